Background: an optimization exercise with open tools, aiming at small area. Do not read the settings as production practice. Only simulation tests tie the RTL to the original design; equivalence was not proved. The runs stand in the order in which they began. Some may have run side by side, so a run need not build on the results above it, and the first need not be the original design. The series may have gaps, and a smaller design here may also do less where the tests do not look. Power figures rest on the tool's default switching activity, not on a simulated workload.

**flow/design.v**
```verilog
`timescale 1ns / 1ps
module top_module(
    input wire clk,
    input wire rst,
    input wire I2C_SDA_in,
    output wire I2C_SDA_out,
    output wire I2C_SDA_oe,
    input wire dht_in,
    output wire dht_out,
    output wire dht_oe,
    input wire [4:0] BTN,
    output wire I2C_SCL,
    output wire [17:0] LEDR,
    output wire [8:0] LEDG,
    output wire data_out
);
    localparam G2A = 3'd0, G2B = 3'd1, G1 = 3'd2, G1B = 3'd3,
               G3 = 3'd4, G3B = 3'd5, G4 = 3'd6, G4B = 3'd7;
    localparam O_IDLE = 4'd0, O_SLOW = 4'd1, O_WHIGH = 4'd2, O_RLOW = 4'd3,
               O_RHIGH = 4'd4, O_READ = 4'd5, O_WCS = 4'd6, O_CS = 4'd7,
               O_DONE = 4'd8;
    reg [2:0]  g,    g_n;
    reg        Bp,   Bp_n;
    reg [3:0]  ost,  ost_n;
    reg [6:0]  cnt,  cnt_n;
    reg        led3, led3_n;
    reg        M,    M_n;
    reg [15:0] sr,   sr_n;
    reg        so,   so_n;
    reg        soe,  soe_n;
    reg        scl,  scl_n;
    reg        red,  red_n;
    reg [13:0] W,    W_n;
    reg [18:0] I,    I_n;
    wire [7:0] T = sr[15:8];
    wire [7:0] U = sr[7:0];
    wire first = W[10];           
    wire [4:0] st  = I[4:0];
    wire [2:0] bn  = I[7:5];
    wire       x3  = I[8];
    wire [1:0] c   = I[10:9];
    wire [4:0] idx = I[15:11];
    wire [1:0] blk = I[17:16];
    wire       S   = I[18];
    wire [7:0] acc = I[7:0];
    wire [5:0] bc  = I[13:8];
    wire [1:0] rs  = I[15:14];
    wire [2:0] cy  = I[2:0];
    wire       cf  = I[3];
    wire        wm   = W[13];
    wire [4:0]  wk   = W[4:0];
    wire [4:0]  wbit = W[9:5];
    wire [2:0]  wled = W[12:10];
    wire [4:0] Qd = W[4:0];
    wire [3:0] Rd = W[8:5];
    wire [3:0] sd = {W[13:11], W[9]};
    wire cnt_nz = |cnt;
    wire rd_done = ost[3] | (ost[2:1] == 2'b11);         
    assign dht_oe  = ((ost == O_IDLE) & cnt_nz) | ((ost[2:0] == 3'd1) & cnt[6]);
    assign dht_out = ~dht_oe;
    wire din  = dht_oe ? 1'b0 : dht_in;
    wire vbit = (cnt > 7'd50);
    wire [2:0] apos = ~bc[2:0];
    wire [8:0] acar;
    wire [7:0] asum;
    assign acar[0] = 1'b0;
    genvar ai;
    generate for (ai = 0; ai < 8; ai = ai + 1) begin : g_acc
        wire t = acar[ai] | (vbit & (apos == ai));
        assign asum[ai] = acc[ai] ^ t;
        assign acar[ai+1] = acc[ai] & t;
    end endgenerate
    localparam [127:0] LINE1 = "N: 10 T: 06 N:25";
    localparam [127:0] LINE2 = "Temp: 00.00 oC  ";
    localparam [31:0]  BLK1  = 32'h0228010E;
    localparam [7:0]   ADDR  = 8'h4E;
    wire is_q = (idx[4:1] == 4'd9) | (idx[4:1] == 4'd6);
    wire is_r = (idx[4:1] == 4'd8) | (idx[4:1] == 4'd5);
    wire [3:0] dnib = idx[0] ? (is_q ? (Qd[4] ? 4'h4 : 4'h3) : 4'h3)
                             : (is_q ? Qd[3:0] : Rd);
    wire [3:0] nib2 = (is_q | is_r) ? dnib : LINE2[{idx, 2'b00} +: 4];
    reg [3:0] nib;
    always @(*) begin
        case (blk)
            2'd0: nib = BLK1[{idx[2:0], 2'b00} +: 4];
            2'd1: nib = LINE1[{idx, 2'b00} +: 4];
            2'd2: nib = idx[0] ? 4'hC : 4'h0;
            default: nib = nib2;
        endcase
    end
    wire [7:0] byte_v = {nib, 1'b1, ~S, 1'b0, blk[0]};
    assign I2C_SDA_out = so;
    assign I2C_SDA_oe  = soe;
    assign I2C_SCL     = scl;
    wire sda = soe ? so : I2C_SDA_in;
    wire fw = first & (blk == 2'd0) & (idx == 5'd7) & !S;    
    wire [3:0] X = {x3, bn};
    wire [7:0] dx  = idx[4] ? T : U;
    wire       dxk = dx[~sd[2:0]] & rd_done;
    wire [4:0] R2  = {(sd[2:0] == 3'd0) ? 4'd0 : Rd, dxk};
    wire       qb  = (R2 >= 5'd10);
    wire [4:0] R2s = qb ? (R2 - 5'd10) : R2;
    wire [3:0]  ci  = wk[3:0];
    wire [15:0] A1  = {6'd0, T, 2'd0};
    wire [15:0] A2  = {3'd0, T, 5'd0};
    wire [15:0] A3  = {2'd0, T, 6'd0};
    wire [15:0] A4  = {8'd0, U};
    wire [15:0] KA  = 16'd80;
    wire [15:0] KC  = 16'd3000;
    wire [2:0]  ccin = (ci == 4'd0) ? 3'd0 : cy;
    wire        cfin = (ci == 4'd0) ? 1'b1 : cf;
    wire [3:0]  csum = A1[ci] + A2[ci] + A3[ci] + A4[ci] + KA[ci] + ccin;
    wire        cv   = csum[0];
    wire        cf_o = (cv & !KC[ci]) | (!(cv ^ KC[ci]) & cfin);
    wire cur = red ? (wbit[4:3] == 2'b01) : wbit[4];
    assign data_out = g[2] & g[1] & wm & (wk >= 5'd3) & (wk <= (cur ? 5'd11 : 5'd7));
    always @(*) begin
        g_n = g; Bp_n = Bp; ost_n = ost; cnt_n = cnt; led3_n = led3; M_n = M; sr_n = sr;
        so_n = so; soe_n = soe; scl_n = scl; red_n = red; W_n = W; I_n = I;
        case (g)
            G2A: begin
                g_n = G2B;
                I_n = {1'b0, 2'd0, 5'd7, (first ? 2'd0 : 2'd2), 1'b0, 3'd7, 5'd1};
            end
            G2B: g_n = G3;
            G3: begin
                if ((st == 5'd22) && (blk == 2'd3) && ((idx == 5'd20) || (idx == 5'd14))) begin
                    if (!sd[3]) begin
                        {W_n[13:11], W_n[9]} = sd + 4'd1;
                        W_n[8:5]   = R2s[3:0];
                        W_n[4:0]   = {Qd[3:0], qb};
                    end
                end else {W_n[13:11], W_n[9]} = 4'd0;
                I_n[10:9] = c + 2'd1;
                if (c == 2'd1) begin
                    case (st)
                        5'd1: begin soe_n = 1'b1; so_n = 1'b1; scl_n = 1'b1; I_n[4:0] = 5'd2; end
                        5'd2: begin so_n = 1'b0; I_n[4:0] = 5'd3; end
                        5'd3: begin scl_n = 1'b0; I_n[4:0] = 5'd4; end
                        5'd4: begin
                            so_n = ADDR[bn];
                            if (bn == 3'd0) I_n[4:0] = 5'd7;
                            else begin I_n[4:0] = 5'd5; I_n[7:5] = bn - 3'd1; end
                        end
                        5'd5: begin scl_n = 1'b1; I_n[4:0] = 5'd6; end
                        5'd6: begin scl_n = 1'b0; I_n[4:0] = 5'd4; end
                        5'd7: begin scl_n = 1'b1; I_n[4:0] = 5'd8; end
                        5'd8: begin scl_n = 1'b0; soe_n = 1'b0; if (!sda) I_n[4:0] = 5'd10; end
                        5'd10: begin scl_n = 1'b1; if (!sda) I_n[4:0] = 5'd11; end
                        5'd11: begin scl_n = 1'b0; if (sda) I_n[4:0] = 5'd12; end
                        5'd12: begin I_n[7:5] = 3'd7; soe_n = 1'b1; I_n[4:0] = 5'd13; end
                        5'd13: begin
                            so_n = byte_v[bn];
                            if (bn == 3'd0) I_n[4:0] = 5'd16;
                            else begin I_n[4:0] = 5'd14; I_n[7:5] = bn - 3'd1; end
                        end
                        5'd14: begin scl_n = 1'b1; I_n[4:0] = 5'd15; end
                        5'd15: begin scl_n = 1'b0; I_n[4:0] = 5'd13; end
                        5'd16: begin scl_n = 1'b1; I_n[4:0] = 5'd17; end
                        5'd17: begin scl_n = 1'b0; soe_n = 1'b0; if (!sda) I_n[4:0] = 5'd19; end
                        5'd19: begin scl_n = 1'b1; if (!sda) I_n[4:0] = 5'd20; end
                        5'd20: begin scl_n = 1'b0; if (sda) I_n[4:0] = 5'd22; end
                        5'd22: begin
                            if (X == (fw ? 4'd7 : 4'd9)) begin
                                I_n[8:5] = 4'd0;
                                if (!S) begin I_n[18] = 1'b1; I_n[4:0] = 5'd12; end
                                else if (idx == 5'd0) I_n[4:0] = 5'd23;
                                else begin I_n[15:11] = idx - 5'd1; I_n[18] = 1'b0; I_n[4:0] = 5'd12; end
                            end else I_n[8:5] = X + 4'd1;
                        end
                        5'd23: begin
                            if (blk == 2'd3) I_n[4:0] = 5'd24;
                            else begin
                                I_n[17:16] = blk + 2'd1;
                                I_n[15:11] = (blk == 2'd1) ? 5'd1 : 5'd31;
                                I_n[18] = 1'b0;
                                I_n[4:0] = 5'd12;
                            end
                        end
                        5'd24: begin
                            soe_n = 1'b1; so_n = 1'b1; scl_n = 1'b1;
                            I_n = {1'b0, 2'd0, 5'd7, c + 2'd1, 1'b0, 3'd7, 5'd1};
                            g_n = G3B;
                        end
                        default: soe_n = 1'b0;
                    endcase
                end
            end
            G3B: begin
                g_n = G4;
                W_n = {1'b0, 2'b00, first, first, 4'b0000, 2'b00, first, 1'b0, 1'b1};
            end
            G4: begin
                if (wk == ((wm & !cur) ? 5'd16 : 5'd19)) begin
                    W_n[4:0] = 5'd0;
                    if (wbit == 5'd23) begin
                        W_n[9:5] = 5'd0;
                        W_n[12:10] = wled + 3'd1;
                        if (wled == 3'd7) W_n[13] = 1'b0;     
                    end else W_n[9:5] = wbit + 5'd1;
                end else W_n[4:0] = wk + 5'd1;
                if (!wm) begin
                    if (W[12:0] == 13'd0) g_n = G4B;
                    if ((wled == 3'd0) && (wbit == 5'd1) && (wk[4:2] != 3'b011) && !wk[4]) begin
                        I_n[2:0] = csum[3:1];
                        I_n[3]   = cf_o;
                    end
                    if ((wled == 3'd1) && (wbit == 5'd16) && (wk == 5'd4)) red_n = cf;
                    if ((wled == 3'd1) && (wbit == 5'd16) && (wk == 5'd5)) begin W_n[13] = 1'b1; W_n[12:0] = 13'd0; end
                end
            end
            G4B: g_n = G1;
            G1: begin
                if (BTN == 5'b00001) Bp_n = 1'b1;
                if (Bp) begin
                    case (ost[2:0])
                        3'd0: begin
                            if (ost[3]) begin        
                                Bp_n = 1'b0;
                                g_n = G1B;
                                cnt_n = cnt + 7'd1;
                                if (cnt > 7'd100) begin cnt_n = 7'd0; ost_n = 4'd9; end
                            end else begin           
                                cnt_n = cnt + 7'd1;
                                if (cnt > 7'd100) ost_n = O_SLOW;
                            end
                        end
                        3'd1: begin
                            if (cnt > 7'd40) ost_n[2:0] = 3'd2;
                            else cnt_n = cnt + 7'd1;
                        end
                        3'd2: if (!din) ost_n[2:0] = 3'd3;
                        3'd3: begin
                            if (cnt > 7'd85) begin cnt_n = 7'd0; ost_n[2:0] = 3'd4; end
                            else cnt_n = cnt + 7'd1;
                        end
                        3'd4: begin
                            I_n[15:14] = 2'd0;
                            if (!ost[3]) begin I_n[13:0] = 14'd0; M_n = 1'b0; end
                            if (din) begin
                                if (cnt > 7'd85) begin cnt_n = 7'd0; ost_n[2:0] = 3'd5; end
                                else cnt_n = cnt + 7'd1;
                            end else cnt_n = 7'd0;
                        end
                        3'd5: begin
                            case (rs)
                                2'd0: if (!din) begin cnt_n = 7'd0; I_n[15:14] = 2'd1; end
                                2'd1: if (din) begin cnt_n = 7'd0; I_n[15:14] = 2'd2; end
                                2'd2: begin
                                    if (din) begin
                                        if (cnt != 7'd127) cnt_n = cnt + 7'd1;
                                        led3_n = 1'b1;
                                    end else begin
                                        if (!ost[3]) begin
                                            I_n[13:8] = bc + 6'd1;
                                            if (!bc[5]) I_n[7:0] = asum;
                                            else M_n = M | (vbit ^ acc[~bc[2:0]]);
                                            if (bc[5:4] == 2'b01) sr_n = {sr[14:0], vbit};
                                            if (bc == 6'd39) ost_n = O_WCS;
                                        end
                                        cnt_n = 7'd0;
                                        I_n[15:14] = 2'd0;
                                    end
                                end
                                default: ;
                            endcase
                        end
                        3'd6: if (!ost[3]) ost_n = O_CS;
                        default: if (!ost[3]) ost_n = O_DONE;
                    endcase
                end
            end
            default: g_n = G2A;    
        endcase
    end
    always @(posedge clk or negedge rst) begin
        if (!rst) begin
            g <= G2A; Bp <= 1'b0; ost <= O_IDLE; cnt <= 7'd0; led3 <= 1'b0;
            so <= 1'b1; soe <= 1'b1; scl <= 1'b1; red <= 1'b0;
            W[10] <= 1'b1;
        end else begin
            g <= g_n; Bp <= Bp_n; ost <= ost_n; cnt <= cnt_n; led3 <= led3_n;
            so <= so_n; soe <= soe_n; scl <= scl_n; red <= red_n;
            W[10] <= W_n[10];
        end
    end
    always @(posedge clk) begin
        M <= M_n; sr <= sr_n;
        W[13:11] <= W_n[13:11]; W[9:0] <= W_n[9:0];
        I <= I_n;
    end
    wire in_read = (ost == O_READ);
    wire ledg_v  = ost[3] & ((ost[2:0] != 3'd0) | cnt_nz);
    assign LEDG[8]   = 1'b0;
    assign LEDG[7]   = ledg_v & (M | T[7]);
    assign LEDG[6:0] = (ledg_v & !M) ? T[6:0] : 7'd0;
    assign LEDR[2:0]   = 3'b000;
    assign LEDR[6:3]   = {4{red}};
    assign LEDR[7]     = 1'b0;
    assign LEDR[8]     = (ost != O_IDLE) | cnt_nz;
    assign LEDR[9]     = rd_done | (in_read & ((rs != 2'd0) | (bc != 6'd0)));
    assign LEDR[10]    = rd_done | (in_read & (rs[1] | (bc != 6'd0)));
    assign LEDR[11]    = led3;
    assign LEDR[12]    = rd_done;
    assign LEDR[13]    = ost[3];
    assign LEDR[14]    = 1'b0;
    assign LEDR[15]    = g[2];
    assign LEDR[16]    = !g[2] & !first;
    assign LEDR[17]    = 1'b0;
endmodule
```
**flow/constraint.sdc**
```tcl
create_clock -name core_clock -period 10.0 [get_ports {clk}]
set_input_delay 2.0000 -clock core_clock [delete_from_list [all_inputs] [get_ports {clk}]]
set_output_delay 2.0000 -clock core_clock [all_outputs]
set_load 0.01 [all_outputs]
```
**flow/config.mk**
```make
export PLATFORM = sky130hd
export DESIGN_NAME = top_module
export DESIGN_NICKNAME = top_module
export VERILOG_FILES = /design/flow/design.v
export SDC_FILE = /design/flow/constraint.sdc
export NUM_CORES = 4
export LEC_CHECK = 0
export CAP_MARGIN = 20
export CORE_MARGIN = 2
export CORE_UTILIZATION = 40
export SLEW_MARGIN = 20
```
**flow/run.sh**
```bash
#!/bin/bash
# synth_recipe.tcl (not shown) runs the flow's synth.tcl, then flattens the netlist and writes it again
# the make line also repeats each setting of config.mk as NAME=value (left out here)
make -C /OpenROAD-flow-scripts/flow DESIGN_CONFIG=/design/flow/config.mk WORK_HOME=/design/flow/orfs CLKGATE_MAP_FILE= SYNTH_SCRIPT=/design/flow/synth_recipe.tcl finish
```
==> results of run 1 <==
state kept, by name, indices dropped and copies added (netlist names), named ones only:
name and count:
W 14, g 1, sr 16, M 1
Bp 1, ost 4, cnt 7, red 1
soe 1, led3 1, scl 1, I 19
so 1
cell usage after synthesis, types with 17 or more instances:
| master | count | area share, % |
|---|---|---|
| inv_1 | 51 | 2.6 |
| and2_1 | 17 | 1.4 |
| ha_1 | 61 | 10 |
| dfrtp_1 | 17 | 5.7 |
| a21oi_1 | 59 | 3.9 |
| nand2_1 | 89 | 4.5 |
| xnor2_1 | 18 | 2.1 |
| nand2b_1 | 22 | 1.8 |
| o21ai_0 | 54 | 3.6 |
| clkbuf_1 | 49 | 2.5 |
| edfxtp_1 | 49 | 20 |
| nand3_1 | 20 | 1.3 |
| nor2_1 | 61 | 3.1 |
routing by layer:
metal	share of wire [%]	routed length (um)	global-route usage [%]
met5	0	0	0
met4	2.8	614	8.579
met3	6.1	1353	2.480
met2	46	10120	34.99
met1	46	10090	31.67
worst max path at each step:
stage                     slack, ns           start       end  depth (start not counted)
after floorplan                5.67  W[9]$_DFFE_PP_  data_out                          9
after global placement         5.33  W[9]$_DFFE_PP_  data_out                          9
after detailed placement       5.27  W[9]$_DFFE_PP_  data_out                          9
after CTS                      4.89  W[9]$_DFFE_PP_  data_out                          9
after global routing           4.62  W[9]$_DFFE_PP_  data_out                          9
final                          4.83  W[9]$_DFFE_PP_  data_out                          9
worst register-to-register path: cells and delay by family (launching register included):
kind	cells	cell delay, ns
fa+ha+maj	4	1.67
flops	1	0.92
compound gates	4	0.78
mux	1	0.62
simple gates	2	0.25
buf+inv	2	0.09
layout by cell type (no fill, tap or decap), types with 16 or more instances in the layout:
cell type,instances
a21oi_1,59
and2_1,17
clkdlybuf4s50_1,34
dfrtp_1,17
edfxtp_1,49
ha_1,61
inv_1,51
nand2_1,89
nand2b_1,22
nand3_1,20
nor2_1,61
nor2b_1,16
nor3_1,16
o21ai_0,54
xnor2_1,18
stage by stage:
stage,worst slack [ns],instances,instance area [um^2]
2_1_floorplan,5.669,901,7528
3_3_place_gp,5.334,1104,7888
3_5_place_dp,5.270,1104,7888
4_1_cts,4.889,1120,8168
5_1_grt,4.624,1120,8168
6_report,4.831,1120,8168
cell families after synthesis:
group	after synthesis	synth area share (%)
muxes	26	5.368
xor gates and xnor gates	20	2.334
AOI/OAI and AO/OA	272	25.19
other	1	0.04996
buffers and inverters	128	7.435
DFF	70	26.67
and+or+nand+nor	313	21.85
adders and majority gates	65	11.10
layout make-up:
type	count	area [um^2]
fill	1831	10410
multi-input combinational	703	4975
sequential	70	2002
timing repair buffer	45	422.9
tap	234	292.8
clock buffer	9	225.2
inverter	52	195.2
clock inverter	7	55.05
==> results.ini, run 1 <==
[synth]
synthFlopType = edfxtp_1
syn_avg_cell_area_um2 = 8.387
ys_seq_area_share_pct = 26.67
synth_seq_cells = 70
synth_area_mm2 = 0.007506
syn_inst = 895
synth_cell_types = 91
async_flop_share_pct = 30.00
synth_warnings = 1
synth_edf_count = 49

[route]
num_vias = 6915
drt-vias-per-instance = 6.174
drt_iter0_drc = 729
drc = 0
wire_per_inst_um = 19.81
dr.pass1.iters = 6
ant_nets = 0
wirelength_mm = 22.18

[critical_path]
cp_top_family = compound AO/OA/AOI/OAI gates
crit_slowest_cell = clkdlybuf4s50_1
worstPathMaxFanout = 11
required_ns = 8.00
rr_startpoint = W[0]$_DFFE_PP_
worst-r2r-cell-count = 13
r2r_end = I[0]$_DFFE_PP_
worst-path-buf-inv = 3
crit_top_cell = inv_1
crit_path_end_kind = primary output
r2r_setup_slack_ns = 5.40
cp.arrival_ns = 3.17
path_class = reg -> out
crit_chain = inv_1 > o21a_1 > inv_1 > ha_1 > a31o_2 > a21oi_1 > a31oi_1 > a2111oi_0 > clkdlybuf4s50_1
crit_path_max_incr_delay_ns = 0.63
start_kind = flop

[clock_network]
cts_htree_levels = 3
clockBufferDepth = 2
clk_latency_ns = 0.36
cts_tree = done
path_clk_slew_ns = 0.07
cts_root_buf = clkbuf_16
clock_sinks = 70
hold_buffers = 0
cts_setup_buffers = 0
post_cts_resized = 0
cts_made_buffers = 9

[global_routing]
grt_pass1_wl_mm = 35.21
grt-ovfl-total = 0
grt_max_degree = 39
antenna_found_initial = 0
grt_use_total_pct = 22.31
grt_pass1_vias = 6401

[placement]
gp_congestion = 0.9017
dpl.hpwl_mm = 15.77
port_buffers = 34

[floorplanning]
start_util_pct = 40.40
coreArea_mm2 = 0.01858
fp.dieH_um = 141.0
dieArea_mm2 = 0.01988
fp.dieW_um = 141.0
fp-row-count = 50
ios = 42

[outcome]
status = finished clean

[sta]
holdWs_ns = 0.4761
fin_skew_ns = 0.01293
tns_ns = 0
finalMaxSlewViolations = 0
rsz0062_at_grt = no
worst_slew_pin_slew_ns = 1.050
worst_slew_margin_rel_pct = 30.01
final.min_clock_period_ns = 5.169
finalHoldViolations = 0
clock.fmax_mhz = 193.5
setup_violations = 0
fin_crit_sh_pct = 51.69

[final_layout]
diodes = 0
num-nets-final = 954
final_core_utilization_pct = 43.96
area_growth_syn_to_layout_pct = 8.818
final_layout_size_suffix_gt1_share_pct = 7.901

[min_path]
whs_path_depth = 0
min_delay_worst_endpoint = sr[2]$_DFFE_PP_
worstHoldStart = sr[1]$_DFFE_PP_
hp-class = reg -> reg

[job]
drv_cap = 0

Power of run 1 is not shown: the default activity estimate is doubtful for this run.
==> run 2, diff against run 1 <==
--- a/flow/design.v
+++ b/flow/design.v
@@ -16,6 +16,9 @@
 );
     localparam G2A = 3'd0, G2B = 3'd1, G1 = 3'd2, G1B = 3'd3,
                G3 = 3'd4, G3B = 3'd5, G4 = 3'd6, G4B = 3'd7;
+    localparam S_A = 4'd0, S_B = 4'd1, S_C = 4'd2, S_BL = 4'd3, S_CL = 4'd4, S_D = 4'd5,
+               S_E = 4'd6, S_LOAD = 4'd7, S_WAIT = 4'd8, S_NEXT = 4'd9, S_END = 4'd10,
+               S_ST1 = 4'd11, S_ST2 = 4'd12, S_ST3 = 4'd13;
     localparam O_IDLE = 4'd0, O_SLOW = 4'd1, O_WHIGH = 4'd2, O_RLOW = 4'd3,
                O_RHIGH = 4'd4, O_READ = 4'd5, O_WCS = 4'd6, O_CS = 4'd7,
                O_DONE = 4'd8;
@@ -31,17 +34,17 @@
     reg        scl,  scl_n;
     reg        red,  red_n;
     reg [13:0] W,    W_n;
-    reg [18:0] I,    I_n;
+    reg [17:0] I,    I_n;
     wire [7:0] T = sr[15:8];
     wire [7:0] U = sr[7:0];
     wire first = W[10];           
-    wire [4:0] st  = I[4:0];
-    wire [2:0] bn  = I[7:5];
-    wire       x3  = I[8];
-    wire [1:0] c   = I[10:9];
-    wire [4:0] idx = I[15:11];
-    wire [1:0] blk = I[17:16];
-    wire       S   = I[18];
+    wire [3:0] st  = I[3:0];
+    wire [2:0] bn  = I[6:4];
+    wire       x3  = I[7];
+    wire [1:0] c   = I[9:8];
+    wire [4:0] idx = I[14:10];
+    wire [1:0] blk = I[16:15];
+    wire       S   = I[17];
     wire [7:0] acc = I[7:0];
     wire [5:0] bc  = I[13:8];
     wire [1:0] rs  = I[15:14];
@@ -72,8 +75,8 @@
     end endgenerate
     localparam [127:0] LINE1 = "N: 10 T: 06 N:25";
     localparam [127:0] LINE2 = "Temp: 00.00 oC  ";
-    localparam [31:0]  BLK1  = 32'h0228010E;
-    localparam [7:0]   ADDR  = 8'h4E;
+    localparam [35:0]  BLK1  = 36'h40228010E;      
+    wire addr = (blk == 2'd0) & idx[3];
     wire is_q = (idx[4:1] == 4'd9) | (idx[4:1] == 4'd6);
     wire is_r = (idx[4:1] == 4'd8) | (idx[4:1] == 4'd5);
     wire [3:0] dnib = idx[0] ? (is_q ? (Qd[4] ? 4'h4 : 4'h3) : 4'h3)
@@ -82,13 +85,13 @@
     reg [3:0] nib;
     always @(*) begin
         case (blk)
-            2'd0: nib = BLK1[{idx[2:0], 2'b00} +: 4];
+            2'd0: nib = BLK1[{idx[3:0], 2'b00} +: 4];
             2'd1: nib = LINE1[{idx, 2'b00} +: 4];
             2'd2: nib = idx[0] ? 4'hC : 4'h0;
             default: nib = nib2;
         endcase
     end
-    wire [7:0] byte_v = {nib, 1'b1, ~S, 1'b0, blk[0]};
+    wire [7:0] byte_v = {nib, 1'b1, ~S, addr, blk[0]};
     assign I2C_SDA_out = so;
     assign I2C_SDA_oe  = soe;
     assign I2C_SCL     = scl;
@@ -120,69 +123,63 @@
         case (g)
             G2A: begin
                 g_n = G2B;
-                I_n = {1'b0, 2'd0, 5'd7, (first ? 2'd0 : 2'd2), 1'b0, 3'd7, 5'd1};
+                I_n = {1'b0, 2'd0, 5'd8, (first ? 2'd0 : 2'd2), 1'b0, 3'd7, S_ST1};
             end
             G2B: g_n = G3;
             G3: begin
-                if ((st == 5'd22) && (blk == 2'd3) && ((idx == 5'd20) || (idx == 5'd14))) begin
+                if ((st == S_WAIT) && (blk == 2'd3) && ((idx == 5'd20) || (idx == 5'd14))) begin
                     if (!sd[3]) begin
                         {W_n[13:11], W_n[9]} = sd + 4'd1;
                         W_n[8:5]   = R2s[3:0];
                         W_n[4:0]   = {Qd[3:0], qb};
                     end
                 end else {W_n[13:11], W_n[9]} = 4'd0;
-                I_n[10:9] = c + 2'd1;
+                I_n[9:8] = c + 2'd1;
                 if (c == 2'd1) begin
                     case (st)
-                        5'd1: begin soe_n = 1'b1; so_n = 1'b1; scl_n = 1'b1; I_n[4:0] = 5'd2; end
-                        5'd2: begin so_n = 1'b0; I_n[4:0] = 5'd3; end
-                        5'd3: begin scl_n = 1'b0; I_n[4:0] = 5'd4; end
-                        5'd4: begin
-                            so_n = ADDR[bn];
-                            if (bn == 3'd0) I_n[4:0] = 5'd7;
-                            else begin I_n[4:0] = 5'd5; I_n[7:5] = bn - 3'd1; end
-                        end
-                        5'd5: begin scl_n = 1'b1; I_n[4:0] = 5'd6; end
-                        5'd6: begin scl_n = 1'b0; I_n[4:0] = 5'd4; end
-                        5'd7: begin scl_n = 1'b1; I_n[4:0] = 5'd8; end
-                        5'd8: begin scl_n = 1'b0; soe_n = 1'b0; if (!sda) I_n[4:0] = 5'd10; end
-                        5'd10: begin scl_n = 1'b1; if (!sda) I_n[4:0] = 5'd11; end
-                        5'd11: begin scl_n = 1'b0; if (sda) I_n[4:0] = 5'd12; end
-                        5'd12: begin I_n[7:5] = 3'd7; soe_n = 1'b1; I_n[4:0] = 5'd13; end
-                        5'd13: begin
+                        S_ST1: begin soe_n = 1'b1; so_n = 1'b1; scl_n = 1'b1; I_n[3:0] = S_ST2; end
+                        S_ST2: begin so_n = 1'b0; I_n[3:0] = S_ST3; end
+                        S_ST3: begin scl_n = 1'b0; I_n[3:0] = S_A; end
+                        S_A: begin
                             so_n = byte_v[bn];
-                            if (bn == 3'd0) I_n[4:0] = 5'd16;
-                            else begin I_n[4:0] = 5'd14; I_n[7:5] = bn - 3'd1; end
+                            if (bn == 3'd0) I_n[3:0] = S_BL;
+                            else begin I_n[3:0] = S_B; I_n[6:4] = bn - 3'd1; end
+                        end
+                        S_B:  begin scl_n = 1'b1; I_n[3:0] = S_C; end
+                        S_C:  begin scl_n = 1'b0; I_n[3:0] = S_A; end
+                        S_BL: begin scl_n = 1'b1; I_n[3:0] = S_CL; end
+                        S_CL: begin scl_n = 1'b0; soe_n = 1'b0; if (!sda) I_n[3:0] = S_D; end
+                        S_D:  begin scl_n = 1'b1; if (!sda) I_n[3:0] = S_E; end
+                        S_E:  begin
+                            scl_n = 1'b0;
+                            if (sda) begin
+                                if (addr) begin I_n[14:10] = 5'd7; I_n[3:0] = S_LOAD; end
+                                else I_n[3:0] = S_WAIT;
+                            end
                         end
-                        5'd14: begin scl_n = 1'b1; I_n[4:0] = 5'd15; end
-                        5'd15: begin scl_n = 1'b0; I_n[4:0] = 5'd13; end
-                        5'd16: begin scl_n = 1'b1; I_n[4:0] = 5'd17; end
-                        5'd17: begin scl_n = 1'b0; soe_n = 1'b0; if (!sda) I_n[4:0] = 5'd19; end
-                        5'd19: begin scl_n = 1'b1; if (!sda) I_n[4:0] = 5'd20; end
-                        5'd20: begin scl_n = 1'b0; if (sda) I_n[4:0] = 5'd22; end
-                        5'd22: begin
+                        S_LOAD: begin I_n[6:4] = 3'd7; soe_n = 1'b1; I_n[3:0] = S_A; end
+                        S_WAIT: begin
                             if (X == (fw ? 4'd7 : 4'd9)) begin
-                                I_n[8:5] = 4'd0;
-                                if (!S) begin I_n[18] = 1'b1; I_n[4:0] = 5'd12; end
-                                else if (idx == 5'd0) I_n[4:0] = 5'd23;
-                                else begin I_n[15:11] = idx - 5'd1; I_n[18] = 1'b0; I_n[4:0] = 5'd12; end
-                            end else I_n[8:5] = X + 4'd1;
+                                I_n[7:4] = 4'd0;
+                                if (!S) begin I_n[17] = 1'b1; I_n[3:0] = S_LOAD; end
+                                else if (idx == 5'd0) I_n[3:0] = S_NEXT;
+                                else begin I_n[14:10] = idx - 5'd1; I_n[17] = 1'b0; I_n[3:0] = S_LOAD; end
+                            end else I_n[7:4] = X + 4'd1;
                         end
-                        5'd23: begin
-                            if (blk == 2'd3) I_n[4:0] = 5'd24;
+                        S_NEXT: begin
+                            if (blk == 2'd3) I_n[3:0] = S_END;
                             else begin
-                                I_n[17:16] = blk + 2'd1;
-                                I_n[15:11] = (blk == 2'd1) ? 5'd1 : 5'd31;
-                                I_n[18] = 1'b0;
-                                I_n[4:0] = 5'd12;
+                                I_n[16:15] = blk + 2'd1;
+                                I_n[14:10] = (blk == 2'd1) ? 5'd1 : 5'd31;
+                                I_n[17] = 1'b0;
+                                I_n[3:0] = S_LOAD;
                             end
                         end
-                        5'd24: begin
+                        S_END: begin
                             soe_n = 1'b1; so_n = 1'b1; scl_n = 1'b1;
-                            I_n = {1'b0, 2'd0, 5'd7, c + 2'd1, 1'b0, 3'd7, 5'd1};
                             g_n = G3B;
                         end
-                        default: soe_n = 1'b0;
+                        default: ;
                     endcase
                 end
             end
@@ -209,7 +206,7 @@
                     if ((wled == 3'd1) && (wbit == 5'd16) && (wk == 5'd5)) begin W_n[13] = 1'b1; W_n[12:0] = 13'd0; end
                 end
             end
-            G4B: g_n = G1;
+            G4B: begin g_n = G1; I_n = 18'd0; end    
             G1: begin
                 if (BTN == 5'b00001) Bp_n = 1'b1;
                 if (Bp) begin
@@ -235,8 +232,6 @@
                             else cnt_n = cnt + 7'd1;
                         end
                         3'd4: begin
-                            I_n[15:14] = 2'd0;
-                            if (!ost[3]) begin I_n[13:0] = 14'd0; M_n = 1'b0; end
                             if (din) begin
                                 if (cnt > 7'd85) begin cnt_n = 7'd0; ost_n[2:0] = 3'd5; end
                                 else cnt_n = cnt + 7'd1;
@@ -275,17 +270,17 @@
     end
     always @(posedge clk or negedge rst) begin
         if (!rst) begin
-            g <= G2A; Bp <= 1'b0; ost <= O_IDLE; cnt <= 7'd0; led3 <= 1'b0;
+            g <= G2A; Bp <= 1'b0; ost <= O_IDLE; cnt <= 7'd0; led3 <= 1'b0; M <= 1'b0;
             so <= 1'b1; soe <= 1'b1; scl <= 1'b1; red <= 1'b0;
             W[10] <= 1'b1;
         end else begin
-            g <= g_n; Bp <= Bp_n; ost <= ost_n; cnt <= cnt_n; led3 <= led3_n;
+            g <= g_n; Bp <= Bp_n; ost <= ost_n; cnt <= cnt_n; led3 <= led3_n; M <= M_n;
             so <= so_n; soe <= soe_n; scl <= scl_n; red <= red_n;
             W[10] <= W_n[10];
         end
     end
     always @(posedge clk) begin
-        M <= M_n; sr <= sr_n;
+        sr <= sr_n;
         W[13:11] <= W_n[13:11]; W[9:0] <= W_n[9:0];
         I <= I_n;
     end
==> results.ini, run 2 <==
[placement]
gp_congestion = 0.9401  ; was 0.9017
port_buffers = 34  ; unchanged
dpl.hpwl_mm = 16.62  ; was 15.77 mm

[job]
drv_cap = 0  ; unchanged

[global_routing]
grt-ovfl-total = 0  ; unchanged
grt_use_total_pct = 23.64  ; was 22.31%
grt_use_met1_pct = 32.16  ; was 31.67%
grt_max_degree = 47  ; was 39
met3_usage_pct = 4.662  ; was 2.480%
busiest_layer = met2  ; unchanged
grt_pass1_wl_mm = 36.43  ; was 35.21 mm
antenna_found_initial = 0  ; unchanged
grt_pass1_vias = 6409  ; was 6,401
met2_usage_pct = 36.48  ; was 34.99%

[route]
ant_nets = 0  ; unchanged
drt_iter0_drc = 820  ; was 729
drt-vias-per-instance = 6.373  ; was 6.174
dr.pass1.iters = 5  ; was 6
num_vias = 6889  ; was 6,915
wirelength_mm = 23.11  ; was 22.18 mm
drc = 0  ; unchanged
wire_per_inst_um = 21.38  ; was 19.81 um

[critical_path]
worstPathMaxFanout = 11  ; unchanged
path_class = reg -> out  ; unchanged
required_ns = 8.00  ; about the same
cp.arrival_ns = 3.14  ; was 3.17 ns
crit_path_end_kind = primary output  ; unchanged
start_kind = flop  ; unchanged

[floorplanning]
ios = 42  ; unchanged
fp-row-count = 49  ; was 50
start_util_pct = 40.68  ; was 40.40%
fp.dieW_um = 139.2  ; was 141.0 um
fp.dieH_um = 139.2  ; was 141.0 um
coreArea_mm2 = 0.01796  ; was 0.01858 mm^2
dieArea_mm2 = 0.01936  ; was 0.01988 mm^2

[synth]
synth_warnings = 1  ; unchanged
synthFlopType = edfxtp_1  ; unchanged
synthTopCellsByArea = edfxtp_1, ha_1, dfrtp_1, nand2_1, a21oi_1  ; unchanged
syn_avg_cell_area_um2 = 8.497  ; was 8.387 um^2
synth_cell_types = 97  ; was 91
netlist_top_cells_count = nand2_1, a21oi_1, o21ai_0  ; was nand2_1, ha_1, nor2_1
syn_inst = 860  ; was 895
synth.most_common_cell = nand2_1  ; unchanged
async_flop_share_pct = 31.88  ; was 30.00%
synth_top_cell_by_area = edfxtp_1  ; unchanged
ys_seq_area_share_pct = 26.92  ; was 26.67%
synth_area_mm2 = 0.007307  ; was 0.007506 mm^2
synth_edf_count = 47  ; was 49
synth_top_area_share_pct = 19.32  ; was 19.60%
synth_seq_cells = 69  ; was 70

[final_layout]
area_growth_syn_to_layout_pct = 8.682  ; was 8.818%
n_fill_cell = 1800  ; was 1,831
num-nets-final = 916  ; was 954
diodes = 0  ; unchanged
reg.largest.list = I x18, sr x16, W x14  ; was I x19, sr x16, W x14
largest_register_ffs = 18  ; was 19
largest_register = I  ; unchanged
final_layout_size_suffix_gt1_share_pct = 8.920  ; was 7.901%
final_common_cell = nand2_1  ; unchanged
layout_common_cells = nand2_1, a21oi_1, o21ai_0, ha_1, edfxtp_1  ; was nand2_1, nor2_1, ha_1

[clock_network]
cts_made_buffers = 9  ; unchanged
path_clk_slew_ns = 0.06  ; was 0.07 ns
hold_buffers = 0  ; unchanged
cts_setup_buffers = 0  ; unchanged
cts_tree = done  ; unchanged
cts_htree_levels = 3  ; unchanged
clk_latency_ns = 0.36  ; about the same
post_cts_resized = 0  ; unchanged
cts_root_buf = clkbuf_16  ; unchanged
clock_sinks = 69  ; was 70
clockBufferDepth = 2  ; unchanged

[sta]
fin_skew_ns = 0.009813  ; was 0.01293 ns
finalHoldViolations = 0  ; unchanged
setup_violations = 0  ; unchanged
final.min_clock_period_ns = 5.142  ; was 5.169 ns
finalMaxSlewViolations = 0  ; unchanged
rsz0062_at_grt = no  ; unchanged
clock.fmax_mhz = 194.5  ; was 193.5 MHz
tns_ns = 0  ; unchanged
worst_slew_pin_slew_ns = 1.048  ; was 1.050 ns
fin_crit_sh_pct = 51.42  ; was 51.69%
worst_slew_margin_rel_pct = 29.66  ; was 30.01%

[outcome]
status = finished clean  ; unchanged

[min_path]
hp-class = reg -> reg  ; unchanged

run 2: area by class of cell:
| class | instances | area (um^2) | area share (%) |
|---|---|---|---|
| well taps | 229 | 286.5 | 3.608 |
| clock buffers | 9 | 225.2 | 2.836 |
| clock inverters | 7 | 51.30 | 0.6460 |
| multi-input cells | 678 | 4827 | 60.78 |
| flip-flops and latches | 69 | 1967 | 24.77 |
| repair buffers | 44 | 415.4 | 5.231 |
| inverters | 45 | 168.9 | 2.127 |
run 2: worst paths after layout:
path / startpoint / to / slack [ns] / cells after the start
min reg2reg: sr[3]$_DFFE_PP_ / sr[4]$_DFFE_PP_ / 0.48 / 0
min in group asynchronous: rst / ost[2]$_DFFE_PN0P_ / 2.02 / 2
max reg2reg: cnt[0]$_DFFE_PN0P_ / I[7]$_DFFE_PP_ / 5.12 / 22
max in group asynchronous: rst / W[10]$_DFFE_PN1P_ / 7.66 / 2
max: W[9]$_DFFE_PP_ / data_out / 4.86 / 9
min: sr[3]$_DFFE_PP_ / sr[4]$_DFFE_PP_ / 0.48 / 0
run 2: cell families after synthesis:
family                   share of synthesized area, %
AO/OA/AOI/OAI                                   24.59
XOR/XNOR                                        1.798
adder cells (fa/ha/maj)                         10.72
buffers and inverters                           7.329
flip-flops                                      26.92
multiplexers                                    6.216
other                                         0.05132
AND/OR/NAND/NOR                                 22.38
run 2: per-stage QoR:
step / instances / setup slack (ns) / instance area (um^2) / hold WS [ns] / util, %
after global routing: 1081 / 4.660 / 7941 / 0.5003 / 44.21
after detailed placement: 1065 / 5.151 / 7665 / 0.4597 / 42.67
after CTS: 1081 / 4.890 / 7941 / 0.4811 / 44.21
after global placement: 1065 / 5.287 / 7665 / 0.4583 / 42.67
final: 1081 / 4.858 / 7941 / 0.4799 / 44.21
after floorplan: 866 / 5.625 / 7330 / 0.4377 / -
run 2: routing by layer:
metal | up-vias | wire length (um) | share of wire [%]
met5 | - | 0 | 0
met4 | 0 | 970 | 4.2
met3 | 63 | 1455 | 6.3
met2 | 294 | 10540 | 46
met1 | 3357 | 10140 | 44
li1 | 3175 | - | -
run 2: worst max-delay path, cell delays in order, from the launching register on:
cell	delay [ns]
edfxtp_1	0.56
and2_1	0.24
or2_2	0.31
inv_1	0.06
ha_1	0.23
a31o_2	0.20
a21oi_1	0.14
a31oi_1	0.06
a2111oi_0	0.38
clkdlybuf4s50_1	0.61
Power of run 2 is not shown: the default activity estimate is doubtful for this run.
==> run 3, diff against run 2 <==
==> flow/flow/run.sh (new file) <==
#!/bin/bash
# Standard ORFS layout, with the combinational part of the standard synthesis
# re-mapped for area (registers untouched). Each tool logs to its own file here.
set -uo pipefail
W=$PWD
R=$W/orfs/results/$FLOW_PLATFORM/top_module/base
LIB=$FLOW_HOME/platforms/$FLOW_PLATFORM/lib/sky130_fd_sc_hd__tt_025C_1v80.lib

bash standard.sh synth > $W/standard_synth.log 2>&1 || exit 1

cp $R/1_2_yosys.v $W/netlist_standard.v
sed -e "s|@LIB@|$LIB|g" -e "s|@IN@|$W/netlist_standard.v|" -e "s|@TOP@|$FLOW_TOP|" \
    -e "s|@ABC@|$W/flow/abc.script|" -e "s|@OUT@|$W/netlist_remapped.v|g" flow/remap.ys > $W/remap_run.ys
if yosys -s $W/remap_run.ys > $W/yosys_remap.log 2>&1; then
  ffl() { grep -oE "sky130_fd_sc_hd__(df|edf|sdf|sedf|dl)[a-z]*_[0-9]+ +[^ ]+" "$1" | sort; }
  if [[ "$(ffl $W/netlist_standard.v)" == "$(ffl $W/netlist_remapped.v)" ]]; then
    cp $W/netlist_remapped.v $R/1_2_yosys.v
    touch $R/1_2_yosys.v
    echo "remapped netlist in use" > $W/remap_status.log
  else
    echo "register mismatch: standard netlist kept" > $W/remap_status.log
  fi
else
  echo "remap failed: standard netlist kept" > $W/remap_status.log
fi

bash standard.sh finish > $W/standard_finish.log 2>&1
==> flow/flow/abc.script (new file) <==
strash
&get -n
&deepsyn -T 60
&put
dch
amap
topo
==> flow/flow/remap.ys (new file) <==
# Re-map the combinational logic of the standard synthesis netlist for area.
# Every flip-flop instance (name, cell type, connections) is kept as it is:
# sequential cells are read as black boxes, only combinational cells are
# flattened into gates and re-mapped by ABC.
read_liberty -ignore_miss_func @LIB@
blackbox sky130_fd_sc_hd__df* sky130_fd_sc_hd__edf* sky130_fd_sc_hd__sdf* sky130_fd_sc_hd__sedf* sky130_fd_sc_hd__dlr* sky130_fd_sc_hd__dlx* sky130_fd_sc_hd__lpflow_inputisolatch* sky130_fd_sc_hd__conb*
read_verilog @IN@
hierarchy -top @TOP@
flatten
techmap
opt -full
abc -liberty @LIB@ -dont_use *lpflow* -dont_use *probe* -script @ABC@
opt_clean -purge
hilomap -singleton -hicell sky130_fd_sc_hd__conb_1 HI -locell sky130_fd_sc_hd__conb_1 LO
insbuf -buf sky130_fd_sc_hd__buf_4 A X
splitnets
opt_clean -purge
tee -o @OUT@.stat stat -liberty @LIB@
write_verilog -noattr -nohex -nodec @OUT@
==> flow/standard.sh (new file) <==
#!/bin/bash
# synth_recipe.tcl (not shown) runs the flow's synth.tcl, then flattens the netlist and writes it again
# the make line also repeats each setting of config.mk as NAME=value (left out here)
make -C /OpenROAD-flow-scripts/flow DESIGN_CONFIG=/design/flow/config.mk WORK_HOME=/design/flow/orfs CLKGATE_MAP_FILE= SYNTH_SCRIPT=/design/flow/synth_recipe.tcl "${@:-finish}"
removed: flow/run.sh
==> results.ini, run 3 <==
[critical_path]
path_class = reg -> out  ; unchanged
worstPathMaxFanout = 10  ; was 11
worst-r2r-cell-count = 12  ; was 22
crit_path_end_kind = primary output  ; unchanged
start_kind = flop  ; unchanged
cp.arrival_ns = 2.89  ; was 3.14 ns
required_ns = 8.00  ; about the same

[floorplanning]
start_util_pct = 40.99  ; was 40.68%
dieArea_mm2 = 0.01391  ; was 0.01936 mm^2
fp-row-count = 41  ; was 49
coreArea_mm2 = 0.01267  ; was 0.01796 mm^2
ios = 42  ; unchanged
fp.dieW_um = 118.0  ; was 139.2 um
fp.dieH_um = 118.0  ; was 139.2 um

[clock_network]
cts_htree_levels = 3  ; unchanged
cts_root_buf = clkbuf_16  ; unchanged
post_cts_resized = 0  ; unchanged
hold_buffers = 0  ; unchanged
clock_sinks = 69  ; unchanged
cts_setup_buffers = 0  ; unchanged
cts_tree = done  ; unchanged
cts_made_buffers = 9  ; unchanged
clockBufferDepth = 2  ; unchanged
clk_latency_ns = 0.35  ; was 0.36 ns
path_clk_slew_ns = 0.06  ; about the same

[final_layout]
area_growth_syn_to_layout_pct = 15.97  ; was 8.682%
layoutNonFillerInstCount = 943  ; was 1,081
diodes = 0  ; unchanged
largest_register_ffs = 18  ; unchanged
final_common_cell = nor2_1  ; was nand2_1
largest_register = I  ; unchanged
reg.largest.list = I x18, sr x16, W x14  ; unchanged
n_fill_cell = 1295  ; was 1,800
final_layout_size_suffix_gt1_share_pct = 3.113  ; was 8.920%
layout_common_cells = nor2_1, clkinv_1, nand2_1  ; was nand2_1, a21oi_1, o21ai_0, ha_1, edfxtp_1
num-nets-final = 775  ; was 916

[sta]
clock.fmax_mhz = 204.6  ; was 194.5 MHz
worst_slew_pin_slew_ns = 0.9715  ; was 1.048 ns
setup_violations = 0  ; unchanged
fin_skew_ns = 0.006842  ; was 0.009813 ns
finalHoldViolations = 0  ; unchanged
rsz0062_at_grt = no  ; unchanged
worst_slew_margin_rel_pct = 34.39  ; was 29.66%
final.min_clock_period_ns = 4.888  ; was 5.142 ns
tns_ns = 0  ; unchanged
finalMaxSlewViolations = 0  ; unchanged
fin_crit_sh_pct = 48.88  ; was 51.42%

[route]
dr.pass1.iters = 5  ; unchanged
wirelength_mm = 17.63  ; was 23.11 mm
wire_per_inst_um = 18.69  ; was 21.38 um
drt_iter0_drc = 653  ; was 820
drc = 0  ; unchanged
ant_nets = 0  ; unchanged
num_vias = 5644  ; was 6,889
drt-vias-per-instance = 5.985  ; was 6.373

[global_routing]
grt_max_degree = 17  ; was 47
grt-ovfl-total = 0  ; unchanged
antenna_found_initial = 0  ; unchanged
grt_use_total_pct = 25.71  ; was 23.64%
grt_pass1_vias = 5212  ; was 6,409
grt_pass1_wl_mm = 28.23  ; was 36.43 mm

[placement]
gp_congestion = 0.9841  ; was 0.9401
dpl.hpwl_mm = 13.81  ; was 16.62 mm
dpl.cell_count = 927  ; was 1,065
port_buffers = 34  ; unchanged

[synth]
synth_warnings = 1  ; unchanged
syn_inst = 725  ; was 860
synth_area_mm2 = 0.005194  ; was 0.007307 mm^2
syn_avg_cell_area_um2 = 7.164  ; was 8.497 um^2

[job]
drv_cap = 0  ; unchanged

[min_path]
whs_path_depth = 0  ; unchanged
hp-class = reg -> reg  ; unchanged

[outcome]
status = finished clean  ; unchanged

## run 3: metal layers
layer  global-route usage [%]  up-vias  part of all wire, %
met5                        0        -                    0
met4                    12.27        0                  4.4
met3                    3.973       51                  6.5
met2                    39.21      268                   44
met1                    35.63     2647                   45
li1                         -     2678                    -
## run 3: stage by stage
step | instance area [um^2] | setup slack, ns | hold slack, ns | utilization [%]
final | 6023 | 5.112 | 0.4645 | 47.54
after global routing | 6023 | 4.898 | 0.4714 | 47.54
after CTS | 6023 | 5.107 | 0.4677 | 47.54
after detailed placement | 5700 | 5.193 | 0.4516 | 44.99
after global placement | 5697 | 5.300 | 0.4443 | 44.96
after floorplan | 5216 | 6.173 | 0.4174 | -
## run 3: worst paths after layout
path,end,slack (ns),startpoint
max in group asynchronous,soe$_DFFE_PN1P_,7.40,rst
setup reg to reg,I[3]$_DFFE_PP_,5.87,g[1]$_DFFE_PN0P_
hold / removal,sr[15]$_DFFE_PP_,0.46,sr[14]$_DFFE_PP_
hold reg to reg,sr[15]$_DFFE_PP_,0.46,sr[14]$_DFFE_PP_
setup / recovery,LEDR[9],5.11,I[12]$_DFFE_PP_
min in group asynchronous,async pin,1.96,rst
## run 3: cell type report
| cell class | instances | area, um^2 | area share [%] |
|---|---|---|---|
| Clock inverter | 6 | 93.84 | 1.558 |
| Timing Repair Buffer | 38 | 370.4 | 6.149 |
| Tap cell | 172 | 215.2 | 3.573 |
| Clock buffer | 10 | 229.0 | 3.801 |
| Sequential cell | 69 | 1967 | 32.65 |
| Multi-Input combinational cell | 540 | 2743 | 45.53 |
| Inverter | 108 | 405.4 | 6.730 |
## run 3: critical path: stages (launching register included)
cell	delay, ns
edfxtp_1	0.53
nor2_1	0.20
clkinv_1	0.14
nor2_1	0.15
clkinv_1	0.15
nor2_1	0.19
clkinv_1	0.11
nor3_1	0.26
o21ai_0	0.15
o21bai_1	0.17
clkdlybuf4s50_1	0.48
Power of run 3 is not shown: the default activity estimate is doubtful for this run.
==> run 4, diff against run 3 <==
--- a/flow/config.mk
+++ b/flow/config.mk
@@ -8,4 +8,5 @@
 export CAP_MARGIN = 20
 export CORE_MARGIN = 2
 export CORE_UTILIZATION = 40
+export CTS_BUF_LIST = sky130_fd_sc_hd__clkbuf_8
 export SLEW_MARGIN = 20
==> results.ini, run 4 <==
[clock_network]
path_clk_slew_ns = 0.08  ; was 0.06 ns
cts_made_buffers = 9  ; unchanged
cts_tree = done  ; unchanged
cts_root_buf = clkbuf_8  ; was clkbuf_16
cts_setup_buffers = 0  ; unchanged
cts_htree_levels = 3  ; unchanged
post_cts_resized = 0  ; unchanged
hold_buffers = 0  ; unchanged
clockBufferDepth = 2  ; unchanged
clk_latency_ns = 0.38  ; was 0.35 ns
clock_sinks = 69  ; unchanged

[sta]
worst_slew_margin_rel_pct = 35.15  ; was 34.39%
finalMaxSlewViolations = 0  ; unchanged
fin_skew_ns = 0.01045  ; was 0.006842 ns
finalHoldViolations = 0  ; unchanged
setup_violations = 0  ; unchanged
clock.fmax_mhz = 203.4  ; was 204.6 MHz
final.min_clock_period_ns = 4.918  ; was 4.888 ns
tns_ns = 0  ; unchanged
fin_crit_sh_pct = 49.18  ; was 48.88%
worst_slew_pin_slew_ns = 0.9602  ; was 0.9715 ns
rsz0062_at_grt = no  ; unchanged

[synth]
synth_area_mm2 = 0.005194  ; unchanged
syn_avg_cell_area_um2 = 7.164  ; unchanged
synth_warnings = 1  ; unchanged
syn_inst = 725  ; unchanged

[route]
wire_per_inst_um = 18.74  ; was 18.69 um
drc = 0  ; unchanged
dr.pass1.iters = 6  ; was 5
drt-vias-per-instance = 5.945  ; was 5.985
drt_iter0_drc = 701  ; was 653
ant_nets = 0  ; unchanged
wirelength_mm = 17.67  ; was 17.63 mm
num_vias = 5606  ; was 5,644

[min_path]
whs_path_depth = 0  ; unchanged
hp-class = reg -> reg  ; unchanged

[final_layout]
area_growth_syn_to_layout_pct = 14.02  ; was 15.97%
diodes = 0  ; unchanged
layoutNonFillerInstCount = 943  ; unchanged
final_layout_size_suffix_gt1_share_pct = 3.113  ; unchanged
largest_register = I  ; unchanged
finalInstanceArea_mm2 = 0.005922  ; was 0.006023 mm^2
final_core_utilization_pct = 46.74  ; was 47.54%
final_common_cell = nor2_1  ; unchanged
reg.largest.list = I x18, sr x16, W x14  ; unchanged
layout_common_cells = nor2_1, clkinv_1, nand2_1  ; unchanged
largest_register_ffs = 18  ; unchanged
n_fill_cell = 1310  ; was 1,295
num-nets-final = 775  ; unchanged

[floorplanning]
fp.dieH_um = 118.0  ; unchanged
start_util_pct = 40.99  ; unchanged
fp-row-count = 41  ; unchanged
dieArea_mm2 = 0.01391  ; unchanged
coreArea_mm2 = 0.01267  ; unchanged
fp.dieW_um = 118.0  ; unchanged
ios = 42  ; unchanged

[critical_path]
worst-r2r-cell-count = 12  ; unchanged
crit_path_end_kind = primary output  ; unchanged
rr_startpoint = g[1]$_DFFE_PN0P_  ; unchanged
crit_slowest_cell = edfxtp_1  ; unchanged
r2r_end = I[3]$_DFFE_PP_  ; unchanged
crit_start = I[12]$_DFFE_PP_  ; unchanged
cp-endpoint = LEDR[9]  ; unchanged
worstPathMaxFanout = 10  ; unchanged
start_kind = flop  ; unchanged
crit_chain = nor2_1 > clkinv_1 > nor2_1 > clkinv_1 > nor2_1 > clkinv_1 > nor3_1 > o21ai_0 > o21bai_1 > clkdlybuf4s50_1  ; unchanged
crit_path_max_incr_delay_ns = 0.53  ; about the same
path_class = reg -> out  ; unchanged
r2r_setup_slack_ns = 5.86  ; was 5.87 ns
required_ns = 8.00  ; about the same
cp.arrival_ns = 2.92  ; was 2.89 ns

[placement]
postPlaceCellArea_mm2 = 0.005700  ; unchanged
port_buffers = 34  ; unchanged
gp_congestion = 0.9841  ; unchanged
dpl.hpwl_mm = 13.81  ; unchanged
dpl.cell_count = 927  ; unchanged

[global_routing]
grt-ovfl-total = 0  ; unchanged
antenna_found_initial = 0  ; unchanged
grt_pass1_wl_mm = 28.26  ; was 28.23 mm
grt_use_total_pct = 25.67  ; was 25.71%
grt_pass1_vias = 5239  ; was 5,212
grt_max_degree = 17  ; unchanged

[outcome]
status = finished clean  ; unchanged

[job]
drv_cap = 0  ; unchanged

-- run 4: area by class of cell --
cell class / count / area [um^2] / share of cell area (%)
Multi-Input combinational cell: 540 / 2743 / 46.31
Sequential cell: 69 / 1967 / 33.21
Inverter: 108 / 405.4 / 6.846
Timing Repair Buffer: 38 / 370.4 / 6.254
Tap cell: 172 / 215.2 / 3.634
Clock buffer: 9 / 123.9 / 2.092
Clock inverter: 7 / 97.59 / 1.648
-- run 4: worst max-delay path, delay by kind of cell, from the launching register on --
kind / cells / cell delay, ns
flip-flops: 1 / 0.53
buffers and inverters: 4 / 0.89
AO/OA/AOI/OAI: 2 / 0.32
AND/OR/NAND/NOR: 4 / 0.80
-- run 4: stage by stage --
step	hold slack, ns	setup WS [ns]
after floorplan	0.4174	6.173
after global placement	0.4443	5.300
after detailed placement	0.4516	5.193
after CTS	0.4735	5.064
after global routing	0.4781	4.858
final	0.4696	5.082
-- run 4: worst min path at each step --
stage | endpoint | startpoint
floorplan | sr[1]$_DFFE_PP_ | sr[0]$_DFFE_PP_
global placement | sr[15]$_DFFE_PP_ | sr[14]$_DFFE_PP_
detailed placement | sr[9]$_DFFE_PP_ | sr[8]$_DFFE_PP_
CTS | sr[15]$_DFFE_PP_ | sr[14]$_DFFE_PP_
global route | sr[15]$_DFFE_PP_ | sr[14]$_DFFE_PP_
finish | sr[15]$_DFFE_PP_ | sr[14]$_DFFE_PP_
-- run 4: per-layer routing --
| metal | vias up | part of all wire, % | global-route usage, % |
|---|---|---|---|
| met4 | 0 | 4.3 | 12.42 |
| met5 | - | 0 | 0 |
| met3 | 47 | 6.3 | 3.876 |
| li1 | 2668 | - | - |
| met1 | 2623 | 45 | 35.32 |
| met2 | 268 | 45 | 39.43 |
Power of run 4 is not shown: the default activity estimate is doubtful for this run.
==> run 5, diff against run 4 <==
--- a/flow/design.v
+++ b/flow/design.v
@@ -30,8 +30,6 @@
     reg        M,    M_n;
     reg [15:0] sr,   sr_n;
     reg        so,   so_n;
-    reg        soe,  soe_n;
-    reg        scl,  scl_n;
     reg        red,  red_n;
     reg [13:0] W,    W_n;
     reg [17:0] I,    I_n;
@@ -93,6 +91,11 @@
     end
     wire [7:0] byte_v = {nib, 1'b1, ~S, addr, blk[0]};
     assign I2C_SDA_out = so;
+    wire ackw = (st == S_CL) | (st == S_D) | (st == S_E);
+    wire in3  = (g == G3);
+    wire st_start = (st == S_ST1) | (st == S_ST2) | (st == S_ST3);
+    wire scl = !in3 | st_start | (st == S_C) | ((st == S_CL) & !x3) | ((st == S_D) & x3) | ((st == S_E) & !x3);
+    wire soe = !in3 | st_start | (st == S_A) | (st == S_B) | (st == S_C) | (st == S_BL) | ((st == S_CL) & !x3);
     assign I2C_SDA_oe  = soe;
     assign I2C_SCL     = scl;
     wire sda = soe ? so : I2C_SDA_in;
@@ -119,7 +122,7 @@
     assign data_out = g[2] & g[1] & wm & (wk >= 5'd3) & (wk <= (cur ? 5'd11 : 5'd7));
     always @(*) begin
         g_n = g; Bp_n = Bp; ost_n = ost; cnt_n = cnt; led3_n = led3; M_n = M; sr_n = sr;
-        so_n = so; soe_n = soe; scl_n = scl; red_n = red; W_n = W; I_n = I;
+        so_n = so; red_n = red; W_n = W; I_n = I;
         case (g)
             G2A: begin
                 g_n = G2B;
@@ -137,27 +140,27 @@
                 I_n[9:8] = c + 2'd1;
                 if (c == 2'd1) begin
                     case (st)
-                        S_ST1: begin soe_n = 1'b1; so_n = 1'b1; scl_n = 1'b1; I_n[3:0] = S_ST2; end
+                        S_ST1: begin so_n = 1'b1; I_n[3:0] = S_ST2; end
                         S_ST2: begin so_n = 1'b0; I_n[3:0] = S_ST3; end
-                        S_ST3: begin scl_n = 1'b0; I_n[3:0] = S_A; end
+                        S_ST3: I_n[3:0] = S_A;
                         S_A: begin
                             so_n = byte_v[bn];
                             if (bn == 3'd0) I_n[3:0] = S_BL;
                             else begin I_n[3:0] = S_B; I_n[6:4] = bn - 3'd1; end
                         end
-                        S_B:  begin scl_n = 1'b1; I_n[3:0] = S_C; end
-                        S_C:  begin scl_n = 1'b0; I_n[3:0] = S_A; end
-                        S_BL: begin scl_n = 1'b1; I_n[3:0] = S_CL; end
-                        S_CL: begin scl_n = 1'b0; soe_n = 1'b0; if (!sda) I_n[3:0] = S_D; end
-                        S_D:  begin scl_n = 1'b1; if (!sda) I_n[3:0] = S_E; end
+                        S_B:  I_n[3:0] = S_C;
+                        S_C:  I_n[3:0] = S_A;
+                        S_BL: I_n[3:0] = S_CL;
+                        S_CL: begin I_n[7] = sda; if (!sda) I_n[3:0] = S_D; end
+                        S_D:  begin I_n[7] = sda; if (!sda) I_n[3:0] = S_E; end
                         S_E:  begin
-                            scl_n = 1'b0;
+                            I_n[7] = !sda;
                             if (sda) begin
                                 if (addr) begin I_n[14:10] = 5'd7; I_n[3:0] = S_LOAD; end
                                 else I_n[3:0] = S_WAIT;
                             end
                         end
-                        S_LOAD: begin I_n[6:4] = 3'd7; soe_n = 1'b1; I_n[3:0] = S_A; end
+                        S_LOAD: begin I_n[6:4] = 3'd7; I_n[3:0] = S_A; end
                         S_WAIT: begin
                             if (X == (fw ? 4'd7 : 4'd9)) begin
                                 I_n[7:4] = 4'd0;
@@ -176,7 +179,7 @@
                             end
                         end
                         S_END: begin
-                            soe_n = 1'b1; so_n = 1'b1; scl_n = 1'b1;
+                            so_n = 1'b1;
                             g_n = G3B;
                         end
                         default: ;
@@ -271,11 +274,11 @@
     always @(posedge clk or negedge rst) begin
         if (!rst) begin
             g <= G2A; Bp <= 1'b0; ost <= O_IDLE; cnt <= 7'd0; led3 <= 1'b0; M <= 1'b0;
-            so <= 1'b1; soe <= 1'b1; scl <= 1'b1; red <= 1'b0;
+            so <= 1'b1; red <= 1'b0;
             W[10] <= 1'b1;
         end else begin
             g <= g_n; Bp <= Bp_n; ost <= ost_n; cnt <= cnt_n; led3 <= led3_n; M <= M_n;
-            so <= so_n; soe <= soe_n; scl <= scl_n; red <= red_n;
+            so <= so_n; red <= red_n;
             W[10] <= W_n[10];
         end
     end
==> flow/flow/abc.script (replaced) <==
strash
&get -n
&deepsyn -T 180
&put
dch
amap
strash
dch
amap
topo
==> results.ini, run 5 <==
[floorplanning]
fp.dieW_um = 117.2  ; was 118.0 um
ios = 42  ; unchanged
start_util_pct = 40.81  ; was 40.99%
fp.dieH_um = 117.2  ; was 118.0 um
fp-row-count = 41  ; unchanged
dieArea_mm2 = 0.01374  ; was 0.01391 mm^2
coreArea_mm2 = 0.01257  ; was 0.01267 mm^2

[sta]
tns_ns = 0  ; unchanged
worst_slew_pin_slew_ns = 0.8702  ; was 0.9602 ns
fin_skew_ns = 0.008763  ; was 0.01045 ns
finalMaxSlewViolations = 0  ; unchanged
fin_crit_sh_pct = 55.23  ; was 49.18%
holdWs_ns = 0.4870  ; was 0.4696 ns
fin_ws_ns = 4.477  ; was 5.082 ns
rsz0062_at_grt = no  ; unchanged
finalHoldViolations = 0  ; unchanged
worst_slew_margin_rel_pct = 41.45  ; was 35.15%
final.min_clock_period_ns = 5.523  ; was 4.918 ns
setup_violations = 0  ; unchanged
clock.fmax_mhz = 181.1  ; was 203.4 MHz

[clock_network]
cts_root_buf = clkbuf_8  ; unchanged
hold_buffers = 0  ; unchanged
path_clk_slew_ns = 0.09  ; was 0.08 ns
clockBufferDepth = 2  ; unchanged
cts_tree = done  ; unchanged
clock_sinks = 67  ; was 69
cts_htree_levels = 3  ; unchanged
cts_setup_buffers = 0  ; unchanged
clk_latency_ns = 0.37  ; was 0.38 ns
cts_made_buffers = 9  ; unchanged
post_cts_resized = 0  ; unchanged

[final_layout]
largest_register_ffs = 18  ; unchanged
final_core_utilization_pct = 46.31  ; was 46.74%
num-nets-final = 758  ; was 775
final_layout_size_suffix_gt1_share_pct = 2.918  ; was 3.113%
layout_common_cells = nor2_1, clkinv_1, nand2_1  ; unchanged
area_growth_syn_to_layout_pct = 13.49  ; was 14.02%
largest_register = I  ; unchanged
reg.largest.list = I x18, sr x16, W x14  ; unchanged
final_common_cell = nor2_1  ; unchanged
diodes = 0  ; unchanged

[critical_path]
start_kind = flop  ; unchanged
crit_top_cell = clkinv_1
worst-path-buf-inv = 4  ; unchanged
crit_slowest_cell = nor2_1  ; was edfxtp_1
cp.arrival_ns = 3.52  ; was 2.92 ns
cp_top_family = buffers and inverters  ; unchanged
worstPathMaxFanout = 8  ; was 10
path_class = reg -> out  ; unchanged
crit_chain = clkinv_1 > nor2_1 > clkinv_1 > nor2_1 > clkinv_1 > a21oi_1 > o221ai_1 > a31o_1 > clkdlybuf4s50_1  ; was nor2_1 > clkinv_1 > nor2_1 > clkinv_1 > nor2_1 > clkinv_1 > nor3_1 > o21ai_0 > o21bai_1 > clkdlybuf4s50_1
crit_path_max_incr_delay_ns = 0.47  ; was 0.53 ns
crit_path_end_kind = primary output  ; unchanged
required_ns = 8.00  ; about the same
worst-r2r-cell-count = 10  ; was 12
cp.depth = 9  ; was 10

[synth]
syn_avg_cell_area_um2 = 7.234  ; was 7.164 um^2
synth_warnings = 1  ; unchanged
synth_area_mm2 = 0.005129  ; was 0.005194 mm^2
syn_inst = 709  ; was 725

[global_routing]
met3_usage_pct = 3.605  ; was 3.876%
met2_usage_pct = 42.38  ; was 39.43%
grt_max_degree = 21  ; was 17
grt-ovfl-total = 0  ; unchanged
busiest_layer = met2  ; unchanged
grt_use_total_pct = 27.52  ; was 25.67%
grt_pass1_wl_mm = 28.64  ; was 28.26 mm
grt_pass1_vias = 5190  ; was 5,239
antenna_found_initial = 0  ; unchanged
grt_use_met1_pct = 38.16  ; was 35.32%

[job]
drv_cap = 0  ; unchanged

[placement]
gp_congestion = 1.009  ; was 0.9841
dpl_worst_slack_ns = 4.799  ; was 5.193 ns
port_buffers = 34  ; unchanged
dpl.hpwl_mm = 13.90  ; was 13.81 mm

[route]
drt_iter0_drc = 862  ; was 701
wire_per_inst_um = 19.49  ; was 18.74 um
ant_nets = 0  ; unchanged
dr.pass1.iters = 8  ; was 6
wirelength_mm = 18.04  ; was 17.67 mm
num_vias = 5667  ; was 5,606
drt-vias-per-instance = 6.120  ; was 5.945
drc = 0  ; unchanged

[min_path]
whs_path_depth = 0  ; unchanged
hp-class = reg -> reg  ; unchanged
worstHoldStart = sr[0]$_DFFE_PP_  ; was sr[14]$_DFFE_PP_

[outcome]
status = finished clean  ; unchanged

## run 5: path summary, 6_finish.rpt
check | endpoint | slack [ns]
max | I2C_SCL | 4.48
min | sr[1]$_DFFE_PP_ | 0.49
max reg2reg | I[0]$_DFFE_PP_ | 5.95
min reg2reg | sr[1]$_DFFE_PP_ | 0.49
max in group asynchronous | so$_DFFE_PN1P_ | 8.00
min in group asynchronous | cnt[6]$_DFFE_PN0P_ | 1.61
## run 5: per-layer routing
metal | up-vias | routed length, um
met5 | - | 0
met4 | 0 | 885
met3 | 69 | 1476
met2 | 368 | 7949
met1 | 2599 | 7732
li1 | 2631 | -
## run 5: area by class of cell
class	count	area (um^2)
sequential	67	1914
clock buffer	9	123.9
timing repair buffer	37	357.8
fill	1300	6748
clock inverter	7	77.57
tap	172	215.2
multi-input combinational	537	2768
inverter	97	364.1
## run 5: metrics by stage
step	cells	area (um^2)
6_report	926	5821
2_1_floorplan	715	5151
3_5_place_dp	910	5619
5_1_grt	926	5821
3_3_place_gp	910	5624
4_1_cts	926	5821
## run 5: worst reg2reg max path, stage by stage (launching register included)
cell	delay [ns]
dfrtp_1	0.45
clkinv_1	0.25
nor2_1	0.31
clkinv_1	0.25
nor2_1	0.47
clkinv_1	0.34
a21oi_1	0.26
o211ai_1	0.20
a31oi_1	0.29
nor3_1	0.11
nor4_1	0.74
Power of run 5 is not shown: the default activity estimate is doubtful for this run.
==> run 6, diff against run 5 <==
--- a/flow/config.mk
+++ b/flow/config.mk
@@ -8,5 +8,5 @@
 export CAP_MARGIN = 20
 export CORE_MARGIN = 2
 export CORE_UTILIZATION = 40
-export CTS_BUF_LIST = sky130_fd_sc_hd__clkbuf_8
+export CTS_BUF_LIST = sky130_fd_sc_hd__clkbuf_4 sky130_fd_sc_hd__clkbuf_8
 export SLEW_MARGIN = 20
==> results.ini, run 6 <==
[outcome]
status = finished clean  ; unchanged

[clock_network]
post_cts_resized = 0  ; unchanged
cts_made_buffers = 9  ; unchanged
cts_htree_levels = 3  ; unchanged
clock_sinks = 67  ; unchanged
cts_setup_buffers = 0  ; unchanged
hold_buffers = 0  ; unchanged
cts_tree = done  ; unchanged
clockBufferDepth = 2  ; unchanged
path_clk_slew_ns = 0.08  ; was 0.09 ns
clk_latency_ns = 0.38  ; was 0.37 ns
cts_root_buf = clkbuf_8  ; unchanged

[placement]
dpl_worst_slack_ns = 4.991  ; was 4.799 ns
gp_congestion = 1.075  ; was 1.009
port_buffers = 34  ; unchanged
dpl.hpwl_mm = 14.35  ; was 13.90 mm

[critical_path]
worstPathMaxFanout = 8  ; unchanged
path_class = reg -> out  ; unchanged
cp.arrival_ns = 3.38  ; was 3.52 ns
crit_path_end_kind = primary output  ; unchanged
worst-path-buf-inv = 4  ; unchanged
cp_top_family = buffers and inverters  ; unchanged
required_ns = 8.00  ; about the same
start_kind = flop  ; unchanged
crit_slowest_cell = clkdlybuf4s50_1  ; was nor2_1
crit_chain = clkinv_1 > nor2_1 > clkinv_1 > nor2_1 > clkinv_1 > a221o_1 > or2_0 > clkdlybuf4s50_1  ; was clkinv_1 > nor2_1 > clkinv_1 > nor2_1 > clkinv_1 > a21oi_1 > o221ai_1 > a31o_1 > clkdlybuf4s50_1
crit_top_cell = clkinv_1  ; unchanged
crit_path_max_incr_delay_ns = 0.51  ; was 0.47 ns

[route]
dr.pass1.iters = 6  ; was 8
ant_nets = 0  ; unchanged
num_vias = 5648  ; was 5,667
wirelength_mm = 18.46  ; was 18.04 mm
wire_per_inst_um = 19.87  ; was 19.49 um
drc = 0  ; unchanged
drt-vias-per-instance = 6.080  ; was 6.120
drt_iter0_drc = 630  ; was 862

[final_layout]
num-nets-final = 762  ; was 758
layout_common_cells = nor2_1, clkinv_1, nand2_1  ; unchanged
area_growth_syn_to_layout_pct = 13.48  ; was 13.49%
seq_area_mm2 = 0.001914  ; unchanged
reg.largest.list = I x18, sr x16, W x14  ; unchanged
final_layout_size_suffix_gt1_share_pct = 2.774  ; was 2.918%
largest_register = I  ; unchanged
final_common_cell = nor2_1  ; unchanged
largest_register_ffs = 18  ; unchanged
multi_input_area_mm2 = 0.002734  ; was 0.002768 mm^2
diodes = 0  ; unchanged
n_fill_cell = 1303  ; was 1,300

[sta]
finalMaxSlewViolations = 0  ; unchanged
clock.fmax_mhz = 185.9  ; was 181.1 MHz
setup_violations = 0  ; unchanged
rsz0062_at_grt = no  ; unchanged
holdWs_ns = 0.4649  ; was 0.4870 ns
fin_ws_ns = 4.621  ; was 4.477 ns
finalHoldViolations = 0  ; unchanged
worst_slew_margin_rel_pct = 34.00  ; was 41.45%
final.min_clock_period_ns = 5.379  ; was 5.523 ns
fin_skew_ns = 0.01757  ; was 0.008763 ns
worst_slew_pin_slew_ns = 0.9875  ; was 0.8702 ns
fin_crit_sh_pct = 53.79  ; was 55.23%
tns_ns = 0  ; unchanged

[synth]
syn_inst = 713  ; was 709
synth_area_mm2 = 0.005105  ; was 0.005129 mm^2
synth_warnings = 1  ; unchanged
syn_avg_cell_area_um2 = 7.160  ; was 7.234 um^2

[floorplanning]
fp.dieH_um = 117.0  ; was 117.2 um
coreArea_mm2 = 0.01252  ; was 0.01257 mm^2
ios = 42  ; unchanged
fp.dieW_um = 117.0  ; was 117.2 um
fp-row-count = 41  ; unchanged
start_util_pct = 40.78  ; was 40.81%
dieArea_mm2 = 0.01368  ; was 0.01374 mm^2

[job]
drv_cap = 0  ; unchanged

[global_routing]
antenna_found_initial = 0  ; unchanged
grt-ovfl-total = 0  ; unchanged
grt_max_degree = 21  ; unchanged
grt_use_total_pct = 28.09  ; was 27.52%
grt_pass1_vias = 5228  ; was 5,190
grt_pass1_wl_mm = 28.73  ; was 28.64 mm

[min_path]
hp-class = reg -> reg  ; unchanged

[run 6: final timing paths]
| path | from | endpoint | slack [ns] | cells past startpoint |
|---|---|---|---|---|
| setup / recovery | flop | I2C_SDA_oe | 4.62 | 8 |
| setup reg to reg | I[10]$_DFFE_PP_ | I[7]$_DFFE_PP_ | 5.67 | 19 |
| min in group asynchronous | rst | cnt[4]$_DFFE_PN0P_ | 1.60 | 1 |
| hold reg to reg | sr[12]$_DFFE_PP_ | sr[13]$_DFFE_PP_ | 0.46 | 0 |
| max in group asynchronous | rst | W[10]$_DFFE_PN1P_ | 8.02 | 1 |
| hold / removal | sr[12]$_DFFE_PP_ | sr[13]$_DFFE_PP_ | 0.46 | 0 |
[run 6: area by class of cell]
type | instances | area share [%]
tap | 172 | 3.715
timing repair buffer | 37 | 6.177
sequential | 67 | 33.05
inverter | 100 | 6.479
clock buffer | 11 | 2.505
multi-input combinational | 538 | 47.19
clock inverter | 4 | 0.8855
[run 6: worst reg2reg max path, stage by stage (launching register included)]
cell and delay (ns):
edfxtp_1 0.72, clkinv_1 0.46, nor2_1 0.44, clkinv_1 0.24
nor2_1 0.20, clkinv_1 0.13, o2111ai_1 0.13, nor2_1 0.10
a21oi_1 0.21, nand2_1 0.13, o21ai_0 0.18, nand2_1 0.12
o21ai_0 0.15, nand2_1 0.12, o21ai_0 0.11, nand2_1 0.10
o21ai_0 0.11, nand2_1 0.08, o211ai_1 0.10, o311ai_0 0.21
[run 6: through the flow]
step	instances	cell area [um^2]	utilization, %
2_1_floorplan	719	5127	-
3_3_place_gp	913	5593	44.68
3_5_place_dp	914	5600	44.74
4_1_cts	929	5797	46.31
5_1_grt	929	5793	46.28
6_report	929	5793	46.28
[run 6: layer usage]
| metal | track usage [%] | vias up | share of wire, % |
|---|---|---|---|
| met5 | 0 | - | 0 |
| met2 | 43.51 | 304 | 45 |
| met1 | 36.90 | 2641 | 42 |
| met4 | 16.63 | 0 | 5.5 |
| met3 | 4.943 | 64 | 7.9 |
| li1 | - | 2639 | - |
Power of run 6 is not shown: the default activity estimate is doubtful for this run.
==> run 7, diff against run 6 <==
--- a/flow/flow/run.sh
+++ b/flow/flow/run.sh
@@ -24,4 +24,4 @@
   echo "remap failed: standard netlist kept" > $W/remap_status.log
 fi
 
-bash standard.sh finish > $W/standard_finish.log 2>&1
+bash standard.sh finish "BUFFER_PORTS_ARGS=-buffer_cell sky130_fd_sc_hd__buf_1" > $W/standard_finish.log 2>&1
--- a/flow/config.mk
+++ b/flow/config.mk
@@ -8,5 +8,5 @@
 export CAP_MARGIN = 20
 export CORE_MARGIN = 2
 export CORE_UTILIZATION = 40
-export CTS_BUF_LIST = sky130_fd_sc_hd__clkbuf_4 sky130_fd_sc_hd__clkbuf_8
+export CTS_BUF_LIST = sky130_fd_sc_hd__clkbuf_8
 export SLEW_MARGIN = 20
==> results.ini, run 7 <==
[final_layout]
final_common_cell = nor2_1  ; unchanged
diodes = 0  ; unchanged
layout_common_cells = nor2_1, clkinv_1, nand2_1  ; unchanged
n_fill_cell = 1302  ; was 1,303
final_core_utilization_pct = 44.67  ; was 46.28%
num-nets-final = 758  ; was 762
largest_register_ffs = 18  ; unchanged
area_growth_syn_to_layout_pct = 9.466  ; was 13.48%
final_layout_size_suffix_gt1_share_pct = 2.785  ; was 2.774%
reg.largest.list = I x18, sr x16, W x14  ; unchanged
largest_register = I  ; unchanged

[clock_network]
cts_htree_levels = 3  ; unchanged
clk_latency_ns = 0.39  ; was 0.38 ns
cts_root_buf = clkbuf_8  ; unchanged
cts_setup_buffers = 0  ; unchanged
hold_buffers = 0  ; unchanged
cts_tree = done  ; unchanged
clockBufferDepth = 2  ; unchanged
cts_made_buffers = 9  ; unchanged
post_cts_resized = 0  ; unchanged
clock_sinks = 67  ; unchanged
path_clk_slew_ns = 0.08  ; about the same

[floorplanning]
start_util_pct = 40.81  ; was 40.78%
dieArea_mm2 = 0.01374  ; was 0.01368 mm^2
fp-row-count = 41  ; unchanged
fp.dieW_um = 117.2  ; was 117.0 um
ios = 42  ; unchanged
fp.dieH_um = 117.2  ; was 117.0 um
coreArea_mm2 = 0.01257  ; was 0.01252 mm^2

[critical_path]
cp-endpoint = I2C_SCL  ; was I2C_SDA_oe
crit_slowest_cell = nor2_1  ; was clkdlybuf4s50_1
crit_path_end_kind = primary output  ; unchanged
crit_top_cell = clkinv_1  ; unchanged
r2r_setup_slack_ns = 5.87  ; was 5.67 ns
required_ns = 8.00  ; about the same
start_kind = flop  ; unchanged
cp.arrival_ns = 3.26  ; was 3.38 ns
crit_chain = clkinv_1 > nor2_1 > clkinv_1 > nor2_1 > clkinv_1 > a21oi_1 > o221ai_1 > a31o_1 > buf_1  ; was clkinv_1 > nor2_1 > clkinv_1 > nor2_1 > clkinv_1 > a221o_1 > or2_0 > clkdlybuf4s50_1
worstPathMaxFanout = 8  ; unchanged
r2r_end = I[1]$_DFFE_PP_  ; was I[7]$_DFFE_PP_
path_class = reg -> out  ; unchanged
worst-r2r-cell-count = 10  ; was 19
crit_path_max_incr_delay_ns = 0.52  ; was 0.51 ns

[job]
drv_cap = 0  ; unchanged

[pwr]
leakage_nw = 1.823
powerDensity_mw_per_mm2 = 98.56
ir_drop_uv = 61.85
p_total_uw = 553.4

[placement]
gp_congestion = 1.044  ; was 1.075
port_buffers = 34  ; unchanged
dpl.hpwl_mm = 13.53  ; was 14.35 mm

[sta]
rsz0062_at_grt = no  ; unchanged
worst_slew_pin_slew_ns = 0.9181  ; was 0.9875 ns
clock.fmax_mhz = 190.1  ; was 185.9 MHz
fin_skew_ns = 0.02265  ; was 0.01757 ns
finalHoldViolations = 0  ; unchanged
fin_crit_sh_pct = 52.60  ; was 53.79%
finalMaxSlewViolations = 0  ; unchanged
setup_violations = 0  ; unchanged
tns_ns = 0  ; unchanged
final.min_clock_period_ns = 5.260  ; was 5.379 ns
worst_slew_margin_rel_pct = 38.23  ; was 34.00%

[route]
ant_nets = 0  ; unchanged
wire_per_inst_um = 19.03  ; was 19.87 um
drt-vias-per-instance = 6.059  ; was 6.080
dr.pass1.iters = 9  ; was 6
drc = 0  ; unchanged
drt_iter0_drc = 808  ; was 630
wirelength_mm = 17.62  ; was 18.46 mm
num_vias = 5611  ; was 5,648

[synth]
synth_warnings = 1  ; unchanged
syn_inst = 709  ; was 713
synth_area_mm2 = 0.005129  ; was 0.005105 mm^2
syn_avg_cell_area_um2 = 7.234  ; was 7.160 um^2

[global_routing]
grt_use_total_pct = 26.87  ; was 28.09%
antenna_found_initial = 0  ; unchanged
grt_pass1_wl_mm = 28.03  ; was 28.73 mm
grt_max_degree = 21  ; unchanged
grt_pass1_vias = 5185  ; was 5,228
grt-ovfl-total = 0  ; unchanged

[outcome]
status = finished clean  ; unchanged

[min_path]
hp-class = reg -> reg  ; unchanged

-- run 7: worst max-delay path: cells and delay by family, from the launching register on --
family | cells | cell delay, ns
DFF | 1 | 0.45
AOI/OAI and AO/OA | 3 | 0.64
buffers and inverters | 4 | 0.98
and+or+nand+nor | 2 | 0.82
-- run 7: worst min-delay path by stage --
stage                               start              end  slack (ns)  cells past startpoint
after detailed placement  sr[0]$_DFFE_PP_  sr[1]$_DFFE_PP_        0.46                      0
final                     sr[0]$_DFFE_PP_  sr[1]$_DFFE_PP_        0.47                      0
after CTS                 sr[0]$_DFFE_PP_  sr[1]$_DFFE_PP_        0.48                      0
after global placement    sr[0]$_DFFE_PP_  sr[1]$_DFFE_PP_        0.45                      0
after floorplan           sr[0]$_DFFE_PP_  sr[1]$_DFFE_PP_        0.43                      0
after global routing      sr[0]$_DFFE_PP_  sr[1]$_DFFE_PP_        0.49                      0
-- run 7: stage by stage --
| step | worst slack (ns) | hold slack [ns] | area, um^2 | cells |
|---|---|---|---|---|
| after floorplan | 6.010 | 0.4268 | 5151 | 715 |
| after global placement | 5.315 | 0.4459 | 5411 | 910 |
| after detailed placement | 5.156 | 0.4596 | 5411 | 910 |
| after CTS | 4.896 | 0.4772 | 5612 | 926 |
| after global routing | 4.551 | 0.4882 | 5614 | 926 |
| final | 4.740 | 0.4725 | 5614 | 926 |
-- run 7: power by group --
| part | internal, mW | switching [mW] | total, mW |
|---|---|---|---|
| combinational | 0.00472 | 0.0108 | 0.0155 |
| clock | 0.116 | 0.125 | 0.241 |
| sequential | 0.295 | 0.00161 | 0.297 |
| total | 0.416 | 0.137 | 0.553 |
-- run 7: final cells by class --
class / instances / area (um^2) / share of cell area, %
Multi-Input combinational cell: 537 / 2770 / 49.34
Sequential cell: 67 / 1914 / 34.10
Inverter: 97 / 364.1 / 6.485
Tap cell: 172 / 215.2 / 3.833
Timing Repair Buffer: 37 / 150.1 / 2.674
Clock buffer: 9 / 123.9 / 2.206
Clock inverter: 7 / 76.32 / 1.359
-- run 7: routing by layer --
layer | GRT usage (%) | vias up | wire length (um)
met5 | 0 | - | 0
met4 | 14.43 | 0 | 758
met3 | 3.811 | 49 | 1244
met2 | 41.57 | 311 | 8029
met1 | 36.40 | 2617 | 7585
li1 | - | 2634 | -
==> run 8, diff against run 7 <==
--- a/flow/flow/run.sh
+++ b/flow/flow/run.sh
@@ -1,5 +1,5 @@
 #!/bin/bash
-# Standard ORFS layout, with the combinational part of the standard synthesis
+# Standard ORFS layout (ports buffered with buf_1), with the combinational part of the standard synthesis
 # re-mapped for area (registers untouched). Each tool logs to its own file here.
 set -uo pipefail
 W=$PWD
==> results.ini, run 8 <==
[min_path]
whs_path_depth = 0  ; unchanged
hp-class = reg -> reg  ; unchanged

[global_routing]
grt-ovfl-total = 0  ; unchanged
grt_max_degree = 21  ; unchanged
grt_pass1_vias = 5185  ; unchanged
grt_use_total_pct = 26.87  ; unchanged
grt_pass1_wl_mm = 28.03  ; unchanged
antenna_found_initial = 0  ; unchanged

[clock_network]
cts_made_buffers = 9  ; unchanged
cts_setup_buffers = 0  ; unchanged
clock_sinks = 67  ; unchanged
clk_latency_ns = 0.39  ; about the same
cts_htree_levels = 3  ; unchanged
cts_tree = done  ; unchanged
post_cts_resized = 0  ; unchanged
path_clk_slew_ns = 0.08  ; about the same
clockBufferDepth = 2  ; unchanged
cts_root_buf = clkbuf_8  ; unchanged
hold_buffers = 0  ; unchanged

[pwr]
p_total_uw = 553.4  ; unchanged
powerDensity_mw_per_mm2 = 98.56  ; unchanged
leakage_nw = 1.823  ; unchanged
ir_drop_uv = 61.85  ; unchanged

[sta]
fin_ws_ns = 4.740  ; unchanged
setup_violations = 0  ; unchanged
tns_ns = 0  ; unchanged
finalHoldViolations = 0  ; unchanged
worst_slew_margin_rel_pct = 38.23  ; unchanged
fin_crit_sh_pct = 52.60  ; unchanged
holdWs_ns = 0.4725  ; unchanged
rsz0062_at_grt = no  ; unchanged
clock.fmax_mhz = 190.1  ; unchanged
finalMaxSlewViolations = 0  ; unchanged
final.min_clock_period_ns = 5.260  ; unchanged
fin_skew_ns = 0.02265  ; unchanged
worst_slew_pin_slew_ns = 0.9181  ; unchanged

[critical_path]
worstPathMaxFanout = 8  ; unchanged
crit_path_end_kind = primary output  ; unchanged
cp.arrival_ns = 3.26  ; about the same
r2r_setup_slack_ns = 5.87  ; about the same
path_class = reg -> out  ; unchanged
start_kind = flop  ; unchanged
required_ns = 8.00  ; about the same
worst-r2r-cell-count = 10  ; unchanged

[synth]
synth_warnings = 1  ; unchanged
syn_inst = 709  ; unchanged
syn_avg_cell_area_um2 = 7.234  ; unchanged
synth_area_mm2 = 0.005129  ; unchanged

[final_layout]
layoutNonFillerInstCount = 926  ; unchanged
final_core_utilization_pct = 44.67  ; unchanged
layout_common_cells = nor2_1, clkinv_1, nand2_1  ; unchanged
multi_input_area_mm2 = 0.002770  ; unchanged
reg.largest.list = I x18, sr x16, W x14  ; unchanged
largest_register = I  ; unchanged
num-nets-final = 758  ; unchanged
final_common_cell = nor2_1  ; unchanged
largest_register_ffs = 18  ; unchanged
finalInstanceArea_mm2 = 0.005614  ; unchanged
area_growth_syn_to_layout_pct = 9.466  ; unchanged
final_layout_size_suffix_gt1_share_pct = 2.785  ; unchanged
seq_area_mm2 = 0.001914  ; unchanged
n_fill_cell = 1302  ; unchanged
diodes = 0  ; unchanged

[job]
drv_cap = 0  ; unchanged

[placement]
dpl.cell_count = 910  ; unchanged
gp_congestion = 1.044  ; unchanged
postPlaceCellArea_mm2 = 0.005411  ; unchanged
dpl_worst_slack_ns = 5.156  ; unchanged
dpl.hpwl_mm = 13.53  ; unchanged
port_buffers = 34  ; unchanged

[floorplanning]
ios = 42  ; unchanged
fp.dieW_um = 117.2  ; unchanged
coreArea_mm2 = 0.01257  ; unchanged
dieArea_mm2 = 0.01374  ; unchanged
start_util_pct = 40.81  ; unchanged
fp.dieH_um = 117.2  ; unchanged
fp-row-count = 41  ; unchanged

[route]
num_vias = 5611  ; unchanged
drt-vias-per-instance = 6.059  ; unchanged
ant_nets = 0  ; unchanged
wirelength_mm = 17.62  ; unchanged
dr.pass1.iters = 9  ; unchanged
drc = 0  ; unchanged
drt_iter0_drc = 808  ; unchanged
wire_per_inst_um = 19.03  ; unchanged

[outcome]
status = finished clean  ; unchanged

==> run 8: critical path, cell delays in order, from the launching register on <==
cell,delay (ns)
dfrtp_1,0.45
clkinv_1,0.25
nor2_1,0.30
clkinv_1,0.25
nor2_1,0.52
clkinv_1,0.36
a21oi_1,0.28
o221ai_1,0.16
a31o_1,0.20
buf_1,0.12
==> run 8: layout make-up <==
class                           count  area share, %
Multi-Input combinational cell    537          49.34
Sequential cell                    67          34.10
Inverter                           97          6.485
Tap cell                          172          3.833
Timing Repair Buffer               37          2.674
Clock buffer                        9          2.206
Clock inverter                      7          1.359
==> run 8: final timing paths <==
kind,from,end
min in group asynchronous,rst,Bp$_DFFE_PN0P_
min reg2reg,sr[0]$_DFFE_PP_,sr[1]$_DFFE_PP_
max reg2reg,flop,I[1]$_DFFE_PP_
max,flop,I2C_SCL
max in group asynchronous,rst,W[10]$_DFFE_PN1P_
min,sr[0]$_DFFE_PP_,sr[1]$_DFFE_PP_
==> run 8: layer usage <==
metal | part of all wire, % | vias to the layer above | track usage, %
met1 | 43 | 2617 | 36.40
met3 | 7.1 | 49 | 3.811
li1 | - | 2634 | -
met5 | 0 | - | 0
met2 | 46 | 311 | 41.57
met4 | 4.3 | 0 | 14.43
==> run 8: power by group <==
part           switching [mW]  internal (mW)  total, mW
Sequential            0.00161          0.295      0.297
Combinational          0.0108        0.00472     0.0155
Clock                   0.125          0.116      0.241
Total                   0.137          0.416      0.553
==> run 9, diff against run 8 <==
--- a/flow/flow/remap.ys
+++ b/flow/flow/remap.ys
@@ -12,7 +12,7 @@
 abc -liberty @LIB@ -dont_use *lpflow* -dont_use *probe* -script @ABC@
 opt_clean -purge
 hilomap -singleton -hicell sky130_fd_sc_hd__conb_1 HI -locell sky130_fd_sc_hd__conb_1 LO
-insbuf -buf sky130_fd_sc_hd__buf_4 A X
+insbuf -buf sky130_fd_sc_hd__buf_1 A X
 splitnets
 opt_clean -purge
 tee -o @OUT@.stat stat -liberty @LIB@
--- a/flow/config.mk
+++ b/flow/config.mk
@@ -9,4 +9,6 @@
 export CORE_MARGIN = 2
 export CORE_UTILIZATION = 40
 export CTS_BUF_LIST = sky130_fd_sc_hd__clkbuf_8
+export CTS_CLUSTER_DIAMETER = 200
+export CTS_CLUSTER_SIZE = 30
 export SLEW_MARGIN = 20
==> results.ini, run 9 <==
[sta]
finalHoldViolations = 0  ; unchanged
fin_skew_ns = 0.01619  ; was 0.02265 ns
finalMaxSlewViolations = 0  ; unchanged
worst_slew_pin_slew_ns = 0.8864  ; was 0.9181 ns
holdWs_ns = 0.4678  ; was 0.4725 ns
tns_ns = 0  ; unchanged
worst_slew_margin_rel_pct = 40.36  ; was 38.23%
rsz0062_at_grt = no  ; unchanged
final.min_clock_period_ns = 5.266  ; was 5.260 ns
clock.fmax_mhz = 189.9  ; was 190.1 MHz
fin_crit_sh_pct = 52.66  ; was 52.60%
setup_violations = 0  ; unchanged

[clock_network]
cts_tree = done  ; unchanged
path_clk_slew_ns = 0.08  ; about the same
cts_root_buf = clkbuf_8  ; unchanged
cts_made_buffers = 9  ; unchanged
clk_latency_ns = 0.38  ; was 0.39 ns
cts_htree_levels = 3  ; unchanged
hold_buffers = 0  ; unchanged
cts_setup_buffers = 0  ; unchanged
post_cts_resized = 0  ; unchanged
clock_sinks = 67  ; unchanged
clockBufferDepth = 2  ; unchanged

[global_routing]
antenna_found_initial = 0  ; unchanged
grt_max_degree = 21  ; unchanged
grt_use_total_pct = 26.63  ; was 26.87%
grt_pass1_vias = 5135  ; was 5,185
grt-ovfl-total = 0  ; unchanged
grt_pass1_wl_mm = 27.64  ; was 28.03 mm

[placement]
gp_congestion = 0.9713  ; was 1.044
dpl.hpwl_mm = 13.53  ; about the same
port_buffers = 34  ; unchanged

[floorplanning]
coreArea_mm2 = 0.01252  ; was 0.01257 mm^2
dieArea_mm2 = 0.01361  ; was 0.01374 mm^2
ios = 42  ; unchanged
fp.dieH_um = 116.7  ; was 117.2 um
start_util_pct = 40.55  ; was 40.81%
fp.dieW_um = 116.7  ; was 117.2 um
fp-row-count = 41  ; unchanged

[route]
drc = 0  ; unchanged
dr.pass1.iters = 5  ; was 9
drt-vias-per-instance = 6.080  ; was 6.059
num_vias = 5630  ; was 5,611
drt_iter0_drc = 722  ; was 808
wirelength_mm = 17.31  ; was 17.62 mm
wire_per_inst_um = 18.69  ; was 19.03 um
ant_nets = 0  ; unchanged

[final_layout]
largest_register_ffs = 18  ; unchanged
largest_register = I  ; unchanged
layout_common_cells = nor2_1, clkinv_1, nand2_1  ; unchanged
final_layout_size_suffix_gt1_share_pct = 2.785  ; unchanged
area_growth_syn_to_layout_pct = 10.60  ; was 9.466%
final_common_cell = nor2_1  ; unchanged
diodes = 0  ; unchanged
num-nets-final = 758  ; unchanged
reg.largest.list = I x18, sr x16, W x14  ; unchanged

[critical_path]
cp_top_family = buffers and inverters  ; unchanged
path_class = reg -> out  ; unchanged
required_ns = 8.00  ; about the same
crit_path_max_incr_delay_ns = 0.53  ; was 0.52 ns
crit_top_cell = clkinv_1  ; unchanged
start_kind = flop  ; unchanged
worstPathMaxFanout = 8  ; unchanged
cp.arrival_ns = 3.27  ; was 3.26 ns
crit_slowest_cell = nor2_1  ; unchanged
crit_chain = clkinv_1 > nor2_1 > clkinv_1 > nor2_1 > clkinv_1 > a21oi_1 > o221ai_1 > a31o_1 > buf_1  ; unchanged
crit_path_end_kind = primary output  ; unchanged
worst-path-buf-inv = 4  ; unchanged

[job]
drv_cap = 0  ; unchanged

[synth]
syn_inst = 709  ; unchanged
synth_warnings = 1  ; unchanged
syn_avg_cell_area_um2 = 7.160  ; was 7.234 um^2
synth_area_mm2 = 0.005076  ; was 0.005129 mm^2

[min_path]
hp-class = reg -> reg  ; unchanged

[outcome]
status = finished clean  ; unchanged

run 9: cell types whose count changed in the layout (fill, tap and decap cells not counted):
cell	change
inv_6	+1
clkinv_4	-1
run 9: path summary, 6_finish.rpt:
kind,startpoint,end,slack [ns],cells after the start
max reg2reg,flop,I[1]$_DFFE_PP_,5.84,10
min in group asynchronous,rst,cnt[2]$_DFFE_PN0P_,1.58,2
max,flop,I2C_SCL,4.73,9
min,sr[0]$_DFFE_PP_,sr[1]$_DFFE_PP_,0.47,0
max in group asynchronous,rst,so$_DFFE_PN1P_,8.13,2
min reg2reg,sr[0]$_DFFE_PP_,sr[1]$_DFFE_PP_,0.47,0
run 9: stage by stage:
step | util [%] | cell area, um^2 | worst slack [ns] | cells
finish | 44.85 | 5614 | 4.734 | 926
global route | 44.85 | 5614 | 4.452 | 926
CTS | 44.85 | 5614 | 4.825 | 926
detailed placement | 43.25 | 5414 | 5.203 | 910
global placement | 43.23 | 5411 | 5.406 | 910
floorplan | - | 5099 | 6.010 | 715
run 9: final cells by class:
| type | instances | area (um^2) |
|---|---|---|
| well taps | 172 | 215.2 |
| inverters | 97 | 364.1 |
| multi-input cells | 537 | 2770 |
| flip-flops and latches | 67 | 1914 |
| clock buffers | 9 | 123.9 |
| clock inverters | 7 | 76.32 |
| fillers | 1282 | 6903 |
| repair buffers | 37 | 150.1 |
run 9: per-layer routing:
layer  global-route usage (%)  wire [um]
met1                    36.49       7663
met2                    39.50       7501
met3                    5.034       1423
met4                    14.98        723
met5                        0          0
Power of run 9 is not shown: the default activity estimate is doubtful for this run.
==> run 10, diff against run 9 <==
--- a/flow/design.v
+++ b/flow/design.v
@@ -31,7 +31,7 @@
     reg [15:0] sr,   sr_n;
     reg        so,   so_n;
     reg        red,  red_n;
-    reg [13:0] W,    W_n;
+    reg [12:0] W,    W_n;
     reg [17:0] I,    I_n;
     wire [7:0] T = sr[15:8];
     wire [7:0] U = sr[7:0];
@@ -48,13 +48,13 @@
     wire [1:0] rs  = I[15:14];
     wire [2:0] cy  = I[2:0];
     wire       cf  = I[3];
-    wire        wm   = W[13];
+    wire        wm   = !(W[9] & W[8]);    
     wire [4:0]  wk   = W[4:0];
     wire [4:0]  wbit = W[9:5];
     wire [2:0]  wled = W[12:10];
     wire [4:0] Qd = W[4:0];
     wire [3:0] Rd = W[8:5];
-    wire [3:0] sd = {W[13:11], W[9]};
+    wire [2:0] sd = {W[12:11], W[9]};
     wire cnt_nz = |cnt;
     wire rd_done = ost[3] | (ost[2:1] == 2'b11);         
     assign dht_oe  = ((ost == O_IDLE) & cnt_nz) | ((ost[2:0] == 3'd1) & cnt[6]);
@@ -102,8 +102,9 @@
     wire fw = first & (blk == 2'd0) & (idx == 5'd7) & !S;    
     wire [3:0] X = {x3, bn};
     wire [7:0] dx  = idx[4] ? T : U;
-    wire       dxk = dx[~sd[2:0]] & rd_done;
-    wire [4:0] R2  = {(sd[2:0] == 3'd0) ? 4'd0 : Rd, dxk};
+    wire [2:0] dk  = 3'd4 - sd;
+    wire       dxk = dx[dk] & rd_done;
+    wire [4:0] R2  = {(sd == 3'd0) ? {1'b0, dx[7:5] & {3{rd_done}}} : Rd, dxk};
     wire       qb  = (R2 >= 5'd10);
     wire [4:0] R2s = qb ? (R2 - 5'd10) : R2;
     wire [3:0]  ci  = wk[3:0];
@@ -131,12 +132,12 @@
             G2B: g_n = G3;
             G3: begin
                 if ((st == S_WAIT) && (blk == 2'd3) && ((idx == 5'd20) || (idx == 5'd14))) begin
-                    if (!sd[3]) begin
-                        {W_n[13:11], W_n[9]} = sd + 4'd1;
+                    if (sd != 3'd5) begin
+                        {W_n[12:11], W_n[9]} = sd + 3'd1;
                         W_n[8:5]   = R2s[3:0];
                         W_n[4:0]   = {Qd[3:0], qb};
                     end
-                end else {W_n[13:11], W_n[9]} = 4'd0;
+                end else {W_n[12:11], W_n[9]} = 3'd0;
                 I_n[9:8] = c + 2'd1;
                 if (c == 2'd1) begin
                     case (st)
@@ -188,25 +189,27 @@
             end
             G3B: begin
                 g_n = G4;
-                W_n = {1'b0, 2'b00, first, first, 4'b0000, 2'b00, first, 1'b0, 1'b1};
+                W_n = {first, 1'b0, first, 5'b11000, 2'b00, first, 1'b0, 1'b1};
             end
             G4: begin
                 if (wk == ((wm & !cur) ? 5'd16 : 5'd19)) begin
                     W_n[4:0] = 5'd0;
                     if (wbit == 5'd23) begin
-                        W_n[9:5] = 5'd0;
+                        W_n[9:5] = (wled == 3'd7) ? 5'd24 : 5'd0;    
+                        W_n[12:10] = wled + 3'd1;
+                    end else if (wbit == 5'd31) begin
+                        W_n[9:5] = 5'd24;
                         W_n[12:10] = wled + 3'd1;
-                        if (wled == 3'd7) W_n[13] = 1'b0;     
                     end else W_n[9:5] = wbit + 5'd1;
                 end else W_n[4:0] = wk + 5'd1;
                 if (!wm) begin
-                    if (W[12:0] == 13'd0) g_n = G4B;
-                    if ((wled == 3'd0) && (wbit == 5'd1) && (wk[4:2] != 3'b011) && !wk[4]) begin
+                    if ((wled == 3'd0) && (wbit == 5'd24) && (wk == 5'd0)) g_n = G4B;
+                    if ((wled == 3'd0) && (wbit == 5'd25) && (wk[4:2] != 3'b011) && !wk[4]) begin
                         I_n[2:0] = csum[3:1];
                         I_n[3]   = cf_o;
                     end
-                    if ((wled == 3'd1) && (wbit == 5'd16) && (wk == 5'd4)) red_n = cf;
-                    if ((wled == 3'd1) && (wbit == 5'd16) && (wk == 5'd5)) begin W_n[13] = 1'b1; W_n[12:0] = 13'd0; end
+                    if ((wled == 3'd5) && (wbit == 5'd24) && (wk == 5'd4)) red_n = cf;
+                    if ((wled == 3'd5) && (wbit == 5'd24) && (wk == 5'd5)) W_n = 13'd0;
                 end
             end
             G4B: begin g_n = G1; I_n = 18'd0; end    
@@ -284,7 +287,7 @@
     end
     always @(posedge clk) begin
         sr <= sr_n;
-        W[13:11] <= W_n[13:11]; W[9:0] <= W_n[9:0];
+        W[12:11] <= W_n[12:11]; W[9:0] <= W_n[9:0];
         I <= I_n;
     end
     wire in_read = (ost == O_READ);
--- a/flow/flow/remap.ys
+++ b/flow/flow/remap.ys
@@ -12,7 +12,7 @@
 abc -liberty @LIB@ -dont_use *lpflow* -dont_use *probe* -script @ABC@
 opt_clean -purge
 hilomap -singleton -hicell sky130_fd_sc_hd__conb_1 HI -locell sky130_fd_sc_hd__conb_1 LO
-insbuf -buf sky130_fd_sc_hd__buf_1 A X
+insbuf -buf sky130_fd_sc_hd__buf_4 A X
 splitnets
 opt_clean -purge
 tee -o @OUT@.stat stat -liberty @LIB@
--- a/flow/config.mk
+++ b/flow/config.mk
@@ -9,6 +9,4 @@
 export CORE_MARGIN = 2
 export CORE_UTILIZATION = 40
 export CTS_BUF_LIST = sky130_fd_sc_hd__clkbuf_8
-export CTS_CLUSTER_DIAMETER = 200
-export CTS_CLUSTER_SIZE = 30
 export SLEW_MARGIN = 20
==> results.ini, run 10 <==
[outcome]
status = finished clean  ; unchanged

[clock_network]
cts_root_buf = clkbuf_8  ; unchanged
hold_buffers = 0  ; unchanged
cts_htree_levels = 3  ; unchanged
cts_made_buffers = 9  ; unchanged
path_clk_slew_ns = 0.08  ; about the same
clock_sinks = 66  ; was 67
post_cts_resized = 0  ; unchanged
clk_latency_ns = 0.36  ; was 0.38 ns
cts_tree = done  ; unchanged
clockBufferDepth = 2  ; unchanged
cts_setup_buffers = 0  ; unchanged

[global_routing]
met3_usage_pct = 6.231  ; was 5.034%
antenna_found_initial = 0  ; unchanged
met2_usage_pct = 39.73  ; was 39.50%
grt-ovfl-total = 0  ; unchanged
grt_max_degree = 21  ; unchanged
grt_pass1_vias = 5026  ; was 5,135
busiest_layer = met2  ; unchanged
grt_pass1_wl_mm = 26.92  ; was 27.64 mm
grt_use_met1_pct = 36.17  ; was 36.49%
grt_use_total_pct = 25.90  ; was 26.63%

[sta]
fin_crit_sh_pct = 52.41  ; was 52.66%
setup_violations = 0  ; unchanged
clock.fmax_mhz = 190.8  ; was 189.9 MHz
fin_skew_ns = 0.009339  ; was 0.01619 ns
finalMaxSlewViolations = 0  ; unchanged
final.min_clock_period_ns = 5.241  ; was 5.266 ns
rsz0062_at_grt = no  ; unchanged
tns_ns = 0  ; unchanged
finalHoldViolations = 0  ; unchanged
worst_slew_pin_slew_ns = 1.107  ; was 0.8864 ns
worst_slew_margin_rel_pct = 25.51  ; was 40.36%

[critical_path]
crit_path_max_incr_delay_ns = 0.49  ; was 0.53 ns
worstPathMaxFanout = 10  ; was 8
required_ns = 8.00  ; about the same
crit_chain = clkinv_1 > nor2_1 > clkinv_1 > nor2_1 > clkinv_1 > nor2_1 > clkinv_1 > nand2_1 > nor2_1 > nand2_1 > a21oi_1 > nand2_1 > buf_1  ; was clkinv_1 > nor2_1 > clkinv_1 > nor2_1 > clkinv_1 > a21oi_1 > o221ai_1 > a31o_1 > buf_1
start_kind = flop  ; unchanged
crit_path_end_kind = primary output  ; unchanged
worst-r2r-cell-count = 10  ; unchanged
cp.arrival_ns = 3.24  ; was 3.27 ns
path_class = reg -> out  ; unchanged
crit_slowest_cell = edfxtp_1  ; was nor2_1

[final_layout]
num-nets-final = 762  ; was 758
largest_register = I  ; unchanged
layout_common_cells = nor2_1, clkinv_1, nand2_1  ; unchanged
reg.largest.list = I x18, sr x16, W x13  ; was I x18, sr x16, W x14
final_layout_size_suffix_gt1_share_pct = 2.507  ; was 2.785%
largest_register_ffs = 18  ; unchanged
area_growth_syn_to_layout_pct = 9.493  ; was 10.60%
diodes = 0  ; unchanged
final_common_cell = nor2_1  ; unchanged

[floorplanning]
dieArea_mm2 = 0.01364  ; was 0.01361 mm^2
fp.dieH_um = 116.8  ; was 116.7 um
ios = 42  ; unchanged
start_util_pct = 40.64  ; was 40.55%
coreArea_mm2 = 0.01252  ; unchanged
fp-row-count = 41  ; unchanged
fp.dieW_um = 116.8  ; was 116.7 um

[route]
ant_nets = 0  ; unchanged
drt-vias-per-instance = 6.090  ; was 6.080
drc = 0  ; unchanged
wire_per_inst_um = 18.48  ; was 18.69 um
num_vias = 5664  ; was 5,630
dr.pass1.iters = 6  ; was 5
drt_iter0_drc = 730  ; was 722
wirelength_mm = 17.19  ; was 17.31 mm

[placement]
gp_congestion = 1.067  ; was 0.9713
port_buffers = 34  ; unchanged
dpl.hpwl_mm = 13.30  ; was 13.53 mm

[synth]
synth_area_mm2 = 0.005087  ; was 0.005076 mm^2
syn_avg_cell_area_um2 = 7.155  ; was 7.160 um^2
syn_inst = 711  ; was 709
synth_warnings = 1  ; unchanged

[min_path]
whs_path_depth = 2  ; was 0
hp-class = reg -> reg  ; unchanged

[job]
drv_cap = 0  ; unchanged

[run 10: area by class of cell]
| class | count | area [um^2] |
|---|---|---|
| fill | 1304 | 6947 |
| multi-input combinational | 543 | 2768 |
| sequential | 66 | 1884 |
| inverter | 94 | 352.8 |
| tap | 172 | 215.2 |
| timing repair buffer | 39 | 165.2 |
| clock buffer | 9 | 123.9 |
| clock inverter | 7 | 61.31 |
[run 10: routing by layer]
layer / up-vias / share of wire (%)
met4: 0 / 2.8
met5: - / 0
met2: 379 / 45
met3: 51 / 10
li1: 2632 / -
met1: 2602 / 42
[run 10: path summary, 6_finish.rpt]
kind	slack [ns]	to	from
setup / recovery	4.76	I2C_SCL	I[3]$_DFFE_PP_
hold / removal	0.48	so$_DFFE_PN1P_	so$_DFFE_PN1P_
setup reg to reg	5.77	W[6]$_DFFE_PP_	I[14]$_DFFE_PP_
hold reg to reg	0.48	so$_DFFE_PN1P_	so$_DFFE_PN1P_
max in group asynchronous	8.11	W[10]$_DFFE_PN1P_	rst
min in group asynchronous	1.61	red$_DFFE_PN0P_	rst
[run 10: stage by stage]
stage / utilization, % / cells / area (um^2) / hold WS (ns) / worst slack [ns]
floorplan: - / 717 / 5110 / 0.4272 / 5.970
CTS: 44.50 / 930 / 5570 / 0.4823 / 4.831
global route: 44.50 / 930 / 5570 / 0.4984 / 4.397
detailed placement: 43.02 / 914 / 5385 / 0.4702 / 5.229
finish: 44.50 / 930 / 5570 / 0.4813 / 4.759
global placement: 43.02 / 914 / 5385 / 0.4706 / 5.356
[run 10: critical path, delay by kind of cell (launching register included)]
family,cells,cell delay [ns]
flip-flops,1,0.49
buffers and inverters,5,1.04
AND/OR/NAND/NOR,7,1.26
AO/OA/AOI/OAI,1,0.09
Power of run 10 is not shown: the default activity estimate is doubtful for this run.

==> afterwards: timing with drivers on the ports <==
In the flow no input, the clock included, has a driving cell. The finished layouts below were timed again as built, in two steps.
Step 1: set_driving_cell puts a clkbuf_16 on clk and a buf_2 on each other input, an assumption about the parent block.
Step 2 times the ports against the registers' clock, not the clock port: input delays grow and output delays shrink by t, the midpoint of the rising clock arrivals with the driver on.
a / b / c = no drivers / after step 1 / after step 2; a / b = the first two.
run | t (ns) | slack for setup (ns) | clock arrival spread, ns | worst register clock-pin slew, ns
run 1 | 0.393 | 4.831 / 4.788 / 5.181 | 0.013 / 0.013 | 0.07 / 0.07
run 2 | 0.398 | 4.858 / 4.810 / 5.125 | 0.010 / 0.010 | 0.07 / 0.07
run 3 | 0.386 | 5.112 / 5.074 / 5.071 | 0.006 / 0.007 | 0.06 / 0.06
run 4 | 0.407 | 5.082 / 5.047 / 5.093 | 0.011 / 0.011 | 0.09 / 0.09
run 5 | 0.400 | 4.477 / 4.440 / 4.801 | 0.009 / 0.009 | 0.09 / 0.09
run 6 | 0.408 | 4.621 / 4.585 / 4.929 | 0.018 / 0.017 | 0.08 / 0.08
run 7 | 0.409 | 4.740 / 4.705 / 5.040 | 0.023 / 0.023 | 0.10 / 0.10
run 8 | 0.409 | 4.740 / 4.705 / 5.040 | 0.023 / 0.023 | 0.10 / 0.10
run 9 | 0.405 | 4.734 / 4.700 / 5.105 | 0.016 / 0.016 | 0.09 / 0.09
run 10 | 0.392 | 4.759 / 4.725 / 5.117 | 0.010 / 0.010 | 0.08 / 0.08
After both steps setup and hold are still met in every run listed. For run 3, which loses most, drivers alone change the setup slack by -0.038 ns; drivers and shift together by -0.041 ns.
